This design comes from an exercise in tuning for small area on the open sky130 flow, not from production work.
The RTL was checked by simulation tests, not by an equivalence proof against the original design.
Runs are listed by start time; runs that overlapped did not see each other's results, and the first one shown may already differ from the original design.
Some runs may be left out. An edit can pass the tests and still lose a function that they never use.
Power figures rest on the tool's default switching activity, not on a simulated workload. The flow treats the clock pin as an ideal source, which a real chip does not have.

### flow/design.v
module MIPSProcessor (
    input    wire               clk, rst,
    output   wire    [31:0]     imem_addr,
    input    wire    [31:0]     imem_rdata,
    output   wire    [31:0]     dmem_addr,
    output   wire    [31:0]     dmem_wdata,
    output   wire               dmem_we,
    input    wire    [31:0]     dmem_rdata
);
reg  [4:0] phase;
reg        clr;         
reg  [1:0] pidx;        
wire       last;
wire p0  = (phase == 5'd0);
wire p2  = (phase == 5'd2);
wire p31 = (phase == 5'd31);
always @(posedge clk or negedge rst) begin
    if (!rst) begin
        phase <= 5'd0;
        clr   <= 1'b1;
        pidx  <= 2'd0;
    end else begin
        phase <= phase + 5'd1;
        if (p31) begin
            clr  <= 1'b0;
            pidx <= (clr | last) ? 2'd0 : pidx + 2'd1;
        end
    end
end
wire [31:0] I   = imem_rdata;
wire [5:0]  op  = I[31:26];
wire [5:0]  fn  = I[5:0];
wire [4:0]  rs  = I[25:21];
wire [4:0]  rt  = I[20:16];
wire [4:0]  rd  = I[15:11];
wire isR    = (op == 6'b000000);
wire isMul  = isR & (fn == 6'b011100);
wire isSlt  = isR & (fn == 6'b101010);
wire isSub  = isR & (fn == 6'b100010);
wire isAddi = (op == 6'b001000);
wire isLw   = (op == 6'b100011);
wire isSw   = (op == 6'b101011);
wire isBeq  = (op == 6'b000100);
wire isJ    = (op == 6'b000010);
reg  [31:2] pc;
reg  [31:0] addr;       
reg  [31:0] wd;         
reg         ncarry;     
reg         acarry;     
reg         eqf;        
reg  [10:0] mb;         
reg  [3:0]  mc;         
wire [31:0] f0;         
assign f0[0] = 1'b0;
wire        rsbit = f0[rs];
wire        rtbit = f0[rt];
wire        wr;
wire [4:0]  wa;
wire        wbit;
genvar r;
generate
    for (r = 1; r < 32; r = r + 1) begin : g_reg
        reg [31:0] q;
        wire sel = clr | (wr & (wa == r));
        always @(posedge clk)
            q <= {sel ? wbit : q[0], q[31:1]};
        assign f0[r] = q[0];
    end
endgenerate
wire        offmode = isJ | isBeq;
wire [4:0]  k       = offmode ? phase - 5'd2 : phase;
wire [31:0] I26     = {6'b0, I[25:0]};
wire        ibit    = I26[k];
wire        offbit  = (phase >= 5'd2) & (isJ ? ibit : ((k <= 5'd15) ? ibit : I[15]));
wire        immbit  = (phase <= 5'd15) ? ibit : I[15];
wire [31:0] pcv    = {pc, 2'b00};
wire        usepc  = ~clr & ~isJ;
wire        offen  = ~clr & (isJ | (isBeq & (pidx == 2'd1)));
wire        na     = usepc & pcv[phase];
wire        nb     = offen & offbit;
wire        ncin   = (p2 & usepc) | (~p0 & ncarry);
wire        nsum   = na ^ nb ^ ncin;
wire        useimm = isAddi | isLw | isSw;
wire        binv   = isSub | isSlt;
wire        aa     = rsbit;
wire        bb     = (useimm ? immbit : rtbit) ^ binv;
wire        acin   = p0 ? binv : acarry;
wire        asum   = aa ^ bb ^ acin;
wire        eqc    = (p0 | eqf) & ~(rsbit ^ rtbit);
wire [10:0] effb, tap;
genvar m;
generate
    for (m = 0; m < 11; m = m + 1) begin : g_mul
        wire [5:0] s = 6'd11 * pidx + m;
        assign effb[m] = (phase == s) ? rtbit : mb[m];
        if (m == 0)
            assign tap[m] = (pidx == 2'd0) ? rsbit : (pidx == 2'd1) ? wd[21] : wd[10];
        else
            assign tap[m] = (pidx == 2'd0) ? wd[32-m] : (pidx == 2'd1) ? wd[21-m] : wd[10-m];
    end
endgenerate
wire [10:0] pp   = effb & tap;
wire        macc = (pidx != 2'd0) & addr[0];
wire [4:0]  mtot = macc + pp[0] + pp[1] + pp[2] + pp[3] + pp[4] + pp[5] + pp[6]
                 + pp[7] + pp[8] + pp[9] + pp[10] + (p0 ? 4'd0 : mc);
wire        msum = mtot[0];
assign last = isMul ? (pidx == 2'd2) :
              (isSlt | isLw | isSw) ? (pidx == 2'd1) :
              isBeq ? ((pidx == 2'd1) | ~eqc) :
              1'b1;
wire isAdd = isR & ~isMul & ~isSlt;
assign wr  = (pidx == 2'd0) & (isAdd | isAddi)
           | (pidx == 2'd1) & (isSlt | isLw)
           | (pidx == 2'd2) & isMul;
assign wa  = isR ? rd : rt;
assign wbit = clr   ? 1'b0 :
              isLw  ? (p0 ? dmem_rdata[0] : wd[0]) :
              isSlt ? (p0 & ~acarry) :
              isMul ? msum :
              asum;
wire ain = clr ? 1'b0 :
           (isMul & (pidx != 2'd2)) ? msum :
           ((isLw | isSw) & (pidx == 2'd0)) ? asum :
           nsum;
wire win = isMul ? ((pidx == 2'd0) ? rsbit : wd[0]) : rtbit;
wire lwload = isLw & (pidx == 2'd1) & p0;
always @(posedge clk) begin
    addr   <= {ain, addr[31:1]};
    wd[31] <= win;
    wd[30:0] <= lwload ? dmem_rdata[31:1] : wd[31:1];
    ncarry <= (na & nb) | (na & ncin) | (nb & ncin);
    acarry <= (aa & bb) | (aa & acin) | (bb & acin);
    eqf    <= eqc;
    mb     <= p31 ? 11'd0 : effb;
    mc     <= mtot[4:1];
    if (p31 & (clr | last))
        pc <= {ain, addr[31:3]};
end
assign imem_addr  = {pc, 2'b00};
assign dmem_addr  = addr;
assign dmem_wdata = wd;
assign dmem_we    = isSw & (pidx == 2'd1) & p0 & ~clr;
endmodule
### flow/run.sh
#!/bin/bash
# synth_recipe.tcl (not shown) runs the flow's synth.tcl, then flattens the netlist and writes it again
# the make line also repeats each setting of config.mk as NAME=value (left out here)
make -C /OpenROAD-flow-scripts/flow DESIGN_CONFIG=/design/flow/config.mk WORK_HOME=/design/flow/orfs CLKGATE_MAP_FILE= SYNTH_SCRIPT=/design/flow/synth_recipe.tcl finish
### flow/constraint.sdc
create_clock -name core_clock -period 12.0 [get_ports {clk}]
set_input_delay 2.4000 -clock core_clock [delete_from_list [all_inputs] [get_ports {clk}]]
set_output_delay 2.4000 -clock core_clock [all_outputs]
set_load 0.01 [all_outputs]
### flow/config.mk
export PLATFORM = sky130hd
export DESIGN_NAME = MIPSProcessor
export DESIGN_NICKNAME = MIPSProcessor
export VERILOG_FILES = /design/flow/design.v
export SDC_FILE = /design/flow/constraint.sdc
export NUM_CORES = 4
export LEC_CHECK = 0
export CAP_MARGIN = 20
export CORE_MARGIN = 2
export CORE_UTILIZATION = 40
export SLEW_MARGIN = 20
==> results.cfg, run 1 <==
[outcome]
status = timing/DRC/antenna clean

[synth]
synth_edf_count = 30
synth_seq_cells = 1112
muxShareOfSynthArea = 0.0600
synth.area.top_cells = sky130_fd_sc_hd__dfxtp_1, sky130_fd_sc_hd__edfxtp_1, sky130_fd_sc_hd__mux2i_1
syn_area_per_cell_um2 = 15.9
synthArstFlopShare = 0.00719
post_synth_and_or_nand_nor_area_fraction = 0.0448
seq_area_frac_synth = 0.835
synthAdderAreaFrac = 0.0176
yosysTopAreaCellShare = 0.794
ys.flop_type = sky130_fd_sc_hd__dfxtp_1
netlist-cell-type-count = 68
synth.cell_area_mm2 = 0.0271
synthesis.yosys.warnings = 1
synth_cells = 1707
synth_top_cell_by_area = sky130_fd_sc_hd__dfxtp_1
area_fraction_in_compound_gates_after_synthesis = 0.0239
combinational_family_with_the_most_area_after_synthesis = multiplexers
synth_xor_xnor_area_share = 0.00809

[sta]
fmax_ghz = 0.115
finish_stage_setup_viols = 0
final.setup.tns_ns = 0
rsz0062_at_grt = false
report.final.slew_viol_count = 0
tightestPinTransition_ns = 1.10
finalCriticalPeriod_ns = 8.69
slew_headroom = 0.268
fin_crit_sh = 0.724
skew_ns = 0.0548
timing_hold_violations_final = 0
layout_setup_ws_ns = 3.31

[cts]
cts.reportedPaths.clkPinSlew_ns = 0.06
cts_post_setup_buffers_inserted = 0
clock-root-buffer = sky130_fd_sc_hd__clkbuf_16
cts_sinks = 1112
post_cts.resized_instances = 0
tritoncts = yes
cts-buffers-inserted = 100
worst_skew_pair.late_latency_ns = 0.66
maximum_level_of_the_cts_h_tree = 3
cts_hold_repair.buffers = 0
clk_path_buf_depth = 3

[setup_path]
setup.reg_to_reg.worst_slack_ns = 5.26
worstPathMaxFanout = 31
crit_buf_inv = 2
cp_top_family = adder cells
crit_path_frequent_cell = sky130_fd_sc_hd__fa_1
crit_slowest_cell = sky130_fd_sc_hd__clkdlybuf4s50_1
timing.rr.start = pidx[0]
crit_type = input pin to flop
worstPathCellList = clkdlybuf4s50_1, mux4_2, mux2_2, a311o_1, mux2_2, nand2_1, fa_1, fa_1, fa_1, inv_1, fa_1, fa_1, nand3_1, o21ai_1, a211oi_1, a311o_2, o41ai_1
crit_path_max_incr_delay_ns = 0.84
worstSetupStartpointType = input pin
critical_path_arrival_ns = 9.22
timing.reg2reg.worst_path_depth = 18
r2r_end = g_reg[27].q[31]
setup.worst_path.end_class = flop
cp.required_ns = 12.53
cp.depth = 17

[route]
drtPass1Iterations = 5
vias = 12600
detail_route.wirelength_um = 46200
number_of_design_rule_violations_left_by_the_first_detailed_router_iteration = 694
antenna_violating_nets_post_route = 0
post_drt_wl_per_cell_um = 16.0
drt_drc_violations_left = 0
via_per_inst = 4.35

[pwr]
worst_ir_drop_vdd_mv = 0.145
pwrdens_mw_per_mm2 = 213
power_w = 0.00707
leakage_nw = 13.1

[grt]
grt_start_max_net_pins = 32
antenna_found_initial = 4
grt_overflow = 0
grt_first_pass_wirelength_um = 72300
vias_in_the_first_global_route = 12800
grt_usage = 0.134

[die]
die_y_um = 264
io_pins = 163
fp-row-count = 95
dieWidth_um = 264
floorplan.core_area_mm2 = 0.0670
initial_utilization = 0.404
die_area_mm2 = 0.0698

[worst_hold_path]
hold-path-cell-count = 0
hp-class = flop to flop
hold_path.startpoint = g_reg[30].q[21]
worstHoldEndpoint = g_reg[30].q[20]

[final_layout]
layout_commonest_cell = sky130_fd_sc_hd__dfxtp_1
layout.cells.most_common_list = sky130_fd_sc_hd__dfxtp_1, sky130_fd_sc_hd__clkdlybuf4s50_1, sky130_fd_sc_hd__clkbuf_16
final_core_area_utilization = 0.494
final.fill_count = 5625
layout-area-overhead-vs-synth_pct = 22.5
drive_above_1_share = 0.120
finish.net_count = 2032
finish.instance_area_mm2 = 0.0331

[placement]
port_buffers = 160
detailedPlacementHpwl_um = 30200
detailed_place.area_mm2 = 0.0296
pre_cts_slack_ns = 2.73
place_congestion = 0.836

[job]
maxCapViolCount = 0
==> cells by family after synthesis <==
group | count (synthesis)
mux | 128
flops | 1112
buf+inv | 69
other cells | 1
compound gates | 93
fa+ha+maj | 32
xor+xnor | 25
simple gates | 247
==> synth_stat cells, drive strengths merged, types with 8 or more instances <==
master     n
dfxtp   1074
nand2     89
mux2i     60
nor2      47
mux2      45
edfxtp    30
inv       28
clkbuf    24
mux4      23
a21oi     22
ha        22
o21ai     19
nor3      18
buf       17
nand3     17
xnor2     17
nand2b    15
and2      14
fa        10
nor2b      9
nor4       9
xor2       8
==> power by group <==
group | switching (W) | total, W | internal, W
sequential | 0.00000731 | 0.00372 | 0.00372
clock | 0.00136 | 0.00324 | 0.00188
combinational | 0.0000496 | 0.0000973 | 0.0000478
==> layer usage <==
layer,track usage,vias up,wire [µm]
li1,-,6118,-
met1,0.192,6063,22700
met2,0.188,294,19400
met3,0.0410,104,2790
met4,0.0511,6,1310
met5,0,-,37
==> flip-flops by register name, indices dropped and copies added, names as in the netlist <==
register	cells
g.q	992
pidx	2
clr	1
phase	5
wd	32
addr	32
pc	30
mb	11
ncarry	1
acarry	1
mc	4
eqf	1
==> metrics by stage <==
stage	std cells	hold WS, ns
final	2890	0.292
after global routing	2888	0.294
after CTS	2888	0.293
after detailed placement	2705	0.312
after global placement	2705	0.310
after floorplan	1708	0.310
==> final cells by class <==
| class | instances | area, µm² | area share |
|---|---|---|---|
| Antenna cell | 2 | 5.00 | 0.000151 |
| Sequential cell | 1112 | 22600 | 0.682 |
| Timing Repair Buffer | 165 | 1640 | 0.0495 |
| Clock buffer | 138 | 2850 | 0.0859 |
| Tap cell | 873 | 1090 | 0.0330 |
| Inverter | 28 | 105 | 0.00317 |
| Multi-Input combinational cell | 527 | 4200 | 0.127 |
| Clock inverter | 45 | 656 | 0.0198 |
==> worst max-delay path by stage <==
stage | start | endpoint
2_1_floorplan | imem_rdata[16] | g_reg[15].q[31]
3_3_place_gp | imem_rdata[17] | g_reg[27].q[31]
3_5_place_dp | imem_rdata[17] | g_reg[27].q[31]
4_1_cts | imem_rdata[17] | g_reg[27].q[31]
5_1_grt | imem_rdata[17] | g_reg[27].q[31]
6_report | imem_rdata[17] | g_reg[27].q[31]
==> inputs of run 2 (changes only) <==
--- a/flow/config.mk
+++ b/flow/config.mk
@@ -8,4 +8,5 @@
 export CAP_MARGIN = 20
 export CORE_MARGIN = 2
 export CORE_UTILIZATION = 40
+export CTS_BUF_LIST = sky130_fd_sc_hd__clkbuf_4
 export SLEW_MARGIN = 20
==> results.cfg, run 2 <==
[outcome]
status = timing/DRC/antenna clean

[setup_path]
setup.reg_to_reg.worst_slack_ns = 5.26
crit_path_max_incr_delay_ns = 0.85
worstPathMaxFanout = 31
setup.worst_path.end_class = flop
critical_path_arrival_ns = 9.22
cp.required_ns = 12.85
worstPathCellList = clkdlybuf4s50_1, mux4_2, mux2_2, a311o_1, mux2_2, nand2_1, fa_1, fa_1, fa_1, inv_1, fa_1, fa_1, nand3_1, o21ai_1, a211oi_1, a311o_2, o41ai_1
worstSetupStartpointType = input pin
crit_type = input pin to flop
timing.rr.start = pidx[0]
crit_path_frequent_cell = sky130_fd_sc_hd__fa_1
crit_slowest_cell = sky130_fd_sc_hd__clkdlybuf4s50_1
r2r_end = g_reg[27].q[31]
timing.reg2reg.worst_path_depth = 18

[sta]
report.final.slew_viol_count = 0
tightestPinTransition_ns = 1.11
final.setup.tns_ns = 0
finish_stage_setup_viols = 0
layout_setup_ws_ns = 3.63
timing_hold_violations_final = 0
finalCriticalPeriod_ns = 8.37
slew_headroom = 0.261
fin_crit_sh = 0.698
fmax_ghz = 0.119
rsz0062_at_grt = false
skew_ns = 0.0979

[cts]
tritoncts = yes
cts_post_setup_buffers_inserted = 0
clock-root-buffer = sky130_fd_sc_hd__clkbuf_4
cts_sinks = 1112
clk_path_buf_depth = 4
cts_hold_repair.buffers = 0
worst_skew_pair.late_latency_ns = 1.03
cts.reportedPaths.clkPinSlew_ns = 0.07
post_cts.resized_instances = 0
cts-buffers-inserted = 280
maximum_level_of_the_cts_h_tree = 5

[final_layout]
drive_above_1_share = 0.215
combined_area_of_the_multi_input_logic_cells_mm2 = 0.00420
layout.cells.most_common_list = sky130_fd_sc_hd__dfxtp_1, sky130_fd_sc_hd__clkbuf_4, sky130_fd_sc_hd__clkdlybuf4s50_1
layout-area-overhead-vs-synth_pct = 21.8
biggestRegsByFlops = g.q x992, addr x32, wd x32
largest_reg_flops = 992
layout_commonest_cell = sky130_fd_sc_hd__dfxtp_1
final_core_area_utilization = 0.492
registers.top_by_ff_count = g.q
final.fill_count = 5800
layout.area.seq_mm2 = 0.0226
finish.net_count = 2212
layoutNonFillerInstCount = 3163

[die]
io_pins = 163
initial_utilization = 0.404
fp-row-count = 95
dieWidth_um = 264
die_area_mm2 = 0.0698
die_y_um = 264
floorplan.core_area_mm2 = 0.0670

[synth]
synthArstFlopShare = 0.00719
synth.cell_area_mm2 = 0.0271
yosysMostFrequentCell = sky130_fd_sc_hd__dfxtp_1
syn_area_per_cell_um2 = 15.9
yosysTopAreaCellShare = 0.794
ys.flop_type = sky130_fd_sc_hd__dfxtp_1
synth_edf_count = 30
synth_cells = 1707
synth.area.top_cells = sky130_fd_sc_hd__dfxtp_1, sky130_fd_sc_hd__edfxtp_1, sky130_fd_sc_hd__mux2i_1
ys_top_cells_by_count = sky130_fd_sc_hd__dfxtp_1, sky130_fd_sc_hd__nand2_1, sky130_fd_sc_hd__mux2i_1
synth_top_cell_by_area = sky130_fd_sc_hd__dfxtp_1
synthesis.yosys.warnings = 1
seq_area_frac_synth = 0.835
synth_seq_cells = 1112
netlist-cell-type-count = 68

[pwr]
pwrdens_mw_per_mm2 = 205
leakage_nw = 13.4
power.share.clock = 0.433
pwr-share-comb = 0.014
internal_pwr_total_w = 0.00536
power.sequential.fraction = 0.552
switching_share_of_total_power = 0.205
worst_ir_drop_vdd_mv = 0.114
power_w = 0.00674
power.switching_w = 0.00138

[worst_hold_path]
hold_path.startpoint = g_reg[14].q[20]
hold-path-cell-count = 0
worstHoldEndpoint = g_reg[14].q[19]
hp-class = flop to flop

[grt]
grt_usage = 0.140
grt_first_pass_wirelength_um = 75400
vias_in_the_first_global_route = 14300
grt_start_max_net_pins = 32
grt_overflow = 0
antenna_found_initial = 7

[route]
post_drt_wl_per_cell_um = 15.0
number_of_design_rule_violations_left_by_the_first_detailed_router_iteration = 603
vias = 13600
detail_route.wirelength_um = 47400
via_per_inst = 4.29
drtPass1Iterations = 5
antenna_violating_nets_post_route = 0
drt_drc_violations_left = 0

[placement]
place_inst = 2705
pre_cts_slack_ns = 2.73
place_congestion = 0.836
port_buffers = 160
detailedPlacementHpwl_um = 30200

[job]
maxCapViolCount = 0
[run 2: cell counts after synthesis]
Identical to the previous run, type by type.
[run 2: power groups by stage]
stage	Clock [W]	Sequential (W)	Combinational, W
after floorplan	0	0.00381	0.0000409
after global placement	0	0.00381	0.0000954
after detailed placement	0	0.00381	0.0000969
after CTS	0.00305	0.00372	0.0000972
after global routing	0.00326	0.00372	0.000104
final	0.00292	0.00372	0.0000973
[run 2: final cells by class]
type	count	area share
Multi-Input combinational cell	527	0.127
Clock inverter	55	0.00972
Clock buffer	397	0.0904
Antenna cell	6	0.000456
Sequential cell	1112	0.686
Inverter	28	0.00319
Tap cell	873	0.0331
Timing Repair Buffer	165	0.0497
[run 2: cells by family (layout without fill, tap and decap cells)]
kind of cell / after synthesis / count (layout) / synth area share
DFF: 1112 / 1112 / 0.835
and+or+nand+nor: 247 / 247 / 0.0448
muxes: 128 / 128 / 0.0601
AOI/OAI and AO/OA: 93 / 93 / 0.0239
buffers and inverters: 69 / 645 / 0.0103
adders and majority gates: 32 / 32 / 0.0176
xor gates and xnor gates: 25 / 25 / 0.00809
other: 1 / 8 / 0.000139
[run 2: worst max path at each step]
| stage | start | end | depth (start not counted) |
|---|---|---|---|
| global placement | imem_rdata[17] | g_reg[27].q[31] | 17 |
| global route | imem_rdata[17] | g_reg[27].q[31] | 17 |
| floorplan | imem_rdata[16] | g_reg[15].q[31] | 20 |
| detailed placement | imem_rdata[17] | g_reg[27].q[31] | 17 |
| finish | imem_rdata[17] | g_reg[27].q[31] | 17 |
| CTS | imem_rdata[17] | g_reg[27].q[31] | 17 |
[run 2: worst max-delay path, delay by kind of cell]
| kind | cells | cell delay, ns |
|---|---|---|
| adder cells (fa/ha/maj) | 5 | 2.62 |
| AO/OA/AOI/OAI | 5 | 1.88 |
| multiplexers | 3 | 1.23 |
| buffers and inverters | 2 | 0.91 |
| AND/OR/NAND/NOR | 2 | 0.15 |
[run 2: layer usage]
metal,part of all wire,track usage
met1,0.48,0.185
met4,0.027,0.0774
met5,0.00089,0
met2,0.43,0.193
met3,0.064,0.0578
[run 2: stage by stage]
step / hold slack (ns) / instance area, µm²
3_5_place_dp: 0.312 / 29600
6_report: 0.276 / 33000
3_3_place_gp: 0.310 / 29600
2_1_floorplan: 0.310 / 27100
4_1_cts: 0.252 / 32900
5_1_grt: 0.271 / 33000
==> inputs of run 3 (changes only) <==
--- a/flow/config.mk
+++ b/flow/config.mk
@@ -8,5 +8,5 @@
 export CAP_MARGIN = 20
 export CORE_MARGIN = 2
 export CORE_UTILIZATION = 40
-export CTS_BUF_LIST = sky130_fd_sc_hd__clkbuf_4
+export CTS_BUF_LIST = sky130_fd_sc_hd__clkbuf_2 sky130_fd_sc_hd__clkbuf_4 sky130_fd_sc_hd__clkbuf_8
 export SLEW_MARGIN = 20
==> results.cfg, run 3 <==
[outcome]
status = timing/DRC/antenna clean

[final_layout]
largest_reg_flops = 992
layout.area.seq_mm2 = 0.0226
drive_above_1_share = 0.175
finish.net_count = 2094
final_core_area_utilization = 0.496
final.fill_count = 5650
layout.cells.most_common_list = sky130_fd_sc_hd__dfxtp_1, sky130_fd_sc_hd__clkbuf_8, sky130_fd_sc_hd__clkdlybuf4s50_1
layout_commonest_cell = sky130_fd_sc_hd__dfxtp_1
combined_area_of_the_multi_input_logic_cells_mm2 = 0.00420
biggestRegsByFlops = g.q x992, addr x32, wd x32
layout-area-overhead-vs-synth_pct = 22.7
registers.top_by_ff_count = g.q

[setup_path]
crit_path_frequent_cell = sky130_fd_sc_hd__fa_1
worstPathMaxFanout = 31
crit_type = input pin to flop
critical_path_arrival_ns = 9.19
worstSetupStartpointType = input pin
setup.worst_path.end_class = flop
crit_buf_inv = 2
crit_slowest_cell = sky130_fd_sc_hd__clkdlybuf4s50_1
crit_path_max_incr_delay_ns = 0.84
cp_top_family = adder cells
worstPathCellList = clkdlybuf4s50_1, mux4_2, mux2_2, a311o_1, mux2_2, nand2_1, fa_1, fa_1, fa_1, inv_1, fa_1, fa_1, nand3_1, o21ai_1, a211oi_1, a311o_2, o41ai_1
cp.required_ns = 12.69

[placement]
port_buffers = 160
detailedPlacementHpwl_um = 30200
place_congestion = 0.836

[die]
floorplan.core_area_mm2 = 0.0670
fp-row-count = 95
die_area_mm2 = 0.0698
dieWidth_um = 264
initial_utilization = 0.404
die_y_um = 264
io_pins = 163

[route]
drtPass1Iterations = 5
antenna_violating_nets_post_route = 0
drt_drc_violations_left = 0
via_per_inst = 4.32
post_drt_wl_per_cell_um = 15.6
detail_route.wirelength_um = 46700
vias = 13000
number_of_design_rule_violations_left_by_the_first_detailed_router_iteration = 637

[cts]
cts-buffers-inserted = 162
cts_hold_repair.buffers = 0
maximum_level_of_the_cts_h_tree = 4
cts_post_setup_buffers_inserted = 0
worst_skew_pair.late_latency_ns = 0.80
cts_sinks = 1112
tritoncts = yes
clock-root-buffer = sky130_fd_sc_hd__clkbuf_8
post_cts.resized_instances = 0
clk_path_buf_depth = 3
cts.reportedPaths.clkPinSlew_ns = 0.06

[pwr]
worst_ir_drop_vdd_mv = 0.0961
switching_share_of_total_power = 0.204
pwr-share-comb = 0.014
leakage_nw = 13.3
power.share.clock = 0.451
power.switching_w = 0.00142
power.sequential.fraction = 0.535
internal_pwr_total_w = 0.00555
pwrdens_mw_per_mm2 = 210

[synth]
yosysMostFrequentCell = sky130_fd_sc_hd__dfxtp_1
seq_area_frac_synth = 0.835
synth_top_cell_by_area = sky130_fd_sc_hd__dfxtp_1
yosysTopAreaCellShare = 0.794
synthArstFlopShare = 0.00719
synth_edf_count = 30
synthesis.yosys.warnings = 1
netlist-cell-type-count = 68
ys_top_cells_by_count = sky130_fd_sc_hd__dfxtp_1, sky130_fd_sc_hd__nand2_1, sky130_fd_sc_hd__mux2i_1
ys.flop_type = sky130_fd_sc_hd__dfxtp_1
synth.area.top_cells = sky130_fd_sc_hd__dfxtp_1, sky130_fd_sc_hd__edfxtp_1, sky130_fd_sc_hd__mux2i_1
syn_area_per_cell_um2 = 15.9
synth.cell_area_mm2 = 0.0271
synth_seq_cells = 1112
synth_cells = 1707

[sta]
finalCriticalPeriod_ns = 8.49
slew_headroom = 0.264
report.final.slew_viol_count = 0
rsz0062_at_grt = false
skew_ns = 0.0432
fin_crit_sh = 0.708
finish_stage_setup_viols = 0
fmax_ghz = 0.118
tightestPinTransition_ns = 1.10
final.setup.tns_ns = 0
timing_hold_violations_final = 0

[grt]
grt_first_pass_wirelength_um = 73500
vias_in_the_first_global_route = 13300
grt_start_max_net_pins = 32
grt_overflow = 0
antenna_found_initial = 5
grt_usage = 0.137

[job]
maxCapViolCount = 0

[worst_hold_path]
hp-class = flop to flop
[run 3: cell counts after synthesis]
No cell type changed its count.
[run 3: final cells by class]
| cell class | instances | share of cell area |
|---|---|---|
| timing repair buffer | 165 | 0.0493 |
| sequential | 1112 | 0.680 |
| antenna | 1 | 0.0000753 |
| clock buffer | 260 | 0.0960 |
| inverter | 28 | 0.00316 |
| multi-input combinational | 527 | 0.126 |
| clock inverter | 33 | 0.0118 |
| tap | 873 | 0.0329 |
[run 3: worst paths after layout]
kind                            cells after the start            from         endpoint  slack [ns]
worst max-delay path                               17  imem_rdata[17]  g_reg[27].q[31]        3.51
worst min-delay path                                0  g_reg[29].q[4]   g_reg[29].q[3]        0.28
worst max register to register                     18         pidx[0]  g_reg[27].q[31]        5.30
worst min register to register                      0  g_reg[29].q[4]   g_reg[29].q[3]        0.28
max in group asynchronous                           1             rst         phase[4]        9.67
min in group asynchronous                           1             rst         phase[1]        1.95
[run 3: worst reg2reg max path, delay by kind of cell (launching register included)]
kind / cells / cell delay [ns]
compound gates: 4 / 1.29
simple gates: 3 / 0.64
flops: 1 / 0.40
buf+inv: 2 / 0.23
xor+xnor: 1 / 0.31
mux: 2 / 0.56
fa+ha+maj: 6 / 3.18
[run 3: power by group through the flow]
stage               combinational [W]  clock [W]  sequential (W)
finish                      0.0000973    0.00315         0.00373
global route                 0.000104    0.00343         0.00372
CTS                         0.0000972    0.00326         0.00373
detailed placement          0.0000969          0         0.00381
global placement            0.0000954          0         0.00381
floorplan                   0.0000409          0         0.00381
[run 3: cell families after synthesis]
logic type               count (synthesis)  share of synthesized area
multiplexers                           128                     0.0601
AO/OA/AOI/OAI                           93                     0.0239
other                                    1                   0.000139
AND/OR/NAND/NOR                        247                     0.0448
flip-flops                            1112                      0.835
buffers and inverters                   69                     0.0103
adder cells (fa/ha/maj)                 32                     0.0176
XOR/XNOR                                25                    0.00809
[run 3: routing by layer]
layer | global-route usage | vias to the layer above | wire (µm)
met5 | 0 | - | 40
met4 | 0.0648 | 6 | 1280
met3 | 0.0556 | 116 | 3310
met2 | 0.190 | 331 | 19600
met1 | 0.186 | 6239 | 22500
li1 | - | 6275 | -
[run 3: through the flow]
step | worst slack, ns | hold WS [ns] | std cells | power [W] | instance area [µm²]
2_1_floorplan | 4.00 | 0.310 | 1708 | 0.00385 | 27100
3_3_place_gp | 2.51 | 0.310 | 2705 | 0.00390 | 29600
3_5_place_dp | 2.73 | 0.312 | 2705 | 0.00390 | 29600
4_1_cts | 3.57 | 0.279 | 2998 | 0.00709 | 33200
5_1_grt | 3.20 | 0.296 | 2998 | 0.00726 | 33200
6_report | 3.51 | 0.283 | 2999 | 0.00697 | 33200
==> inputs of run 4 (changes only) <==
--- a/flow/config.mk
+++ b/flow/config.mk
@@ -8,5 +8,6 @@
 export CAP_MARGIN = 20
 export CORE_MARGIN = 2
 export CORE_UTILIZATION = 40
-export CTS_BUF_LIST = sky130_fd_sc_hd__clkbuf_2 sky130_fd_sc_hd__clkbuf_4 sky130_fd_sc_hd__clkbuf_8
+export CTS_CLUSTER_DIAMETER = 80
+export CTS_CLUSTER_SIZE = 25
 export SLEW_MARGIN = 20
==> results.cfg, run 4 <==
[grt]
grt_overflow = 0
grt_start_max_net_pins = 32
grt_usage = 0.128
antenna_found_initial = 2
grt_first_pass_wirelength_um = 69600
vias_in_the_first_global_route = 12200

[setup_path]
r2r_end = g_reg[27].q[31]
timing.reg2reg.worst_path_depth = 18
crit_slowest_cell = sky130_fd_sc_hd__clkdlybuf4s50_1
critical_path_arrival_ns = 9.17
setup.reg_to_reg.worst_slack_ns = 5.29
crit_path_max_incr_delay_ns = 0.84
cp_top_family = adder cells
crit_buf_inv = 2
timing.rr.start = pidx[0]
cp.required_ns = 12.56
setup.worst_path.end_class = flop
crit_type = input pin to flop
worstPathMaxFanout = 31
worstPathCellList = clkdlybuf4s50_1, mux4_2, mux2_2, a311o_1, mux2_2, nand2_1, fa_1, fa_1, fa_1, inv_1, fa_1, fa_1, nand3_1, o21ai_1, a211oi_1, a311o_2, o41ai_1
worstSetupStartpointType = input pin
crit_path_frequent_cell = sky130_fd_sc_hd__fa_1

[sta]
skew_ns = 0.0714
fmax_ghz = 0.116
rsz0062_at_grt = false
finish_stage_setup_viols = 0
tightestPinTransition_ns = 1.13
finalCriticalPeriod_ns = 8.61
slew_headroom = 0.245
final.setup.tns_ns = 0
timing_hold_violations_final = 0
fin_crit_sh = 0.717
report.final.slew_viol_count = 0
final.hold.worst_slack_ns = 0.276

[route]
number_of_design_rule_violations_left_by_the_first_detailed_router_iteration = 657
drt_drc_violations_left = 0
detail_route.wirelength_um = 44700
drtPass1Iterations = 5
via_per_inst = 4.38
vias = 12200
antenna_violating_nets_post_route = 0
post_drt_wl_per_cell_um = 16.1

[final_layout]
drive_above_1_share = 0.0758
layout_commonest_cell = sky130_fd_sc_hd__dfxtp_1
largest_reg_flops = 992
finish.instance_area_mm2 = 0.0312
final.fill_count = 5800
finish.net_count = 1985
layout-area-overhead-vs-synth_pct = 15.2
layout.cells.most_common_list = sky130_fd_sc_hd__dfxtp_1, sky130_fd_sc_hd__clkdlybuf4s50_1, sky130_fd_sc_hd__nand2_1
registers.top_by_ff_count = g.q
biggestRegsByFlops = g.q x992, addr x32, wd x32

[die]
io_pins = 163
fp-row-count = 95
die_y_um = 264
die_area_mm2 = 0.0698
initial_utilization = 0.404
dieWidth_um = 264
floorplan.core_area_mm2 = 0.0670

[pwr]
pwrdens_mw_per_mm2 = 185
leakage_nw = 12.2
power.share.clock = 0.337
power.sequential.fraction = 0.646
power.switching_w = 0.00116
internal_pwr_total_w = 0.00459
worst_ir_drop_vdd_mv = 0.116
pwr-share-comb = 0.017
switching_share_of_total_power = 0.202

[synth]
synth.cell_area_mm2 = 0.0271
synth_cells = 1707
ys_top_cells_by_count = sky130_fd_sc_hd__dfxtp_1, sky130_fd_sc_hd__nand2_1, sky130_fd_sc_hd__mux2i_1
netlist-cell-type-count = 68
synth_edf_count = 30
synth_seq_cells = 1112
seq_area_frac_synth = 0.835
synthesis.yosys.warnings = 1
synthArstFlopShare = 0.00719
synth_top_cell_by_area = sky130_fd_sc_hd__dfxtp_1
ys.flop_type = sky130_fd_sc_hd__dfxtp_1
yosysMostFrequentCell = sky130_fd_sc_hd__dfxtp_1
yosysTopAreaCellShare = 0.794
synth.area.top_cells = sky130_fd_sc_hd__dfxtp_1, sky130_fd_sc_hd__edfxtp_1, sky130_fd_sc_hd__mux2i_1
syn_area_per_cell_um2 = 15.9

[cts]
post_cts.resized_instances = 0
maximum_level_of_the_cts_h_tree = 2
cts_hold_repair.buffers = 0
cts_post_setup_buffers_inserted = 0
worst_skew_pair.late_latency_ns = 0.67
tritoncts = yes
cts_sinks = 1112
cts.reportedPaths.clkPinSlew_ns = 0.09
clock-root-buffer = sky130_fd_sc_hd__clkbuf_16
clk_path_buf_depth = 3
cts-buffers-inserted = 53

[placement]
detailed_place.area_mm2 = 0.0296
port_buffers = 160
place_congestion = 0.836
detailedPlacementHpwl_um = 30200

[worst_hold_path]
hold_path.startpoint = g_reg[20].q[1]
hold-path-cell-count = 0
worstHoldEndpoint = g_reg[20].q[0]
hp-class = flop to flop

[outcome]
status = timing/DRC/antenna clean

[job]
maxCapViolCount = 0
==> run 4: kinds of logic (layout without fill, tap and decap cells) <==
family                   after synthesis  in the layout  synth area share
flip-flops                          1112           1112             0.835
adder cells (fa/ha/maj)               32             32            0.0176
XOR/XNOR                              25             25           0.00809
AND/OR/NAND/NOR                      247            247            0.0448
other                                  1              3          0.000139
multiplexers                         128            128            0.0601
buffers and inverters                 69            261            0.0103
AO/OA/AOI/OAI                         93             93            0.0239
==> run 4: how the worst max path moves through the flow <==
stage                         from              end  slack, ns  depth (start not counted)
floorplan           imem_rdata[16]  g_reg[15].q[31]       4.00                         20
global placement    imem_rdata[17]  g_reg[27].q[31]       2.51                         17
detailed placement  imem_rdata[17]  g_reg[27].q[31]       2.73                         17
CTS                 imem_rdata[17]  g_reg[27].q[31]       3.40                         17
global route        imem_rdata[17]  g_reg[27].q[31]       3.02                         17
finish              imem_rdata[17]  g_reg[27].q[31]       3.39                         17
==> run 4: worst reg2reg max path: cells and delay by family (launching register included) <==
| kind | cells | cell delay (ns) |
|---|---|---|
| and+or+nand+nor | 3 | 0.64 |
| buffers and inverters | 2 | 0.23 |
| adders and majority gates | 6 | 3.18 |
| DFF | 1 | 0.42 |
| xor gates and xnor gates | 1 | 0.31 |
| AOI/OAI and AO/OA | 4 | 1.29 |
| muxes | 2 | 0.56 |
==> run 4: through the flow <==
step / std cells / setup slack, ns / power, W / util
final: 2774 / 3.39 / 0.00576 / 0.465
after floorplan: 1708 / 4.00 / 0.00385 / -
after detailed placement: 2705 / 2.73 / 0.00390 / 0.442
after global placement: 2705 / 2.51 / 0.00390 / 0.442
after CTS: 2773 / 3.40 / 0.00583 / 0.465
after global routing: 2773 / 3.02 / 0.00598 / 0.465
==> run 4: layout make-up <==
type	count	area (µm²)	area share
Sequential cell	1112	22600	0.725
Antenna cell	1	2.50	0.0000803
Inverter	28	105	0.00337
Tap cell	873	1090	0.0350
Clock buffer	57	1350	0.0433
Multi-Input combinational cell	527	4200	0.135
Clock inverter	11	188	0.00602
Timing Repair Buffer	165	1640	0.0526
==> run 4: power by group through the flow <==
stage | clock network (W) | logic (W) | registers, W
global placement | 0 | 0.0000954 | 0.00381
floorplan | 0 | 0.0000409 | 0.00381
CTS | 0.00201 | 0.0000973 | 0.00372
finish | 0.00194 | 0.0000971 | 0.00372
detailed placement | 0 | 0.0000969 | 0.00381
global route | 0.00215 | 0.000104 | 0.00372
==> run 4: routing by layer <==
metal,GRT usage,up-vias,share of wire
li1,-,5945,-
met1,0.189,5879,0.50
met2,0.183,245,0.41
met3,0.0325,89,0.058
met4,0.0462,4,0.029
met5,0,-,0.00051
==> inputs of run 5 (changes only) <==
--- a/flow/config.mk
+++ b/flow/config.mk
@@ -5,6 +5,7 @@
 export SDC_FILE = /design/flow/constraint.sdc
 export NUM_CORES = 4
 export LEC_CHECK = 0
+export ABC_AREA = 1
 export CAP_MARGIN = 20
 export CORE_MARGIN = 2
 export CORE_UTILIZATION = 40
==> results.cfg, run 5 <==
[setup_path]
timing.reg2reg.worst_path_depth = 22
timing.rr.start = pidx[0]
cp.required_ns = 12.56
r2r_end = g_reg[1].q[31]
crit_type = input pin to flop
worstPathMaxFanout = 18
setup.worst_path.end_class = flop
worstSetupStartpointType = input pin
critical_path_arrival_ns = 8.59
setup.reg_to_reg.worst_slack_ns = 5.11

[synth]
syn_area_per_cell_um2 = 13.9
synth.cell_area_mm2 = 0.0272
ys.flop_type = sky130_fd_sc_hd__dfxtp_1
synth_cells = 1965
yosysMostFrequentCell = sky130_fd_sc_hd__dfxtp_1
ys_top_cells_by_count = sky130_fd_sc_hd__dfxtp_1, sky130_fd_sc_hd__nand2_1, sky130_fd_sc_hd__inv_1, sky130_fd_sc_hd__nand3_1, sky130_fd_sc_hd__nor2_1
synthArstFlopShare = 0.00719
synth.area.top_cells = sky130_fd_sc_hd__dfxtp_1, sky130_fd_sc_hd__edfxtp_1, sky130_fd_sc_hd__nand2_1
synth_edf_count = 30
synth_seq_cells = 1112
seq_area_frac_synth = 0.830
synth_top_cell_by_area = sky130_fd_sc_hd__dfxtp_1
synthesis.yosys.warnings = 1
netlist-cell-type-count = 53
yosysTopAreaCellShare = 0.790

[grt]
grt_first_pass_wirelength_um = 72800
grt_start_max_net_pins = 42
vias_in_the_first_global_route = 12700
antenna_found_initial = 2
grt_overflow = 0
grt_usage = 0.134

[pwr]
power.switching_w = 0.00119
pwr-share-comb = 0.033
leakage_nw = 12.7
pwrdens_mw_per_mm2 = 187
switching_share_of_total_power = 0.204
internal_pwr_total_w = 0.00466
power.sequential.fraction = 0.639
power.share.clock = 0.327
worst_ir_drop_vdd_mv = 0.0991

[final_layout]
layout.area.seq_mm2 = 0.0226
registers.top_by_ff_count = g.q
layout_commonest_cell = sky130_fd_sc_hd__dfxtp_1
layout-area-overhead-vs-synth_pct = 14.8
combined_area_of_the_multi_input_logic_cells_mm2 = 0.00394
antenna_cells_inserted = 0
layout.cells.most_common_list = sky130_fd_sc_hd__dfxtp_1, sky130_fd_sc_hd__nand2_1, sky130_fd_sc_hd__clkdlybuf4s50_1
finish.net_count = 2241
final.fill_count = 5977
drive_above_1_share = 0.0663
finish.instance_area_mm2 = 0.0313
biggestRegsByFlops = g.q x992, addr x32, wd x32
largest_reg_flops = 992

[die]
die_y_um = 265
dieWidth_um = 265
floorplan.core_area_mm2 = 0.0673
io_pins = 163
die_area_mm2 = 0.0702
initial_utilization = 0.405
fp-row-count = 95

[cts]
cts_hold_repair.buffers = 0
clk_path_buf_depth = 3
clock-root-buffer = sky130_fd_sc_hd__clkbuf_16
worst_skew_pair.late_latency_ns = 0.62
cts_post_setup_buffers_inserted = 0
maximum_level_of_the_cts_h_tree = 2
cts-buffers-inserted = 53
tritoncts = yes
cts.reportedPaths.clkPinSlew_ns = 0.09
cts_sinks = 1112
post_cts.resized_instances = 0

[sta]
report.final.slew_viol_count = 0
tightestPinTransition_ns = 0.817
fin_crit_sh = 0.669
skew_ns = 0.0277
slew_headroom = 0.450
final.setup.tns_ns = 0
finish_stage_setup_viols = 0
timing_hold_violations_final = 0
finalCriticalPeriod_ns = 8.03
rsz0062_at_grt = false
fmax_ghz = 0.124

[placement]
place_congestion = 0.803
detailed_place.area_mm2 = 0.0297
port_buffers = 160
detailedPlacementHpwl_um = 32100

[job]
maxCapViolCount = 0

[worst_hold_path]
hold-path-cell-count = 0
worstHoldEndpoint = g_reg[25].q[0]
hp-class = flop to flop
hold_path.startpoint = g_reg[25].q[1]

[route]
antenna_violating_nets_post_route = 0
drt_drc_violations_left = 0
vias = 13200
drtPass1Iterations = 5
detail_route.wirelength_um = 47300
via_per_inst = 4.35
number_of_design_rule_violations_left_by_the_first_detailed_router_iteration = 814
post_drt_wl_per_cell_um = 15.6

[outcome]
status = timing/DRC/antenna clean
[run 5: cells by family after synthesis]
group,after synthesis,share of synthesized area
xor gates and xnor gates,15,0.00482
and+or+nand+nor,460,0.0754
buffers and inverters,166,0.0254
adders and majority gates,32,0.0175
other,1,0.000138
AOI/OAI and AO/OA,139,0.0308
DFF,1112,0.830
muxes,40,0.0160
[run 5: how the worst max path moves through the flow]
stage	from	to	cells after the start
2_1_floorplan	imem_rdata[16]	g_reg[19].q[31]	27
6_report	imem_rdata[21]	g_reg[1].q[31]	27
4_1_cts	imem_rdata[21]	g_reg[1].q[31]	27
5_1_grt	imem_rdata[21]	g_reg[12].q[31]	27
3_5_place_dp	imem_rdata[21]	g_reg[1].q[31]	27
3_3_place_gp	imem_rdata[16]	g_reg[1].q[31]	25
[run 5: metal layers]
layer	vias up	part of all wire	GRT usage
li1	6567	-	-
met1	6294	0.51	0.203
met2	226	0.42	0.194
met3	81	0.045	0.0234
met4	2	0.023	0.0406
met5	-	0.00019	0
[run 5: through the flow]
step | setup WS, ns | power [W] | cells | util | hold slack, ns
CTS | 3.95 | 0.00593 | 3030 | 0.465 | 0.314
global placement | 3.51 | 0.00402 | 2961 | 0.442 | 0.310
finish | 3.97 | 0.00585 | 3030 | 0.465 | 0.317
detailed placement | 3.30 | 0.00402 | 2961 | 0.442 | 0.312
global route | 3.54 | 0.00608 | 3030 | 0.465 | 0.323
floorplan | 4.99 | 0.00393 | 1966 | - | 0.310
[run 5: power by group through the flow]
stage / Combinational (W) / Sequential (W) / Clock (W)
final: 0.000196 / 0.00374 / 0.00191
after detailed placement: 0.000196 / 0.00383 / 0
after global routing: 0.000218 / 0.00374 / 0.00212
after CTS: 0.000198 / 0.00374 / 0.00199
after global placement: 0.000194 / 0.00383 / 0
after floorplan: 0.000109 / 0.00383 / 0
[run 5: critical path, stage by stage]
cell,delay [ns]
sky130_fd_sc_hd__clkdlybuf4s50_1,0.74
sky130_fd_sc_hd__inv_1,0.52
sky130_fd_sc_hd__nand2_1,0.11
sky130_fd_sc_hd__nand3_1,0.09
sky130_fd_sc_hd__nand3_1,0.08
sky130_fd_sc_hd__nand2_1,0.09
sky130_fd_sc_hd__nand2_1,0.07
sky130_fd_sc_hd__nand2_1,0.06
sky130_fd_sc_hd__nand2_1,0.05
sky130_fd_sc_hd__nand2_1,0.11
sky130_fd_sc_hd__nand2_1,0.08
sky130_fd_sc_hd__o21ai_0,0.10
sky130_fd_sc_hd__nand2_1,0.10
sky130_fd_sc_hd__fa_1,0.52
sky130_fd_sc_hd__fa_1,0.53
sky130_fd_sc_hd__fa_1,0.55
sky130_fd_sc_hd__inv_1,0.06
sky130_fd_sc_hd__fa_1,0.50
sky130_fd_sc_hd__fa_1,0.63
sky130_fd_sc_hd__o211ai_1,0.11
sky130_fd_sc_hd__nand2_1,0.07
sky130_fd_sc_hd__nand2_1,0.07
sky130_fd_sc_hd__nor2_4,0.40
sky130_fd_sc_hd__inv_2,0.23
sky130_fd_sc_hd__a21oi_1,0.16
sky130_fd_sc_hd__a31oi_1,0.06
sky130_fd_sc_hd__inv_1,0.08
[run 5: area by class of cell]
cell class,instances,area share
Tap cell,873,0.0350
Clock inverter,10,0.00372
Inverter,124,0.0151
Sequential cell,1112,0.723
Multi-Input combinational cell,688,0.126
Timing Repair Buffer,164,0.0522
Clock buffer,59,0.0445
==> inputs of run 6 (changes only) <==
==> flow/flow/run.sh (new file) <==
#!/bin/bash
# Standard ORFS layout (standard.sh), with two changes:
#  - port buffers use the smallest buffer cell instead of the resizer's pick
#  - clock tree: larger sink clusters and no dummy loads
set -e
cp standard.sh standard_sh.log
export BUFFER_PORTS_ARGS="-buffer_cell sky130_fd_sc_hd__buf_1"
export CTS_ARGS="-sink_clustering_enable -repair_clock_nets -dont_use_dummy_load -sink_clustering_size 25 -sink_clustering_max_diameter 80"
bash standard.sh > standard.log 2>&1
==> flow/standard.sh (new file) <==
#!/bin/bash
# synth_recipe.tcl (not shown) runs the flow's synth.tcl, then flattens the netlist and writes it again
# the make line also repeats each setting of config.mk as NAME=value (left out here)
make -C /OpenROAD-flow-scripts/flow DESIGN_CONFIG=/design/flow/config.mk WORK_HOME=/design/flow/orfs CLKGATE_MAP_FILE= SYNTH_SCRIPT=/design/flow/synth_recipe.tcl "${@:-finish}"
==> flow/config.mk (replaced) <==
export PLATFORM = sky130hd
export DESIGN_NAME = MIPSProcessor
export DESIGN_NICKNAME = MIPSProcessor
export VERILOG_FILES = /design/flow/design.v
export SDC_FILE = /design/flow/constraint.sdc
export NUM_CORES = 4
export LEC_CHECK = 0
export CAP_MARGIN = 20
export CORE_MARGIN = 2
export CORE_UTILIZATION = 40
export SLEW_MARGIN = 20
removed: flow/run.sh
==> results.cfg, run 6 <==
[final_layout]
registers.top_by_ff_count = g.q
layout-area-overhead-vs-synth_pct = 10.9
layout.cells.most_common_list = sky130_fd_sc_hd__dfxtp_1, sky130_fd_sc_hd__buf_1, sky130_fd_sc_hd__nand2_1
finish.net_count = 1988
biggestRegsByFlops = g.q x992, addr x32, wd x32
drive_above_1_share = 0.0704
layout_commonest_cell = sky130_fd_sc_hd__dfxtp_1
largest_reg_flops = 992
finish.instance_area_mm2 = 0.0300

[die]
die_y_um = 264
fp-row-count = 95
floorplan.core_area_mm2 = 0.0670
initial_utilization = 0.404
die_area_mm2 = 0.0698
io_pins = 163
dieWidth_um = 264

[synth]
ys_top_cells_by_count = sky130_fd_sc_hd__dfxtp_1, sky130_fd_sc_hd__nand2_1, sky130_fd_sc_hd__mux2i_1
synth.cell_area_mm2 = 0.0271
post_synth_and_or_nand_nor_area_fraction = 0.0448
synth_top_cell_by_area = sky130_fd_sc_hd__dfxtp_1
synth_seq_cells = 1112
synthesis.yosys.warnings = 1
ys.flop_type = sky130_fd_sc_hd__dfxtp_1
area_fraction_in_compound_gates_after_synthesis = 0.0239
syn_area_per_cell_um2 = 15.9
synth.area.top_cells = sky130_fd_sc_hd__dfxtp_1, sky130_fd_sc_hd__edfxtp_1, sky130_fd_sc_hd__mux2i_1
synth_edf_count = 30
muxShareOfSynthArea = 0.0600
seq_area_frac_synth = 0.835
synth_cells = 1707
synth_xor_xnor_area_share = 0.00809
synthArstFlopShare = 0.00719
yosysTopAreaCellShare = 0.794
yosysMostFrequentCell = sky130_fd_sc_hd__dfxtp_1
netlist-cell-type-count = 68
synthAdderAreaFrac = 0.0176
combinational_family_with_the_most_area_after_synthesis = multiplexers

[route]
wl_met3_um = 2770
post_drt_wl_per_cell_um = 16.1
drtPass1Iterations = 5
number_of_design_rule_violations_left_by_the_first_detailed_router_iteration = 786
drt_drc_violations_left = 0
top_routing_layer_used = met5
vias = 12100
met2_wirelength_um = 18400
route.layer.met1.wl_um = 22200
via_per_inst = 4.37
detail_route.wirelength_um = 44400
antenna_violating_nets_post_route = 0

[pwr]
leakage_nw = 11.7
pwrdens_mw_per_mm2 = 187
worst_ir_drop_vdd_mv = 0.116

[placement]
detailed_place.area_mm2 = 0.0286
detailedPlacementHpwl_um = 30200
port_buffers = 160
place_congestion = 0.859

[setup_path]
setup.reg_to_reg.worst_slack_ns = 5.36
worstPathMaxFanout = 31
crit_type = input pin to flop
timing.reg2reg.worst_path_depth = 19
cp.required_ns = 12.49
setup.worst_path.end_class = flop
timing.critical_path.from = imem_rdata[17]
cp-endpoint = g_reg[27].q[31]
critical_path_arrival_ns = 8.81
r2r_end = g_reg[27].q[31]
timing.rr.start = pidx[0]
worstSetupStartpointType = input pin

[cts]
cts_sinks = 1112
cts_hold_repair.buffers = 0
post_cts.resized_instances = 0
worst_skew_pair.late_latency_ns = 0.65
maximum_level_of_the_cts_h_tree = 2
tritoncts = yes
cts-buffers-inserted = 54
cts_post_setup_buffers_inserted = 0
clock-root-buffer = sky130_fd_sc_hd__clkbuf_16
cts.reportedPaths.clkPinSlew_ns = 0.09
clk_path_buf_depth = 3

[sta]
slew_headroom = 0.248
finish_stage_setup_viols = 0
final.setup.tns_ns = 0
rsz0062_at_grt = false
tightestPinTransition_ns = 1.13
skew_ns = 0.0762
timing_hold_violations_final = 0
fin_crit_sh = 0.693
report.final.slew_viol_count = 0
fmax_ghz = 0.120
finalCriticalPeriod_ns = 8.32

[grt]
grt_start_max_net_pins = 32
grt_overflow = 0
antenna_found_initial = 8
grt_first_pass_wirelength_um = 68400
vias_in_the_first_global_route = 11900
grt_usage = 0.126

[worst_hold_path]
hold_path.startpoint = g_reg[6].q[7]
hp-class = flop to flop
hold-path-cell-count = 0

[job]
maxCapViolCount = 0

[outcome]
status = timing/DRC/antenna clean
run 6: changes by cell type after synthesis, moves of 11 or more:
cell                       previous run  this run
sky130_fd_sc_hd__mux2_1               0        13
sky130_fd_sc_hd__inv_1              111        27
sky130_fd_sc_hd__nand2_1            212        89
sky130_fd_sc_hd__xnor2_1              6        17
sky130_fd_sc_hd__nand3_1            111        16
sky130_fd_sc_hd__o21ai_1             21         5
sky130_fd_sc_hd__nor2_1              86        47
sky130_fd_sc_hd__o21ai_0             39        14
sky130_fd_sc_hd__mux2i_1             12        60
sky130_fd_sc_hd__mux4_2               0        23
sky130_fd_sc_hd__a21oi_1             36        21
sky130_fd_sc_hd__and2_1               0        14
sky130_fd_sc_hd__nand2b_1             0        15
run 6: area by class of cell:
| type | instances | area [µm²] |
|---|---|---|
| repair buffers | 167 | 653 |
| multi-input cells | 527 | 4190 |
| flip-flops and latches | 1112 | 22600 |
| well taps | 873 | 1090 |
| diodes | 2 | 5.00 |
| inverters | 28 | 105 |
| fillers | 5981 | 37000 |
| clock buffers | 54 | 1350 |
run 6: how the worst min path moves through the flow:
stage / endpoint / slack, ns
after CTS: g_reg[9].q[16] / 0.26
after floorplan: g_reg[10].q[0] / 0.31
after detailed placement: g_reg[19].q[1] / 0.31
after global routing: g_reg[9].q[16] / 0.26
after global placement: g_reg[22].q[13] / 0.31
final: g_reg[6].q[6] / 0.26
run 6: layer usage:
metal / vias to the layer above / global-route usage
met5: - / 0
met4: 8 / 0.0378
met3: 79 / 0.0371
met2: 233 / 0.183
met1: 5821 / 0.183
li1: 5936 / -
run 6: power by group:
part	switching, W	total (W)	internal, W
logic	0.0000480	0.0000741	0.0000261
clock network	0.00102	0.00182	0.000800
registers	0.00000745	0.00372	0.00371
total	0.00108	0.00562	0.00454
run 6: cells by family after synthesis:
group / after synthesis
AOI/OAI and AO/OA: 93
DFF: 1112
buffers and inverters: 69
adders and majority gates: 32
muxes: 128
other: 1
xor gates and xnor gates: 25
and+or+nand+nor: 247
run 6: per-stage QoR:
stage | hold slack [ns] | util | power [W] | std cells | setup slack, ns
5_1_grt | 0.255 | 0.448 | 0.00582 | 2762 | 3.37
6_report | 0.264 | 0.448 | 0.00562 | 2763 | 3.68
4_1_cts | 0.257 | 0.447 | 0.00569 | 2761 | 3.73
3_5_place_dp | 0.312 | 0.427 | 0.00388 | 2707 | 3.10
3_3_place_gp | 0.310 | 0.427 | 0.00388 | 2707 | 3.24
2_1_floorplan | 0.310 | - | 0.00385 | 1708 | 4.00
run 6: critical path, cell delays in order:
cell and delay [ns]:
sky130_fd_sc_hd__buf_1 0.53, sky130_fd_sc_hd__mux4_2 0.60, sky130_fd_sc_hd__mux2_2 0.28, sky130_fd_sc_hd__a311o_1 0.58, sky130_fd_sc_hd__mux2_2 0.37, sky130_fd_sc_hd__nand2_1 0.09, sky130_fd_sc_hd__fa_1 0.45, sky130_fd_sc_hd__fa_1 0.52
sky130_fd_sc_hd__fa_1 0.57, sky130_fd_sc_hd__inv_1 0.06, sky130_fd_sc_hd__fa_1 0.50, sky130_fd_sc_hd__fa_1 0.59, sky130_fd_sc_hd__nand3_1 0.07, sky130_fd_sc_hd__o21ai_1 0.11, sky130_fd_sc_hd__a211oi_1 0.09, sky130_fd_sc_hd__a311o_1 0.36
sky130_fd_sc_hd__buf_4 0.24, sky130_fd_sc_hd__o41ai_1 0.38
==> inputs of run 7 (changes only) <==
--- a/flow/design.v
+++ b/flow/design.v
@@ -12,7 +12,6 @@
 reg  [1:0] pidx;        
 wire       last;
 wire p0  = (phase == 5'd0);
-wire p2  = (phase == 5'd2);
 wire p31 = (phase == 5'd31);
 always @(posedge clk or negedge rst) begin
     if (!rst) begin
@@ -67,18 +66,16 @@
         assign f0[r] = q[0];
     end
 endgenerate
-wire        offmode = isJ | isBeq;
-wire [4:0]  k       = offmode ? phase - 5'd2 : phase;
 wire [31:0] I26     = {6'b0, I[25:0]};
-wire        ibit    = I26[k];
-wire        offbit  = (phase >= 5'd2) & (isJ ? ibit : ((k <= 5'd15) ? ibit : I[15]));
+wire        ibit    = I26[phase];
 wire        immbit  = (phase <= 5'd15) ? ibit : I[15];
-wire [31:0] pcv    = {pc, 2'b00};
+wire        offbit  = isJ ? ibit : immbit;
+wire [31:0] pcs    = {2'b00, pc};
 wire        usepc  = ~clr & ~isJ;
 wire        offen  = ~clr & (isJ | (isBeq & (pidx == 2'd1)));
-wire        na     = usepc & pcv[phase];
+wire        na     = usepc & pcs[phase];
 wire        nb     = offen & offbit;
-wire        ncin   = (p2 & usepc) | (~p0 & ncarry);
+wire        ncin   = p0 ? usepc : ncarry;
 wire        nsum   = na ^ nb ^ ncin;
 wire        useimm = isAddi | isLw | isSw;
 wire        binv   = isSub | isSlt;
@@ -101,9 +98,21 @@
 endgenerate
 wire [10:0] pp   = effb & tap;
 wire        macc = (pidx != 2'd0) & addr[0];
-wire [4:0]  mtot = macc + pp[0] + pp[1] + pp[2] + pp[3] + pp[4] + pp[5] + pp[6]
-                 + pp[7] + pp[8] + pp[9] + pp[10] + (p0 ? 4'd0 : mc);
-wire        msum = mtot[0];
+wire [3:0]  mci = p0 ? 4'd0 : mc;
+wire [1:0]  fa_a = macc  + pp[0] + pp[1];
+wire [1:0]  fa_b = pp[2] + pp[3] + pp[4];
+wire [1:0]  fa_c = pp[5] + pp[6] + pp[7];
+wire [1:0]  fa_d = pp[8] + pp[9] + pp[10];
+wire [1:0]  fa_e = fa_a[0] + fa_b[0] + fa_c[0];
+wire [1:0]  fa_f = fa_d[0] + mci[0] + fa_e[0];
+wire [1:0]  fa_g = fa_a[1] + fa_b[1] + fa_c[1];
+wire [1:0]  fa_h = fa_d[1] + fa_e[1] + fa_f[1];
+wire [1:0]  fa_i = fa_g[0] + fa_h[0] + mci[1];
+wire [1:0]  fa_j = fa_g[1] + fa_h[1] + fa_i[1];
+wire [1:0]  fa_k = fa_j[0] + mci[2];
+wire [1:0]  fa_l = fa_j[1] + fa_k[1] + mci[3];
+wire        msum = fa_f[0];
+wire [4:0]  mtot = {fa_l, fa_k[0], fa_i[0], fa_f[0]};
 assign last = isMul ? (pidx == 2'd2) :
               (isSlt | isLw | isSw) ? (pidx == 2'd1) :
               isBeq ? ((pidx == 2'd1) | ~eqc) :
@@ -114,7 +123,7 @@
            | (pidx == 2'd2) & isMul;
 assign wa  = isR ? rd : rt;
 assign wbit = clr   ? 1'b0 :
-              isLw  ? (p0 ? dmem_rdata[0] : wd[0]) :
+              isLw  ? (wd[0] | (p0 & dmem_rdata[0])) :
               isSlt ? (p0 & ~acarry) :
               isMul ? msum :
               asum;
@@ -122,19 +131,19 @@
            (isMul & (pidx != 2'd2)) ? msum :
            ((isLw | isSw) & (pidx == 2'd0)) ? asum :
            nsum;
-wire win = isMul ? ((pidx == 2'd0) ? rsbit : wd[0]) : rtbit;
+wire win = isMul ? ((pidx == 2'd0) ? rsbit : wd[0]) : (rtbit & ~isLw);
 wire lwload = isLw & (pidx == 2'd1) & p0;
 always @(posedge clk) begin
     addr   <= {ain, addr[31:1]};
     wd[31] <= win;
-    wd[30:0] <= lwload ? dmem_rdata[31:1] : wd[31:1];
+    wd[30:0] <= wd[31:1] | ({31{lwload}} & dmem_rdata[31:1]);
     ncarry <= (na & nb) | (na & ncin) | (nb & ncin);
     acarry <= (aa & bb) | (aa & acin) | (bb & acin);
     eqf    <= eqc;
     mb     <= p31 ? 11'd0 : effb;
     mc     <= mtot[4:1];
     if (p31 & (clr | last))
-        pc <= {ain, addr[31:3]};
+        pc <= addr[30:1];
 end
 assign imem_addr  = {pc, 2'b00};
 assign dmem_addr  = addr;
==> results.cfg, run 7 <==
[die]
initial_utilization = 0.404
fp-row-count = 94
die_y_um = 262
io_pins = 163
dieWidth_um = 262
die_area_mm2 = 0.0686
floorplan.core_area_mm2 = 0.0659

[route]
drtPass1Iterations = 4
detail_route.wirelength_um = 40200
vias = 11400
via_per_inst = 4.30
drt_drc_violations_left = 0
number_of_design_rule_violations_left_by_the_first_detailed_router_iteration = 593
antenna_violating_nets_post_route = 0
post_drt_wl_per_cell_um = 15.2

[synth]
yosysMostFrequentCell = sky130_fd_sc_hd__dfxtp_1
synth_seq_cells = 1112
synth_top_cell_by_area = sky130_fd_sc_hd__dfxtp_1
synth.cell_area_mm2 = 0.0266
synth_cells = 1617
ys_top_cells_by_count = sky130_fd_sc_hd__dfxtp_1, sky130_fd_sc_hd__nor2b_1, sky130_fd_sc_hd__nand2_1
ys.flop_type = sky130_fd_sc_hd__dfxtp_1
synth_edf_count = 30
netlist-cell-type-count = 70
syn_area_per_cell_um2 = 16.5
synth.area.top_cells = sky130_fd_sc_hd__dfxtp_1, sky130_fd_sc_hd__edfxtp_1, sky130_fd_sc_hd__mux4_2
synthArstFlopShare = 0.00719
synthesis.yosys.warnings = 1
seq_area_frac_synth = 0.849
yosysTopAreaCellShare = 0.808

[cts]
worst_skew_pair.late_latency_ns = 0.62
clk_path_buf_depth = 3
cts_post_setup_buffers_inserted = 0
tritoncts = yes
cts.reportedPaths.clkPinSlew_ns = 0.09
post_cts.resized_instances = 0
cts-buffers-inserted = 52
cts_sinks = 1112
cts_hold_repair.buffers = 0
clock-root-buffer = sky130_fd_sc_hd__clkbuf_16
maximum_level_of_the_cts_h_tree = 2

[final_layout]
finish.net_count = 1882
final_core_area_utilization = 0.447
drive_above_1_share = 0.0632
registers.top_by_ff_count = g.q
layoutNonFillerInstCount = 2654
layout_commonest_cell = sky130_fd_sc_hd__dfxtp_1
layout-area-overhead-vs-synth_pct = 10.6
biggestRegsByFlops = g.q x992, addr x32, wd x32
layout.cells.most_common_list = sky130_fd_sc_hd__dfxtp_1, sky130_fd_sc_hd__buf_1, sky130_fd_sc_hd__clkbuf_16
largest_reg_flops = 992
final.fill_count = 5760

[sta]
final.setup.tns_ns = 0
skew_ns = 0.0693
report.final.slew_viol_count = 0
timing_hold_violations_final = 0
rsz0062_at_grt = false
slew_headroom = 0.317
tightestPinTransition_ns = 1.02
fmax_ghz = 0.123
fin_crit_sh = 0.680
finalCriticalPeriod_ns = 8.16
finish_stage_setup_viols = 0
layout_setup_ws_ns = 3.84

[pwr]
leakage_nw = 11.5
power.sequential.fraction = 0.662
pwrdens_mw_per_mm2 = 193
power.share.clock = 0.315
internal_pwr_total_w = 0.00456
worst_ir_drop_vdd_mv = 0.111
pwr-share-comb = 0.023
switching_share_of_total_power = 0.196
power.switching_w = 0.00111

[setup_path]
critical_path_arrival_ns = 8.62
worstPathMaxFanout = 14
crit_type = input pin to flop
setup.worst_path.end_class = flop
worstSetupStartpointType = input pin
cp.required_ns = 12.46

[grt]
grt_util_met2 = 0.179
grt_usage = 0.116
grt_first_pass_wirelength_um = 61700
routing_usage_on_met3 = 0.0270
globalRouteMet1Util = 0.158
grt_overflow = 0
antenna_found_initial = 7
grt_start_max_net_pins = 40
global_route.peak_usage_layer = met2
vias_in_the_first_global_route = 11200

[placement]
pre_cts_slack_ns = 3.22
port_buffers = 160
place_congestion = 0.841
detailedPlacementHpwl_um = 26400
place_inst = 2600

[job]
maxCapViolCount = 0

[worst_hold_path]
hp-class = flop to flop

[outcome]
status = timing/DRC/antenna clean
-- run 7: worst paths after layout --
path	from	endpoint	slack [ns]	depth (start not counted)
worst max-delay path	imem_rdata[16]	mc[2]	3.84	20
worst min-delay path	g_reg[26].q[22]	g_reg[26].q[21]	0.28	0
worst max register to register	pidx[0]	mc[2]	5.59	21
worst min register to register	g_reg[26].q[22]	g_reg[26].q[21]	0.28	0
max in group asynchronous	rst	clr	9.94	1
min in group asynchronous	rst	phase[2]	1.73	1
-- run 7: layout make-up --
cell class	instances	area, µm²	area share
sequential	1112	22600	0.768
tap	864	1080	0.0367
multi-input combinational	437	3720	0.126
timing repair buffer	164	631	0.0214
clock buffer	52	1300	0.0442
antenna	2	5.00	0.000170
inverter	23	86.3	0.00293
-- run 7: cells by family after synthesis --
kind of cell	after synthesis	share of synthesized area
other	1	0.000141
flip-flops	1112	0.849
XOR/XNOR	18	0.00592
adder cells (fa/ha/maj)	26	0.0159
buffers and inverters	69	0.0115
multiplexers	72	0.0419
AO/OA/AOI/OAI	134	0.0358
AND/OR/NAND/NOR	185	0.0394
-- run 7: power by group through the flow --
stage,combinational [W],clock [W],sequential [W]
global route,0.000152,0.00198,0.00376
detailed placement,0.000134,0,0.00384
floorplan,0.0000824,0,0.00384
finish,0.000133,0.00179,0.00375
global placement,0.000132,0,0.00384
CTS,0.000135,0.00186,0.00376
-- run 7: critical path: stages --
cell                       delay, ns
sky130_fd_sc_hd__buf_1          0.52
sky130_fd_sc_hd__mux4_2         0.35
sky130_fd_sc_hd__nor4b_1        0.05
sky130_fd_sc_hd__or3_1          0.40
sky130_fd_sc_hd__nor3_2         0.77
sky130_fd_sc_hd__mux2_2         0.31
sky130_fd_sc_hd__o211ai_1       0.13
sky130_fd_sc_hd__fa_1           0.56
sky130_fd_sc_hd__fa_1           0.55
sky130_fd_sc_hd__inv_1          0.05
sky130_fd_sc_hd__fa_1           0.39
sky130_fd_sc_hd__inv_1          0.09
sky130_fd_sc_hd__fa_1           0.43
sky130_fd_sc_hd__fa_1           0.40
sky130_fd_sc_hd__fa_1           0.47
sky130_fd_sc_hd__inv_1          0.07
sky130_fd_sc_hd__ha_1           0.13
sky130_fd_sc_hd__inv_1          0.05
sky130_fd_sc_hd__fa_1           0.47
sky130_fd_sc_hd__inv_1          0.04
-- run 7: per-layer routing --
metal  share of wire  vias to the layer above
li1                -                     5620
met1            0.48                     5444
met2            0.43                      230
met3           0.052                      103
met4           0.033                       12
met5          0.0020                        -
-- run 7: stage by stage --
step / cell area [µm²] / total power [W] / hold WS (ns)
floorplan: 26600 / 0.00392 / 0.310
global placement: 28100 / 0.00397 / 0.310
detailed placement: 28100 / 0.00398 / 0.312
CTS: 29400 / 0.00575 / 0.283
global route: 29400 / 0.00589 / 0.282
finish: 29400 / 0.00567 / 0.278
==> inputs of run 8 (changes only) <==
==> flow/flow/run.sh (replaced) <==
#!/bin/bash
# Standard ORFS layout (standard.sh), with two changes:
#  - port buffers use the smallest buffer cell instead of the resizer's pick
#  - clock tree: larger sink clusters and no dummy loads
set -e
cp standard.sh standard_sh.log
export BUFFER_PORTS_ARGS="-buffer_cell sky130_fd_sc_hd__buf_1"
export CTS_ARGS="-sink_clustering_enable -repair_clock_nets -dont_use_dummy_load -sink_clustering_size 35 -sink_clustering_max_diameter 60"
bash standard.sh > standard.log 2>&1
--- a/flow/config.mk
+++ b/flow/config.mk
@@ -7,5 +7,6 @@
 export LEC_CHECK = 0
 export CAP_MARGIN = 20
 export CORE_MARGIN = 2
-export CORE_UTILIZATION = 40
+export CORE_UTILIZATION = 65
+export PLACE_DENSITY = 0.75
 export SLEW_MARGIN = 20
==> results.cfg, run 8 <==
[outcome]
status = timing/DRC/antenna clean

[placement]
pre_cts_slack_ns = 3.29
port_buffers = 160
detailedPlacementHpwl_um = 26600
detailed_place.area_mm2 = 0.0277
place_congestion = 0.867

[setup_path]
timing.reg2reg.worst_path_depth = 21
worstPathMaxFanout = 14
timing.rr.start = pidx[0]
critical_path_arrival_ns = 8.61
crit_type = input pin to flop
worstSetupStartpointType = input pin
r2r_end = mc[2]
setup.worst_path.end_class = flop
cp.required_ns = 12.49
setup.reg_to_reg.worst_slack_ns = 5.66

[final_layout]
biggestRegsByFlops = g.q x992, addr x32, wd x32
finish.net_count = 1873
largest_reg_flops = 992
layout_commonest_cell = sky130_fd_sc_hd__dfxtp_1
drive_above_1_share = 0.0585
registers.top_by_ff_count = g.q
finish.instance_area_mm2 = 0.0288
layout.cells.most_common_list = sky130_fd_sc_hd__dfxtp_1, sky130_fd_sc_hd__buf_1, sky130_fd_sc_hd__clkbuf_16
layout-area-overhead-vs-synth_pct = 8.27

[sta]
report.final.slew_viol_count = 0
fmax_ghz = 0.123
final.hold.worst_slack_ns = 0.249
skew_ns = 0.0674
finalCriticalPeriod_ns = 8.12
layout_setup_ws_ns = 3.88
fin_crit_sh = 0.677
timing_hold_violations_final = 0
rsz0062_at_grt = false
slew_headroom = 0.353
finish_stage_setup_viols = 0
final.setup.tns_ns = 0
tightestPinTransition_ns = 0.966

[cts]
cts.reportedPaths.clkPinSlew_ns = 0.11
clk_path_buf_depth = 3
clock-root-buffer = sky130_fd_sc_hd__clkbuf_16
cts_hold_repair.buffers = 0
cts_post_setup_buffers_inserted = 0
post_cts.resized_instances = 0
tritoncts = yes
maximum_level_of_the_cts_h_tree = 2
cts_sinks = 1112
cts-buffers-inserted = 44
worst_skew_pair.late_latency_ns = 0.61

[synth]
yosysTopAreaCellShare = 0.808
synth_top_cell_by_area = sky130_fd_sc_hd__dfxtp_1
synth.area.top_cells = sky130_fd_sc_hd__dfxtp_1, sky130_fd_sc_hd__edfxtp_1, sky130_fd_sc_hd__mux4_2
syn_area_per_cell_um2 = 16.5
synthArstFlopShare = 0.00719
synthesis.yosys.warnings = 1
synth_seq_cells = 1112
seq_area_frac_synth = 0.849
ys_top_cells_by_count = sky130_fd_sc_hd__dfxtp_1, sky130_fd_sc_hd__nor2b_1, sky130_fd_sc_hd__nand2_1
synth.cell_area_mm2 = 0.0266
netlist-cell-type-count = 70
synth_cells = 1617
yosysMostFrequentCell = sky130_fd_sc_hd__dfxtp_1
synth_edf_count = 30
ys.flop_type = sky130_fd_sc_hd__dfxtp_1

[grt]
grt_start_max_net_pins = 40
vias_in_the_first_global_route = 11300
grt_overflow = 0
grt_first_pass_wirelength_um = 64600
grt_usage = 0.204
antenna_found_initial = 6

[route]
met2_wirelength_um = 20200
antenna_violating_nets_post_route = 0
drt_drc_violations_left = 0
route.layer.met1.wl_um = 19800
top_routing_layer_used = met5
detail_route.wirelength_um = 43300
vias = 11400
via_per_inst = 4.93
wl_met3_um = 2060
number_of_design_rule_violations_left_by_the_first_detailed_router_iteration = 673
post_drt_wl_per_cell_um = 18.7
drtPass1Iterations = 4

[job]
maxCapViolCount = 0

[die]
initial_utilization = 0.655
io_pins = 163
die_y_um = 206
dieWidth_um = 206
die_area_mm2 = 0.0426
floorplan.core_area_mm2 = 0.0406
fp-row-count = 74

[worst_hold_path]
worstHoldEndpoint = g_reg[9].q[22]
hp-class = flop to flop
hold-path-cell-count = 0
hold_path.startpoint = g_reg[9].q[23]

[pwr]
pwrdens_mw_per_mm2 = 193
leakage_nw = 11.4
worst_ir_drop_vdd_mv = 0.164
power_w = 0.00556
-- run 8: changes by cell type in the layout (fill, tap and decap cells not counted), sizes merged --
| cell | before | now |
|---|---|---|
| clkbuf | 52 | 44 |
| diode | 2 | 5 |
| buf | 164 | 163 |
-- run 8: how the worst max path moves through the flow --
stage              startpoint  endpoint  cells after the start
6_report       imem_rdata[16]     mc[2]                     20
2_1_floorplan  imem_rdata[16]     mc[2]                     21
3_5_place_dp   imem_rdata[16]     mc[2]                     20
4_1_cts        imem_rdata[16]     mc[2]                     20
5_1_grt        imem_rdata[16]     mc[2]                     20
3_3_place_gp   imem_rdata[16]     mc[2]                     20
-- run 8: per-layer routing --
| metal | global-route usage | vias to the layer above |
|---|---|---|
| met5 | 0 | - |
| met4 | 0.0730 | 2 |
| met3 | 0.0371 | 72 |
| met2 | 0.328 | 276 |
| met1 | 0.279 | 5469 |
| li1 | - | 5604 |
-- run 8: final cells by class --
class,instances,area [µm²]
diodes,5,12.5
clock buffers,44,1100
fillers,2563,11800
inverters,23,86.3
multi-input cells,437,3720
flip-flops and latches,1112,22600
well taps,532,666
repair buffers,163,623
-- run 8: kinds of logic (layout without fill, tap and decap cells) --
| logic type | count (synthesis) | in the layout | synth area share |
|---|---|---|---|
| AOI/OAI and AO/OA | 134 | 134 | 0.0358 |
| DFF | 1112 | 1112 | 0.849 |
| and+or+nand+nor | 185 | 185 | 0.0394 |
| xor gates and xnor gates | 18 | 18 | 0.00592 |
| muxes | 72 | 72 | 0.0419 |
| other | 1 | 7 | 0.000141 |
| buffers and inverters | 69 | 230 | 0.0115 |
| adders and majority gates | 26 | 26 | 0.0159 |
-- run 8: worst max-delay path, cell delays in order --
cell and delay [ns]:
sky130_fd_sc_hd__buf_1 0.55, sky130_fd_sc_hd__mux4_2 0.35, sky130_fd_sc_hd__nor4b_1 0.05, sky130_fd_sc_hd__or3_1 0.40, sky130_fd_sc_hd__nor3_2 0.74, sky130_fd_sc_hd__mux2i_1 0.22
sky130_fd_sc_hd__a211o_1 0.30, sky130_fd_sc_hd__fa_1 0.47, sky130_fd_sc_hd__fa_1 0.55, sky130_fd_sc_hd__inv_1 0.05, sky130_fd_sc_hd__fa_1 0.38, sky130_fd_sc_hd__inv_1 0.08
sky130_fd_sc_hd__fa_1 0.43, sky130_fd_sc_hd__fa_1 0.40, sky130_fd_sc_hd__fa_1 0.46, sky130_fd_sc_hd__inv_1 0.07, sky130_fd_sc_hd__ha_1 0.14, sky130_fd_sc_hd__inv_1 0.05
sky130_fd_sc_hd__fa_1 0.47, sky130_fd_sc_hd__inv_1 0.03
-- run 8: through the flow --
stage,util,std cells
after floorplan,-,1618
after global placement,0.681,2267
after detailed placement,0.681,2267
after CTS,0.708,2311
after global routing,0.709,2312
final,0.709,2316
-- run 8: report_power, final --
group          total (W)  internal (W)  leakage [nW]  switching, W
combinational   0.000132     0.0000548          1.80     0.0000775
clock            0.00167      0.000662         0.542       0.00100
sequential       0.00376       0.00374          9.05     0.0000222
total            0.00556       0.00445          11.4       0.00110
==> inputs of run 9 (changes only) <==
==> flow/design.v (replaced) <==
module MIPSProcessor (
    input    wire               clk, rst,
    output   wire    [31:0]     imem_addr,
    input    wire    [31:0]     imem_rdata,
    output   wire    [31:0]     dmem_addr,
    output   wire    [31:0]     dmem_wdata,
    output   wire               dmem_we,
    input    wire    [31:0]     dmem_rdata
);
reg  [4:0] phase;
reg        clr;         
reg        pidx;        
wire       last;
wire p0  = (phase == 5'd0);
wire p31 = (phase == 5'd31);
always @(posedge clk or negedge rst) begin
    if (!rst) begin
        phase <= 5'd0;
        clr   <= 1'b1;
        pidx  <= 1'b0;
    end else begin
        phase <= phase + 5'd1;
        if (p31) begin
            clr  <= 1'b0;
            pidx <= ~(clr | last);
        end
    end
end
wire [31:0] I   = imem_rdata;
wire [5:0]  op  = I[31:26];
wire [5:0]  fn  = I[5:0];
wire [4:0]  rs  = I[25:21];
wire [4:0]  rt  = I[20:16];
wire [4:0]  rd  = I[15:11];
wire isR    = (op == 6'b000000);
wire isMul  = isR & (fn == 6'b011100);
wire isSlt  = isR & (fn == 6'b101010);
wire isSub  = isR & (fn == 6'b100010);
wire isAddi = (op == 6'b001000);
wire isLw   = (op == 6'b100011);
wire isSw   = (op == 6'b101011);
wire isBeq  = (op == 6'b000100);
wire isJ    = (op == 6'b000010);
reg  [31:2] pc;
reg  [31:0] addr;       
reg  [31:0] wd;         
reg         ncarry;     
reg         acarry;     
reg         eqf;        
reg  [15:0] mb;         
reg  [4:0]  mc;         
wire [31:0] f0;         
assign f0[0] = 1'b0;
wire        rsbit = f0[rs];
wire        rtbit = f0[rt];
wire        wr;
wire [4:0]  wa;
wire        wbit;
genvar r;
generate
    for (r = 1; r < 32; r = r + 1) begin : g_reg
        reg [31:0] q;
        wire sel = clr | (wr & (wa == r));
        always @(posedge clk)
            q <= {sel ? wbit : q[0], q[31:1]};
        assign f0[r] = q[0];
    end
endgenerate
wire [31:0] I26     = {6'b0, I[25:0]};
wire        ibit    = I26[phase];
wire        immbit  = (phase <= 5'd15) ? ibit : I[15];
wire        offbit  = isJ ? ibit : immbit;
wire [31:0] pcs    = {2'b00, pc};
wire        usepc  = ~clr & ~isJ;
wire        offen  = ~clr & (isJ | (isBeq & pidx));
wire        na     = usepc & pcs[phase];
wire        nb     = offen & offbit;
wire        ncin   = p0 ? usepc : ncarry;
wire        nsum   = na ^ nb ^ ncin;
wire        useimm = isAddi | isLw | isSw;
wire        binv   = isSub | isSlt;
wire        aa     = rsbit;
wire        bb     = (useimm ? immbit : rtbit) ^ binv;
wire        acin   = p0 ? binv : acarry;
wire        asum   = aa ^ bb ^ acin;
wire        eqc    = (p0 | eqf) & ~(rsbit ^ rtbit);
wire [15:0] effb, tap;
genvar m;
generate
    for (m = 0; m < 16; m = m + 1) begin : g_mul
        assign effb[m] = (phase == {pidx, m[3:0]}) ? rtbit : mb[m];
        if (m == 0)
            assign tap[m] = pidx ? wd[16] : rsbit;
        else
            assign tap[m] = pidx ? wd[16-m] : wd[32-m];
    end
endgenerate
wire [15:0] pp   = effb & tap;
wire        macc = pidx & addr[0];
wire [4:0]  mci  = p0 ? 5'd0 : mc;
wire [1:0] f1  = pp[0]  + pp[1]  + pp[2];
wire [1:0] f2  = pp[3]  + pp[4]  + pp[5];
wire [1:0] f3  = pp[6]  + pp[7]  + pp[8];
wire [1:0] f4  = pp[9]  + pp[10] + pp[11];
wire [1:0] f5  = pp[12] + pp[13] + pp[14];
wire [1:0] f6  = pp[15] + macc   + mci[0];
wire [1:0] f7  = f1[0] + f2[0] + f3[0];
wire [1:0] f8  = f4[0] + f5[0] + f6[0];
wire [1:0] h1  = f7[0] + f8[0];                        
wire [1:0] f9  = f1[1] + f2[1] + f3[1];
wire [1:0] f10 = f4[1] + f5[1] + f6[1];
wire [1:0] f11 = f7[1] + f8[1] + h1[1];
wire [1:0] f12 = f9[0] + f10[0] + f11[0];
wire [1:0] h2  = f12[0] + mci[1];                      
wire [1:0] f13 = f9[1] + f10[1] + f11[1];
wire [1:0] f14 = f12[1] + h2[1] + mci[2];
wire [1:0] h3  = f13[0] + f14[0];                      
wire [1:0] f15 = f13[1] + f14[1] + h3[1];
wire [1:0] h4  = f15[0] + mci[3];                      
wire [1:0] f16 = f15[1] + h4[1] + mci[4];              
wire        msum = h1[0];
wire [4:0]  mcn  = {f16, h4[0], h3[0], h2[0]};
assign last = (isMul | isSlt | isLw | isSw) ? pidx :
              isBeq ? (pidx | ~eqc) :
              1'b1;
wire isAdd = isR & ~isMul & ~isSlt;
assign wr  = ~pidx & (isAdd | isAddi)
           |  pidx & (isSlt | isLw | isMul);
assign wa  = isR ? rd : rt;
assign wbit = clr   ? 1'b0 :
              isLw  ? (wd[0] | (p0 & dmem_rdata[0])) :
              isSlt ? (p0 & ~acarry) :
              isMul ? msum :
              asum;
wire ain = clr ? 1'b0 :
           (isMul & ~pidx) ? msum :
           ((isLw | isSw) & ~pidx) ? asum :
           nsum;
wire win = isMul ? (pidx ? wd[0] : rsbit) : (rtbit & ~isLw);
wire lwload = isLw & pidx & p0;
always @(posedge clk) begin
    addr   <= {ain, addr[31:1]};
    wd[31] <= win;
    wd[30:0] <= wd[31:1] | ({31{lwload}} & dmem_rdata[31:1]);
    ncarry <= (na & nb) | (na & ncin) | (nb & ncin);
    acarry <= (aa & bb) | (aa & acin) | (bb & acin);
    eqf    <= eqc;
    mb     <= p31 ? 16'd0 : effb;
    mc     <= mcn;
    if (p31 & (clr | last))
        pc <= addr[30:1];
end
assign imem_addr  = {pc, 2'b00};
assign dmem_addr  = addr;
assign dmem_wdata = wd;
assign dmem_we    = isSw & pidx & p0 & ~clr;
endmodule
==> flow/flow/run.sh (replaced) <==
#!/bin/bash
# Standard ORFS layout (standard.sh), with two changes:
#  - port buffers use the smallest buffer cell instead of the resizer's pick
#  - clock tree: larger sink clusters and no dummy loads
set -e
cp standard.sh standard_sh.log
export BUFFER_PORTS_ARGS="-buffer_cell sky130_fd_sc_hd__buf_1"
export CTS_ARGS="-sink_clustering_enable -repair_clock_nets -dont_use_dummy_load -sink_clustering_size 25 -sink_clustering_max_diameter 80"
bash standard.sh > standard.log 2>&1
--- a/flow/config.mk
+++ b/flow/config.mk
@@ -7,6 +7,5 @@
 export LEC_CHECK = 0
 export CAP_MARGIN = 20
 export CORE_MARGIN = 2
-export CORE_UTILIZATION = 65
-export PLACE_DENSITY = 0.75
+export CORE_UTILIZATION = 40
 export SLEW_MARGIN = 20
==> results.cfg, run 9 <==
[outcome]
status = timing/DRC/antenna clean

[die]
initial_utilization = 0.405
floorplan.core_area_mm2 = 0.0659
die_y_um = 262
die_area_mm2 = 0.0687
dieWidth_um = 262
io_pins = 163
fp-row-count = 94

[job]
maxCapViolCount = 0

[cts]
cts_post_setup_buffers_inserted = 0
clock-root-buffer = sky130_fd_sc_hd__clkbuf_16
maximum_level_of_the_cts_h_tree = 2
cts_hold_repair.buffers = 0
cts_sinks = 1117
cts-buffers-inserted = 51
tritoncts = yes
worst_skew_pair.late_latency_ns = 0.62
cts.reportedPaths.clkPinSlew_ns = 0.09
clk_path_buf_depth = 3
post_cts.resized_instances = 0

[synth]
yosysTopAreaCellShare = 0.811
syn_area_per_cell_um2 = 16.5
synth_edf_count = 30
synth_seq_cells = 1117
area_fraction_in_compound_gates_after_synthesis = 0.0336
synth_top_cell_by_area = sky130_fd_sc_hd__dfxtp_1
netlist-cell-type-count = 66
synth.area.top_cells = sky130_fd_sc_hd__dfxtp_1, sky130_fd_sc_hd__edfxtp_1, sky130_fd_sc_hd__mux4_2
yosysMostFrequentCell = sky130_fd_sc_hd__dfxtp_1
synthArstFlopShare = 0.00627
muxShareOfSynthArea = 0.0460
synth.cell_area_mm2 = 0.0267
synth_xor_xnor_area_share = 0.00164
synth_cells = 1615
seq_area_frac_synth = 0.851
ys.flop_type = sky130_fd_sc_hd__dfxtp_1
synthAdderAreaFrac = 0.0182
post_synth_and_or_nand_nor_area_fraction = 0.0365
combinational_family_with_the_most_area_after_synthesis = multiplexers
synthesis.yosys.warnings = 1
ys_top_cells_by_count = sky130_fd_sc_hd__dfxtp_1, sky130_fd_sc_hd__mux2i_1, sky130_fd_sc_hd__nand2b_1

[route]
drtPass1Iterations = 5
number_of_design_rule_violations_left_by_the_first_detailed_router_iteration = 659
antenna_violating_nets_post_route = 0
via_per_inst = 4.29
detail_route.wirelength_um = 40000
vias = 11400
post_drt_wl_per_cell_um = 15.1
drt_drc_violations_left = 0

[sta]
timing_hold_violations_final = 0
slew_headroom = 0.340
fin_crit_sh = 0.735
skew_ns = 0.0576
report.final.slew_viol_count = 0
fmax_ghz = 0.113
rsz0062_at_grt = false
finalCriticalPeriod_ns = 8.82
finish_stage_setup_viols = 0
final.setup.tns_ns = 0
tightestPinTransition_ns = 0.990

[final_layout]
registers.top_by_ff_count = g.q
largest_reg_flops = 992
layout-area-overhead-vs-synth_pct = 10.5
biggestRegsByFlops = g.q x992, addr x32, wd x32
layoutNonFillerInstCount = 2650
layout_commonest_cell = sky130_fd_sc_hd__dfxtp_1
final_core_area_utilization = 0.447
drive_above_1_share = 0.0611
finish.net_count = 1879
layout.cells.most_common_list = sky130_fd_sc_hd__dfxtp_1, sky130_fd_sc_hd__buf_1, sky130_fd_sc_hd__mux2i_1

[setup_path]
worstSetupStartpointType = input pin
worstPathMaxFanout = 29
setup.reg_to_reg.worst_slack_ns = 5.28
cp.required_ns = 12.44
setup.worst_path.end_class = flop
crit_type = input pin to flop
critical_path_arrival_ns = 9.26

[pwr]
pwrdens_mw_per_mm2 = 190
worst_ir_drop_vdd_mv = 0.120
leakage_nw = 11.3
power_w = 0.00559

[grt]
grt_first_pass_wirelength_um = 61600
grt_overflow = 0
vias_in_the_first_global_route = 11200
grt_usage = 0.115
grt_start_max_net_pins = 39
antenna_found_initial = 8

[worst_hold_path]
hp-class = flop to flop

[placement]
detailedPlacementHpwl_um = 26300
port_buffers = 160
place_congestion = 0.821
place_inst = 2596
run 9: cell count changes after synthesis, moves of 16 or more:
cell / previous run / this run
sky130_fd_sc_hd__mux2i_1: 29 / 55
sky130_fd_sc_hd__nand2_1: 37 / 21
sky130_fd_sc_hd__nand2b_1: 16 / 36
sky130_fd_sc_hd__nor2b_1: 41 / 20
sky130_fd_sc_hd__nor3_1: 4 / 33
sky130_fd_sc_hd__o21ai_0: 28 / 10
sky130_fd_sc_hd__o31ai_1: 25 / 2
run 9: critical path, stage by stage:
cell                        delay, ns
sky130_fd_sc_hd__buf_1           0.59
sky130_fd_sc_hd__mux4_2          0.37
sky130_fd_sc_hd__inv_1           0.05
sky130_fd_sc_hd__a2111oi_0       0.73
sky130_fd_sc_hd__nor4_4          0.07
sky130_fd_sc_hd__buf_4           0.26
sky130_fd_sc_hd__a31o_2          0.29
sky130_fd_sc_hd__nor3_1          0.29
sky130_fd_sc_hd__fa_1            0.44
sky130_fd_sc_hd__inv_1           0.09
sky130_fd_sc_hd__fa_1            0.39
sky130_fd_sc_hd__inv_1           0.07
sky130_fd_sc_hd__ha_1            0.13
sky130_fd_sc_hd__inv_1           0.05
sky130_fd_sc_hd__fa_1            0.47
sky130_fd_sc_hd__fa_1            0.51
sky130_fd_sc_hd__inv_1           0.04
sky130_fd_sc_hd__ha_1            0.18
sky130_fd_sc_hd__fa_1            0.48
sky130_fd_sc_hd__ha_1            0.14
sky130_fd_sc_hd__inv_1           0.05
sky130_fd_sc_hd__fa_1            0.50
sky130_fd_sc_hd__inv_1           0.04
sky130_fd_sc_hd__ha_1            0.18
sky130_fd_sc_hd__fa_1            0.42
run 9: area by class of cell:
cell class              instances  area (µm²)
clock buffers                  51        1280
repair buffers                166         646
well taps                     864        1080
flip-flops and latches       1117       22700
diodes                          3        7.51
fillers                      5741       36400
multi-input cells             423        3650
inverters                      26        97.6
run 9: where the power goes:
part | total, W | internal [W] | switching, W
Sequential | 0.00375 | 0.00374 | 0.0000110
Combinational | 0.0000831 | 0.0000317 | 0.0000514
Clock | 0.00176 | 0.000759 | 0.00100
run 9: metrics by stage:
step / setup WS (ns) / hold slack, ns / instance area, µm²
finish: 3.18 / 0.295 / 29500
global route: 2.77 / 0.297 / 29400
CTS: 3.19 / 0.289 / 29400
detailed placement: 2.58 / 0.312 / 28200
global placement: 2.67 / 0.310 / 28200
floorplan: 3.38 / 0.310 / 26700
run 9: final timing paths:
| check | endpoint | startpoint | cells past startpoint |
|---|---|---|---|
| setup / recovery | mc[3] | imem_rdata[16] | 25 |
| hold / removal | g_reg[18].q[2] | g_reg[18].q[3] | 0 |
| setup reg to reg | mc[3] | phase[1] | 23 |
| hold reg to reg | g_reg[18].q[2] | g_reg[18].q[3] | 0 |
| max in group asynchronous | clr | rst | 1 |
| min in group asynchronous | pidx | rst | 1 |
run 9: metal layers:
| layer | GRT usage | up-vias | wire length [µm] |
|---|---|---|---|
| met4 | 0.0427 | 12 | 1140 |
| met1 | 0.163 | 5448 | 19400 |
| met5 | 0 | - | 81 |
| li1 | - | 5600 | - |
| met3 | 0.0269 | 84 | 2210 |
| met2 | 0.170 | 229 | 17200 |
run 9: cell families (layout without fill, tap and decap cells):
| kind of cell | count (synthesis) | in the layout |
|---|---|---|
| compound gates | 120 | 120 |
| xor+xnor | 5 | 5 |
| fa+ha+maj | 28 | 28 |
| buf+inv | 76 | 243 |
| flops | 1117 | 1117 |
| mux | 90 | 90 |
| other cells | 1 | 5 |
| simple gates | 178 | 178 |
==> inputs of run 10 (changes only) <==
==> flow/flow/run.sh (replaced) <==
#!/bin/bash
set -e
cp standard.sh standard_sh.log
export BUFFER_PORTS_ARGS="-buffer_cell sky130_fd_sc_hd__buf_1"
export CTS_ARGS="-sink_clustering_enable -repair_clock_nets -dont_use_dummy_load -sink_clustering_size 30 -sink_clustering_max_diameter 60"
bash standard.sh > standard.log 2>&1
--- a/flow/config.mk
+++ b/flow/config.mk
@@ -7,5 +7,6 @@
 export LEC_CHECK = 0
 export CAP_MARGIN = 20
 export CORE_MARGIN = 2
-export CORE_UTILIZATION = 40
+export CORE_UTILIZATION = 65
+export PLACE_DENSITY = 0.75
 export SLEW_MARGIN = 20
==> results.cfg, run 10 <==
[synth]
yosysMostFrequentCell = sky130_fd_sc_hd__dfxtp_1
synthesis.yosys.warnings = 1
synth.cell_area_mm2 = 0.0267
synthArstFlopShare = 0.00627
ys.flop_type = sky130_fd_sc_hd__dfxtp_1
syn_area_per_cell_um2 = 16.5
synth_edf_count = 30
ys_top_cells_by_count = sky130_fd_sc_hd__dfxtp_1, sky130_fd_sc_hd__mux2i_1, sky130_fd_sc_hd__nand2b_1
synth_seq_cells = 1117
synth.area.top_cells = sky130_fd_sc_hd__dfxtp_1, sky130_fd_sc_hd__edfxtp_1, sky130_fd_sc_hd__mux4_2
netlist-cell-type-count = 66
synth_cells = 1615
synth_top_cell_by_area = sky130_fd_sc_hd__dfxtp_1
yosysTopAreaCellShare = 0.811
seq_area_frac_synth = 0.851

[final_layout]
layout_commonest_cell = sky130_fd_sc_hd__dfxtp_1
layout.area.seq_mm2 = 0.0227
drive_above_1_share = 0.0579
registers.top_by_ff_count = g.q
layout.cells.most_common_list = sky130_fd_sc_hd__dfxtp_1, sky130_fd_sc_hd__buf_1, sky130_fd_sc_hd__mux2i_1
final_core_area_utilization = 0.712
largest_reg_flops = 992
layout-area-overhead-vs-synth_pct = 8.47
final.fill_count = 2566
biggestRegsByFlops = g.q x992, addr x32, wd x32
combined_area_of_the_multi_input_logic_cells_mm2 = 0.00365
finish.net_count = 1874
layoutNonFillerInstCount = 2311

[sta]
final.hold.worst_slack_ns = 0.296
final.setup.tns_ns = 0
slew_headroom = 0.264
layout_setup_ws_ns = 3.10
fmax_ghz = 0.112
tightestPinTransition_ns = 1.10
fin_crit_sh = 0.742
rsz0062_at_grt = false
report.final.slew_viol_count = 0
skew_ns = 0.0720
timing_hold_violations_final = 0
finalCriticalPeriod_ns = 8.90
finish_stage_setup_viols = 0

[setup_path]
crit_type = input pin to flop
timing.critical_path.from = imem_rdata[16]
worstPathMaxFanout = 29
timing.reg2reg.worst_path_depth = 23
cp-endpoint = mc[3]
worstSetupStartpointType = input pin
r2r_end = mc[3]
setup.reg_to_reg.worst_slack_ns = 5.12
setup.worst_path.end_class = flop
critical_path_arrival_ns = 9.35
cp.required_ns = 12.45
timing.rr.start = phase[0]

[cts]
cts.reportedPaths.clkPinSlew_ns = 0.08
clock-root-buffer = sky130_fd_sc_hd__clkbuf_16
maximum_level_of_the_cts_h_tree = 2
cts-buffers-inserted = 47
post_cts.resized_instances = 0
clk_path_buf_depth = 3
tritoncts = yes
cts_hold_repair.buffers = 0
worst_skew_pair.late_latency_ns = 0.62
cts_sinks = 1117
cts_post_setup_buffers_inserted = 0

[placement]
place_congestion = 0.831
port_buffers = 160
place_inst = 2263
detailedPlacementHpwl_um = 25500
pre_cts_slack_ns = 2.50

[route]
antenna_violating_nets_post_route = 0
drtPass1Iterations = 7
detail_route.wirelength_um = 42400
post_drt_wl_per_cell_um = 18.4
vias = 11500
via_per_inst = 4.98
drt_drc_violations_left = 0
number_of_design_rule_violations_left_by_the_first_detailed_router_iteration = 771

[job]
maxCapViolCount = 0

[grt]
antenna_found_initial = 4
vias_in_the_first_global_route = 11400
grt_usage = 0.198
grt_overflow = 0
grt_first_pass_wirelength_um = 63800
grt_start_max_net_pins = 39

[outcome]
status = timing/DRC/antenna clean

[die]
io_pins = 163
die_area_mm2 = 0.0427
fp-row-count = 74
initial_utilization = 0.656
dieWidth_um = 207
die_y_um = 207
floorplan.core_area_mm2 = 0.0406

[pwr]
pwrdens_mw_per_mm2 = 192
leakage_nw = 11.3
worst_ir_drop_vdd_mv = 0.183

[worst_hold_path]
hp-class = flop to flop
-- run 10: worst min path at each step --
stage | from | endpoint | slack, ns | cells past startpoint
6_report | g_reg[3].q[1] | g_reg[3].q[0] | 0.30 | 0
5_1_grt | g_reg[3].q[1] | g_reg[3].q[0] | 0.30 | 0
2_1_floorplan | g_reg[10].q[1] | g_reg[10].q[0] | 0.31 | 0
3_3_place_gp | g_reg[4].q[5] | g_reg[4].q[4] | 0.31 | 0
3_5_place_dp | g_reg[18].q[31] | g_reg[18].q[30] | 0.31 | 0
4_1_cts | g_reg[3].q[1] | g_reg[3].q[0] | 0.30 | 0
-- run 10: routing by layer --
metal | share of wire | GRT usage
met5 | 0.00097 | 0
met4 | 0.026 | 0.0696
met3 | 0.045 | 0.0336
met2 | 0.47 | 0.318
met1 | 0.46 | 0.277
-- run 10: through the flow --
stage / power (W) / area, µm²
5_1_grt: 0.00572 / 28900
3_3_place_gp: 0.00391 / 27700
6_report: 0.00555 / 28900
2_1_floorplan: 0.00388 / 26700
4_1_cts: 0.00560 / 28900
3_5_place_dp: 0.00392 / 27700
-- run 10: area by class of cell --
class | instances | share of cell area
Antenna cell | 1 | 0.0000865
Clock buffer | 47 | 0.0407
Inverter | 26 | 0.00337
Multi-Input combinational cell | 423 | 0.126
Sequential cell | 1117 | 0.785
Tap cell | 532 | 0.0230
Timing Repair Buffer | 165 | 0.0221
-- run 10: logic make-up after synthesis --
group                    share of synthesized area
flip-flops                                   0.851
AND/OR/NAND/NOR                             0.0365
AO/OA/AOI/OAI                               0.0336
multiplexers                                0.0460
buffers and inverters                       0.0127
adder cells (fa/ha/maj)                     0.0182
XOR/XNOR                                   0.00164
other                                     0.000141
-- run 10: critical path, cell delays in order --
cell,delay [ns]
sky130_fd_sc_hd__buf_1,0.62
sky130_fd_sc_hd__mux4_2,0.37
sky130_fd_sc_hd__inv_1,0.04
sky130_fd_sc_hd__a2111oi_0,0.74
sky130_fd_sc_hd__nor4_4,0.07
sky130_fd_sc_hd__buf_4,0.26
sky130_fd_sc_hd__a31o_2,0.29
sky130_fd_sc_hd__nor3_1,0.29
sky130_fd_sc_hd__fa_1,0.44
sky130_fd_sc_hd__inv_1,0.10
sky130_fd_sc_hd__fa_1,0.40
sky130_fd_sc_hd__inv_1,0.08
sky130_fd_sc_hd__ha_1,0.14
sky130_fd_sc_hd__inv_1,0.05
sky130_fd_sc_hd__fa_1,0.47
sky130_fd_sc_hd__fa_1,0.53
sky130_fd_sc_hd__inv_1,0.05
sky130_fd_sc_hd__ha_1,0.18
sky130_fd_sc_hd__fa_1,0.49
sky130_fd_sc_hd__ha_1,0.14
sky130_fd_sc_hd__inv_1,0.05
sky130_fd_sc_hd__fa_1,0.50
sky130_fd_sc_hd__inv_1,0.04
sky130_fd_sc_hd__ha_1,0.18
sky130_fd_sc_hd__fa_1,0.42
-- run 10: power by group --
| part | leakage (nW) | total [W] | switching, W | internal (W) |
|---|---|---|---|---|
| Combinational | 1.59 | 0.0000839 | 0.0000520 | 0.0000319 |
| Clock | 0.579 | 0.00172 | 0.00101 | 0.000704 |
| Sequential | 9.12 | 0.00375 | 0.0000109 | 0.00374 |
==> inputs of run 11 (changes only) <==
--- a/flow/design.v
+++ b/flow/design.v
@@ -88,7 +88,7 @@
 genvar m;
 generate
     for (m = 0; m < 16; m = m + 1) begin : g_mul
-        assign effb[m] = (phase == {pidx, m[3:0]}) ? rtbit : mb[m];
+        assign effb[m] = mb[m] | ((phase == {pidx, m[3:0]}) & rtbit);
         if (m == 0)
             assign tap[m] = pidx ? wd[16] : rsbit;
         else
==> results.cfg, run 11 <==
[outcome]
status = timing/DRC/antenna clean

[pwr]
pwr-share-comb = 0.024
worst_ir_drop_vdd_mv = 0.165
internal_pwr_total_w = 0.00451
power.switching_w = 0.00111
power.sequential.fraction = 0.670
power.share.clock = 0.306
switching_share_of_total_power = 0.198
pwrdens_mw_per_mm2 = 195
leakage_nw = 11.3

[final_layout]
layout-area-overhead-vs-synth_pct = 8.89
biggestRegsByFlops = g.q x992, addr x32, wd x32
finish.net_count = 1862
largest_reg_flops = 992
registers.top_by_ff_count = g.q
final_core_area_utilization = 0.720
layout_commonest_cell = sky130_fd_sc_hd__dfxtp_1
layoutNonFillerInstCount = 2292
final.fill_count = 2432
drive_above_1_share = 0.0583
layout.cells.most_common_list = sky130_fd_sc_hd__dfxtp_1, sky130_fd_sc_hd__buf_1, sky130_fd_sc_hd__mux2i_1
layout.area.seq_mm2 = 0.0227
combined_area_of_the_multi_input_logic_cells_mm2 = 0.00345

[setup_path]
crit_type = input pin to flop
cp.required_ns = 12.44
setup.reg_to_reg.worst_slack_ns = 5.18
worstSetupStartpointType = input pin
worstPathMaxFanout = 19
timing.rr.start = g_reg[13].q[0]
setup.worst_path.end_class = flop
cp-endpoint = mc[3]
r2r_end = mc[3]
timing.reg2reg.worst_path_depth = 22
timing.critical_path.from = imem_rdata[16]
critical_path_arrival_ns = 9.23

[synth]
synthesis.yosys.warnings = 1
seq_area_frac_synth = 0.860
syn_area_per_cell_um2 = 16.6
synth_top_cell_by_area = sky130_fd_sc_hd__dfxtp_1
netlist-cell-type-count = 54
synth.cell_area_mm2 = 0.0264
synth_cells = 1587
synth.area.top_cells = sky130_fd_sc_hd__dfxtp_1, sky130_fd_sc_hd__edfxtp_1, sky130_fd_sc_hd__mux4_2
synthArstFlopShare = 0.00627
yosysTopAreaCellShare = 0.819
synth_edf_count = 30
synth_seq_cells = 1117
ys.flop_type = sky130_fd_sc_hd__dfxtp_1
ys_top_cells_by_count = sky130_fd_sc_hd__dfxtp_1, sky130_fd_sc_hd__mux2i_1, sky130_fd_sc_hd__nor2_1
yosysMostFrequentCell = sky130_fd_sc_hd__dfxtp_1

[sta]
final.setup.tns_ns = 0
fin_crit_sh = 0.733
finish_stage_setup_viols = 0
rsz0062_at_grt = false
report.final.slew_viol_count = 0
tightestPinTransition_ns = 1.10
fmax_ghz = 0.114
finalCriticalPeriod_ns = 8.80
timing_hold_violations_final = 0
skew_ns = 0.0837
slew_headroom = 0.268

[placement]
place_congestion = 0.825
place_inst = 2244
port_buffers = 160
detailedPlacementHpwl_um = 25800

[cts]
maximum_level_of_the_cts_h_tree = 2
clk_path_buf_depth = 3
cts_hold_repair.buffers = 0
clock-root-buffer = sky130_fd_sc_hd__clkbuf_16
worst_skew_pair.late_latency_ns = 0.62
cts-buffers-inserted = 47
tritoncts = yes
cts_post_setup_buffers_inserted = 0
cts.reportedPaths.clkPinSlew_ns = 0.10
post_cts.resized_instances = 0
cts_sinks = 1117

[die]
floorplan.core_area_mm2 = 0.0399
dieWidth_um = 206
fp-row-count = 73
die_y_um = 206
initial_utilization = 0.661
io_pins = 163
die_area_mm2 = 0.0422

[job]
maxCapViolCount = 0

[grt]
grt_overflow = 0
grt_usage = 0.200
grt_start_max_net_pins = 39
grt_first_pass_wirelength_um = 63600
antenna_found_initial = 2
vias_in_the_first_global_route = 11400

[route]
drt_drc_violations_left = 0
via_per_inst = 4.91
number_of_design_rule_violations_left_by_the_first_detailed_router_iteration = 728
drtPass1Iterations = 5
detail_route.wirelength_um = 41900
vias = 11300
antenna_violating_nets_post_route = 0
post_drt_wl_per_cell_um = 18.3

[worst_hold_path]
hp-class = flop to flop
## run 11: cell count changes after synthesis, moves of 5 or more
cell,delta
sky130_fd_sc_hd__and2_1,-6
sky130_fd_sc_hd__nor2b_1,-7
sky130_fd_sc_hd__or2_2,+10
sky130_fd_sc_hd__a21oi_1,-14
sky130_fd_sc_hd__a311o_1,-10
sky130_fd_sc_hd__nor2_1,+7
sky130_fd_sc_hd__buf_4,+5
sky130_fd_sc_hd__nand2_1,+6
sky130_fd_sc_hd__a311oi_1,-7
sky130_fd_sc_hd__a31oi_1,+18
sky130_fd_sc_hd__a31o_2,-6
sky130_fd_sc_hd__clkbuf_1,-7
## run 11: metrics by stage
step	worst slack, ns	total power, W	hold slack [ns]	instance area, µm²
floorplan	3.55	0.00393	0.310	26400
global placement	2.66	0.00398	0.310	27600
detailed placement	2.59	0.00399	0.312	27600
CTS	3.18	0.00566	0.300	28700
global route	2.74	0.00580	0.298	28700
finish	3.20	0.00562	0.302	28700
## run 11: worst min path at each step
stage / from / end / slack [ns] / depth (start not counted)
after floorplan: g_reg[10].q[1] / g_reg[10].q[0] / 0.31 / 0
after global placement: g_reg[27].q[9] / g_reg[27].q[8] / 0.31 / 0
after detailed placement: g_reg[10].q[30] / g_reg[10].q[29] / 0.31 / 0
after CTS: g_reg[2].q[11] / g_reg[2].q[10] / 0.30 / 0
after global routing: g_reg[2].q[11] / g_reg[2].q[10] / 0.30 / 0
final: g_reg[31].q[15] / g_reg[31].q[14] / 0.30 / 0
## run 11: logic make-up (layout without fill, tap and decap cells)
group / after synthesis / after routing / share of synthesized area
AOI/OAI and AO/OA: 91 / 91 / 0.0237
adders and majority gates: 28 / 28 / 0.0184
and+or+nand+nor: 188 / 188 / 0.0378
xor gates and xnor gates: 5 / 5 / 0.00166
buffers and inverters: 65 / 243 / 0.0106
muxes: 92 / 92 / 0.0480
other: 1 / 3 / 0.000142
DFF: 1117 / 1117 / 0.860
## run 11: cell type report
cell class              instances  area share
well taps                     525      0.0229
clock buffers                  47      0.0409
multi-input cells             406       0.120
repair buffers                167      0.0227
inverters                      29     0.00379
flip-flops and latches       1117       0.790
diodes                          1   0.0000871
## run 11: metal layers
layer / GRT usage / vias to the layer above / wire length, µm
met4: 0.0686 / 0 / 1080
met1: 0.276 / 5434 / 19100
met3: 0.0386 / 74 / 2210
met2: 0.322 / 263 / 19600
met5: 0 / - / 0
li1: - / 5480 / -
## run 11: critical path: stages
cell and delay (ns):
sky130_fd_sc_hd__buf_1 0.57, sky130_fd_sc_hd__mux4_2 0.37, sky130_fd_sc_hd__nor2_1 0.04, sky130_fd_sc_hd__o31ai_1 0.23, sky130_fd_sc_hd__and3_1 0.75, sky130_fd_sc_hd__a31oi_1 0.21, sky130_fd_sc_hd__or2_2 0.36, sky130_fd_sc_hd__fa_1 0.50
sky130_fd_sc_hd__fa_1 0.51, sky130_fd_sc_hd__inv_1 0.04, sky130_fd_sc_hd__ha_1 0.17, sky130_fd_sc_hd__inv_1 0.07, sky130_fd_sc_hd__fa_1 0.44, sky130_fd_sc_hd__fa_1 0.52, sky130_fd_sc_hd__inv_1 0.04, sky130_fd_sc_hd__ha_1 0.18
sky130_fd_sc_hd__fa_1 0.48, sky130_fd_sc_hd__ha_1 0.14, sky130_fd_sc_hd__inv_1 0.05, sky130_fd_sc_hd__fa_1 0.49, sky130_fd_sc_hd__inv_1 0.04, sky130_fd_sc_hd__ha_1 0.18, sky130_fd_sc_hd__fa_1 0.43
## run 11: power by group through the flow
stage | logic, W | clock network, W | registers, W
final | 0.000134 | 0.00172 | 0.00377
after global routing | 0.000152 | 0.00188 | 0.00377
after CTS | 0.000137 | 0.00176 | 0.00377
after detailed placement | 0.000135 | 0 | 0.00385
after global placement | 0.000134 | 0 | 0.00385
after floorplan | 0.0000788 | 0 | 0.00385
==> inputs of run 12 (changes only) <==
--- a/flow/config.mk
+++ b/flow/config.mk
@@ -7,6 +7,6 @@
 export LEC_CHECK = 0
 export CAP_MARGIN = 20
 export CORE_MARGIN = 2
-export CORE_UTILIZATION = 65
-export PLACE_DENSITY = 0.75
+export CORE_UTILIZATION = 75
+export PLACE_DENSITY = 0.85
 export SLEW_MARGIN = 20
==> results.cfg, run 12 <==
[synth]
syn_area_per_cell_um2 = 16.6
synth.cell_area_mm2 = 0.0264
synth_top_cell_by_area = sky130_fd_sc_hd__dfxtp_1
synthesis.yosys.warnings = 1
ys.flop_type = sky130_fd_sc_hd__dfxtp_1
netlist-cell-type-count = 54
seq_area_frac_synth = 0.860
synth.area.top_cells = sky130_fd_sc_hd__dfxtp_1, sky130_fd_sc_hd__edfxtp_1, sky130_fd_sc_hd__mux4_2
ys_top_cells_by_count = sky130_fd_sc_hd__dfxtp_1, sky130_fd_sc_hd__mux2i_1, sky130_fd_sc_hd__nor2_1
synth_cells = 1587
synth_seq_cells = 1117
synthArstFlopShare = 0.00627
yosysMostFrequentCell = sky130_fd_sc_hd__dfxtp_1
yosysTopAreaCellShare = 0.819
synth_edf_count = 30

[route]
met2_wirelength_um = 27800
via_per_inst = 5.54
number_of_design_rule_violations_left_by_the_first_detailed_router_iteration = 1081
antenna_violating_nets_post_route = 0
drt_drc_violations_left = 0
vias = 12300
post_drt_wl_per_cell_um = 24.8
wl_met3_um = 3870
detail_route.wirelength_um = 55200
top_routing_layer_used = met5
route.layer.met1.wl_um = 20800
drtPass1Iterations = 7

[sta]
final.setup.tns_ns = 0
skew_ns = 0.0653
finalCriticalPeriod_ns = 9.06
fmax_ghz = 0.110
fin_crit_sh = 0.755
report.final.slew_viol_count = 0
rsz0062_at_grt = false
tightestPinTransition_ns = 1.16
slew_headroom = 0.223
timing_hold_violations_final = 0
finish_stage_setup_viols = 0

[pwr]
worst_ir_drop_vdd_mv = 0.239
power.switching_w = 0.00116
leakage_nw = 11.3
internal_pwr_total_w = 0.00449
power.share.clock = 0.308
power.sequential.fraction = 0.667
switching_share_of_total_power = 0.205
pwrdens_mw_per_mm2 = 197
pwr-share-comb = 0.025
power_w = 0.00565

[setup_path]
setup.reg_to_reg.worst_slack_ns = 5.07
timing.reg2reg.worst_path_depth = 22
cp.required_ns = 12.42
critical_path_arrival_ns = 9.48
r2r_end = mc[3]
cp_top_family = adder cells
cp.depth = 23
cp-endpoint = mc[3]
crit_type = input pin to flop
crit_path_frequent_cell = sky130_fd_sc_hd__fa_1
crit_slowest_cell = sky130_fd_sc_hd__and3_1
crit_buf_inv = 6
timing.rr.start = g_reg[13].q[0]
crit_path_max_incr_delay_ns = 0.75
worstSetupStartpointType = input pin
worstPathCellList = buf_1, nor2b_1, a221oi_1, o31ai_1, and3_1, a31oi_1, or2_2, fa_1, fa_1, inv_1, ha_1, inv_1, fa_1, fa_1, inv_1, ha_1, fa_1, ha_1, inv_1, fa_1, inv_1, ha_1, fa_1
setup.worst_path.end_class = flop
worstPathMaxFanout = 19
timing.critical_path.from = imem_rdata[16]

[final_layout]
layout_commonest_cell = sky130_fd_sc_hd__dfxtp_1
finish.net_count = 1861
largest_reg_flops = 992
biggestRegsByFlops = g.q x992, addr x32, wd x32
registers.top_by_ff_count = g.q
layout-area-overhead-vs-synth_pct = 8.52
layout.cells.most_common_list = sky130_fd_sc_hd__dfxtp_1, sky130_fd_sc_hd__buf_1, sky130_fd_sc_hd__mux2i_1
final_core_area_utilization = 0.827
drive_above_1_share = 0.0584

[die]
die_area_mm2 = 0.0367
initial_utilization = 0.762
die_y_um = 192
io_pins = 163
fp-row-count = 68
dieWidth_um = 192
floorplan.core_area_mm2 = 0.0346

[cts]
cts-buffers-inserted = 46
clock-root-buffer = sky130_fd_sc_hd__clkbuf_16
worst_skew_pair.late_latency_ns = 0.59
tritoncts = yes
cts_post_setup_buffers_inserted = 0
post_cts.resized_instances = 0
cts_hold_repair.buffers = 0
clk_path_buf_depth = 3
cts.reportedPaths.clkPinSlew_ns = 0.11
maximum_level_of_the_cts_h_tree = 2
cts_sinks = 1117

[placement]
port_buffers = 160
detailedPlacementHpwl_um = 31200
place_congestion = 0.872

[outcome]
status = timing/DRC/antenna clean

[job]
maxCapViolCount = 0

[grt]
grt_usage = 0.309
grt_start_max_net_pins = 39
grt_overflow = 0
grt_first_pass_wirelength_um = 81900
vias_in_the_first_global_route = 13000
antenna_found_initial = 6

[worst_hold_path]
hp-class = flop to flop
## run 12: cell counts after synthesis
Identical to the previous run, type by type.
## run 12: kinds of logic after synthesis
family,synth area share
flip-flops,0.860
AND/OR/NAND/NOR,0.0378
multiplexers,0.0480
AO/OA/AOI/OAI,0.0237
buffers and inverters,0.0106
adder cells (fa/ha/maj),0.0184
XOR/XNOR,0.00166
other,0.000142
## run 12: worst min path at each step
stage          slack [ns]            start  cells past startpoint              end
6_report             0.29  g_reg[20].q[16]                      0  g_reg[20].q[15]
5_1_grt              0.29  g_reg[20].q[24]                      0  g_reg[20].q[23]
4_1_cts              0.29  g_reg[20].q[16]                      0  g_reg[20].q[15]
3_5_place_dp         0.31  g_reg[20].q[22]                      0  g_reg[20].q[21]
3_3_place_gp         0.31   g_reg[2].q[17]                      0   g_reg[2].q[16]
2_1_floorplan        0.31   g_reg[10].q[1]                      0   g_reg[10].q[0]
## run 12: metal layers
| layer | vias to the layer above | GRT usage |
|---|---|---|
| met2 | 649 | 0.542 |
| met1 | 5986 | 0.378 |
| met5 | - | 0 |
| li1 | 5482 | - |
| met4 | 2 | 0.133 |
| met3 | 196 | 0.0519 |
## run 12: area by class of cell
| type | count | area [µm²] |
|---|---|---|
| Inverter | 29 | 109 |
| Clock buffer | 46 | 1150 |
| Timing Repair Buffer | 167 | 653 |
| Multi-Input combinational cell | 406 | 3460 |
| Antenna cell | 4 | 10.0 |
| Sequential cell | 1117 | 22700 |
| Fill cell | 1448 | 5980 |
| Tap cell | 455 | 569 |
## run 12: power by group through the flow
stage	Clock, W	Sequential, W	Combinational [W]
2_1_floorplan	0	0.00385	0.0000788
3_3_place_gp	0	0.00385	0.000134
3_5_place_dp	0	0.00385	0.000137
4_1_cts	0.00175	0.00377	0.000141
5_1_grt	0.00186	0.00377	0.000159
6_report	0.00174	0.00377	0.000143
## run 12: per-stage QoR
step | hold WS [ns] | setup WS (ns) | std cells | area (µm²)
5_1_grt | 0.286 | 2.59 | 2223 | 28600
2_1_floorplan | 0.310 | 3.55 | 1588 | 26400
4_1_cts | 0.287 | 3.04 | 2220 | 28600
3_5_place_dp | 0.312 | 2.54 | 2174 | 27500
6_report | 0.292 | 2.94 | 2224 | 28600
3_3_place_gp | 0.310 | 2.68 | 2174 | 27500
==> inputs of run 13 (changes only) <==
==> flow/flow/run.sh (replaced) <==
#!/bin/bash
set -e
cp standard.sh standard_sh.log
export BUFFER_PORTS_ARGS="-buffer_cell sky130_fd_sc_hd__buf_1"
export CTS_ARGS="-sink_clustering_enable -repair_clock_nets -dont_use_dummy_load -sink_clustering_size 30 -sink_clustering_max_diameter 60 -root_buf sky130_fd_sc_hd__clkbuf_8 -tree_buf sky130_fd_sc_hd__clkbuf_8"
bash standard.sh > standard.log 2>&1
--- a/flow/config.mk
+++ b/flow/config.mk
@@ -7,6 +7,6 @@
 export LEC_CHECK = 0
 export CAP_MARGIN = 20
 export CORE_MARGIN = 2
-export CORE_UTILIZATION = 75
-export PLACE_DENSITY = 0.85
+export CORE_UTILIZATION = 65
+export PLACE_DENSITY = 0.75
 export SLEW_MARGIN = 20
==> results.cfg, run 13 <==
[final_layout]
layout-area-overhead-vs-synth_pct = 8.68
layout.cells.most_common_list = sky130_fd_sc_hd__dfxtp_1, sky130_fd_sc_hd__buf_1, sky130_fd_sc_hd__mux2i_1
final.fill_count = 2446
layout.area.seq_mm2 = 0.0227
largest_reg_flops = 992
layout_commonest_cell = sky130_fd_sc_hd__dfxtp_1
biggestRegsByFlops = g.q x992, addr x32, wd x32
registers.top_by_ff_count = g.q
drive_above_1_share = 0.0583
combined_area_of_the_multi_input_logic_cells_mm2 = 0.00345
finish.net_count = 1862
final_core_area_utilization = 0.719

[cts]
maximum_level_of_the_cts_h_tree = 2
clock-root-buffer = sky130_fd_sc_hd__clkbuf_8
clk_path_buf_depth = 3
worst_skew_pair.late_latency_ns = 0.75
cts_hold_repair.buffers = 0
cts_sinks = 1117
cts.reportedPaths.clkPinSlew_ns = 0.10
post_cts.resized_instances = 0
cts_post_setup_buffers_inserted = 0
cts-buffers-inserted = 47
tritoncts = yes

[synth]
yosysTopAreaCellShare = 0.819
synth.cell_area_mm2 = 0.0264
seq_area_frac_synth = 0.860
synthArstFlopShare = 0.00627
netlist-cell-type-count = 54
ys.flop_type = sky130_fd_sc_hd__dfxtp_1
synthesis.yosys.warnings = 1
synth_edf_count = 30
synth.area.top_cells = sky130_fd_sc_hd__dfxtp_1, sky130_fd_sc_hd__edfxtp_1, sky130_fd_sc_hd__mux4_2
synth_cells = 1587
yosysMostFrequentCell = sky130_fd_sc_hd__dfxtp_1
synth_top_cell_by_area = sky130_fd_sc_hd__dfxtp_1
ys_top_cells_by_count = sky130_fd_sc_hd__dfxtp_1, sky130_fd_sc_hd__mux2i_1, sky130_fd_sc_hd__nor2_1
syn_area_per_cell_um2 = 16.6
synth_seq_cells = 1117

[sta]
rsz0062_at_grt = false
report.final.slew_viol_count = 0
final.setup.tns_ns = 0
timing_hold_violations_final = 0
fmax_ghz = 0.115
finish_stage_setup_viols = 0
tightestPinTransition_ns = 1.11
skew_ns = 0.118
finalCriticalPeriod_ns = 8.70
layout_setup_ws_ns = 3.30
fin_crit_sh = 0.725
slew_headroom = 0.257

[route]
detail_route.wirelength_um = 41400
wl_met3_um = 2330
number_of_design_rule_violations_left_by_the_first_detailed_router_iteration = 683
route.layer.met1.wl_um = 19000
drt_drc_violations_left = 0
drtPass1Iterations = 5
vias = 11200
top_routing_layer_used = met4
post_drt_wl_per_cell_um = 18.1
met2_wirelength_um = 19200
via_per_inst = 4.91
antenna_violating_nets_post_route = 0

[setup_path]
timing.critical_path.from = imem_rdata[16]
setup.worst_path.end_class = flop
timing.rr.start = g_reg[13].q[0]
crit_slowest_cell = sky130_fd_sc_hd__and3_1
critical_path_arrival_ns = 9.23
worstPathMaxFanout = 19
crit_path_max_incr_delay_ns = 0.74
crit_type = input pin to flop
worstSetupStartpointType = input pin
worstPathCellList = buf_1, mux4_2, nor2_1, o31ai_1, and3_1, a31oi_1, or2_2, fa_1, fa_1, inv_1, ha_1, inv_1, fa_1, fa_1, inv_1, ha_1, fa_1, ha_1, inv_1, fa_1, inv_1, ha_1, fa_1
cp.required_ns = 12.52
crit_path_frequent_cell = sky130_fd_sc_hd__fa_1

[pwr]
worst_ir_drop_vdd_mv = 0.163
leakage_nw = 11.3
pwrdens_mw_per_mm2 = 194

[die]
dieWidth_um = 206
floorplan.core_area_mm2 = 0.0399
die_y_um = 206
initial_utilization = 0.661
die_area_mm2 = 0.0422
io_pins = 163
fp-row-count = 73

[grt]
vias_in_the_first_global_route = 11400
grt_usage = 0.197
antenna_found_initial = 2
grt_start_max_net_pins = 39
grt_first_pass_wirelength_um = 62900
grt_overflow = 0

[outcome]
status = timing/DRC/antenna clean

[placement]
detailedPlacementHpwl_um = 25800
pre_cts_slack_ns = 2.59
port_buffers = 160
place_congestion = 0.825

[worst_hold_path]
hold_path.startpoint = g_reg[4].q[9]
hp-class = flop to flop

[job]
maxCapViolCount = 0
[run 13: where the power goes]
group / internal, W / total (W) / switching (W)
Sequential: 0.00375 / 0.00377 / 0.0000167
Combinational: 0.0000522 / 0.000134 / 0.0000815
Clock: 0.000659 / 0.00166 / 0.00100
Total: 0.00446 / 0.00556 / 0.00110
[run 13: cell type report]
type                            instances  share of cell area
Multi-Input combinational cell        406               0.120
Tap cell                              525              0.0229
Inverter                               29             0.00379
Antenna cell                            1           0.0000872
Timing Repair Buffer                  167              0.0228
Sequential cell                      1117               0.791
Clock buffer                           47              0.0390
[run 13: worst max-delay path, delay by kind of cell]
kind | cells | cell delay (ns)
compound gates | 2 | 0.44
fa+ha+maj | 11 | 4.04
buf+inv | 6 | 0.82
mux | 1 | 0.37
simple gates | 3 | 1.14
[run 13: metal layers]
metal  up-vias  global-route usage
met2       268               0.315
li1       5492                   -
met5         -                   0
met3        63              0.0393
met1      5425               0.274
met4         0              0.0658
[run 13: worst paths after layout]
check                      cells past startpoint  slack, ns       endpoint
max                                           23       3.30          mc[3]
max reg2reg                                   22       5.18          mc[3]
max in group asynchronous                      1       9.98           pidx
min                                            0       0.28  g_reg[4].q[8]
min reg2reg                                    0       0.28  g_reg[4].q[8]
min in group asynchronous                      1       1.64       phase[0]
[run 13: kinds of logic after synthesis]
| kind of cell | Yosys count | synth area share |
|---|---|---|
| mux | 92 | 0.0480 |
| simple gates | 188 | 0.0378 |
| flops | 1117 | 0.860 |
| fa+ha+maj | 28 | 0.0184 |
| other cells | 1 | 0.000142 |
| compound gates | 91 | 0.0237 |
| buf+inv | 65 | 0.0106 |
| xor+xnor | 5 | 0.00166 |
[run 13: stage by stage]
step	total power (W)	instance area [µm²]	instances	hold WS [ns]
global route	0.00575	28700	2292	0.276
detailed placement	0.00399	27600	2244	0.312
finish	0.00556	28700	2292	0.277
CTS	0.00561	28700	2291	0.261
global placement	0.00398	27600	2244	0.310
floorplan	0.00393	26400	1588	0.310

[what the ideal ports hide]
No port has a modelled driver above. Below, the same layouts with a new extraction and two added sets of constraints.
Step 1 assumes that a clkbuf_16 drives the clock port and a buf_2 every other input.
Step 2, shift: input delay + t, output delay - t, t = (earliest + latest rising clock arrival at the registers) / 2. This alone moves slack from input paths to output paths.
Slacks: no drivers / after step 1 / after step 2; pairs: no drivers / after step 1.
run | t (ns) | setup WS [ns] | worst setup path at the end
run 1 | 0.693 | 3.307 / 3.289 / 2.597 | input to register
run 2 | 1.026 | 3.629 / 3.608 / 2.583 | input to register
run 3 | 0.826 | 3.508 / 3.486 / 2.660 | input to register
run 4 | 0.693 | 3.391 / 3.374 / 2.681 | input to register
run 5 | 0.669 | 3.967 / 3.948 / 3.278 | input to register
run 6 | 0.651 | 3.679 / 3.657 / 3.005 | input to register
run 7 | 0.643 | 3.843 / 3.756 / 3.113 | input to register
run 8 | 0.623 | 3.880 / 3.877 / 3.255 | input to register
run 9 | 0.642 | 3.184 / 3.150 / 2.508 | input to register
run 10 | 0.649 | 3.095 / 3.086 / 2.438 | input to register
run 11 | 0.639 | 3.203 / 3.181 / 2.542 | input to register
run 12 | 0.621 | 2.936 / 2.904 / 2.284 | input to register
run 13 | 0.743 | 3.295 / 3.273 / 2.530 | input to register
After both steps every run listed still meets setup and hold. For run 2, which loses most, drivers alone change the setup slack by -0.021 ns; drivers and shift together by -1.046 ns.
